From an optimization exercise on the open Yosys and OpenROAD flow, aimed at a short achievable clock period and few clock cycles; shortcuts taken in it are not production practice. Where RTL was checked, it was by simulation tests only, not by an equivalence proof against the original. Order is by start time. A run may have started before the one above it ended, and the first run may already hold edits. The series may have gaps, and a smaller design here may also do less where the tests do not look. The RTL of run 1 was laid out without a check of its function. Power and IR drop assume default switching activity.

==> design.v <==
module mul_pp_tree (
	input  logic [31:0] a,
	input  logic [31:0] b,
	input  logic        sg,
	output logic [63:0] r0, r1, r2, r3
);
	logic [63:0] ax;
	logic        bs;
	assign ax = {{32{sg & a[31]}}, a};
	assign bs = sg & b[31];
	logic [63:0] pp0;
	assign pp0 = {64{b[0]}} & (ax << 0);
	logic [63:0] pp1;
	assign pp1 = {64{b[1]}} & (ax << 1);
	logic [63:0] pp2;
	assign pp2 = {64{b[2]}} & (ax << 2);
	logic [63:0] pp3;
	assign pp3 = {64{b[3]}} & (ax << 3);
	logic [63:0] pp4;
	assign pp4 = {64{b[4]}} & (ax << 4);
	logic [63:0] pp5;
	assign pp5 = {64{b[5]}} & (ax << 5);
	logic [63:0] pp6;
	assign pp6 = {64{b[6]}} & (ax << 6);
	logic [63:0] pp7;
	assign pp7 = {64{b[7]}} & (ax << 7);
	logic [63:0] pp8;
	assign pp8 = {64{b[8]}} & (ax << 8);
	logic [63:0] pp9;
	assign pp9 = {64{b[9]}} & (ax << 9);
	logic [63:0] pp10;
	assign pp10 = {64{b[10]}} & (ax << 10);
	logic [63:0] pp11;
	assign pp11 = {64{b[11]}} & (ax << 11);
	logic [63:0] pp12;
	assign pp12 = {64{b[12]}} & (ax << 12);
	logic [63:0] pp13;
	assign pp13 = {64{b[13]}} & (ax << 13);
	logic [63:0] pp14;
	assign pp14 = {64{b[14]}} & (ax << 14);
	logic [63:0] pp15;
	assign pp15 = {64{b[15]}} & (ax << 15);
	logic [63:0] pp16;
	assign pp16 = {64{b[16]}} & (ax << 16);
	logic [63:0] pp17;
	assign pp17 = {64{b[17]}} & (ax << 17);
	logic [63:0] pp18;
	assign pp18 = {64{b[18]}} & (ax << 18);
	logic [63:0] pp19;
	assign pp19 = {64{b[19]}} & (ax << 19);
	logic [63:0] pp20;
	assign pp20 = {64{b[20]}} & (ax << 20);
	logic [63:0] pp21;
	assign pp21 = {64{b[21]}} & (ax << 21);
	logic [63:0] pp22;
	assign pp22 = {64{b[22]}} & (ax << 22);
	logic [63:0] pp23;
	assign pp23 = {64{b[23]}} & (ax << 23);
	logic [63:0] pp24;
	assign pp24 = {64{b[24]}} & (ax << 24);
	logic [63:0] pp25;
	assign pp25 = {64{b[25]}} & (ax << 25);
	logic [63:0] pp26;
	assign pp26 = {64{b[26]}} & (ax << 26);
	logic [63:0] pp27;
	assign pp27 = {64{b[27]}} & (ax << 27);
	logic [63:0] pp28;
	assign pp28 = {64{b[28]}} & (ax << 28);
	logic [63:0] pp29;
	assign pp29 = {64{b[29]}} & (ax << 29);
	logic [63:0] pp30;
	assign pp30 = {64{b[30]}} & (ax << 30);
	logic [63:0] pp31;
	assign pp31 = {64{b[31]}} & (ax << 31);
	logic [63:0] pp32, pp33;
	assign pp32 = {64{bs}} & ((~ax) << 32);
	assign pp33 = {31'b0, bs, 32'b0};
	logic [63:0] t0_0;
	logic [63:0] t0_1;
	logic [63:0] t0_2;
	logic [63:0] t0_3;
	logic [63:0] t0_4;
	logic [63:0] t0_5;
	logic [63:0] t0_6;
	logic [63:0] t0_7;
	logic [63:0] t0_8;
	logic [63:0] t0_9;
	logic [63:0] t0_10;
	logic [63:0] t0_11;
	logic [63:0] t0_12;
	logic [63:0] t0_13;
	logic [63:0] t0_14;
	logic [63:0] t0_15;
	logic [63:0] t0_16;
	logic [63:0] t0_17;
	logic [63:0] t0_18;
	logic [63:0] t0_19;
	logic [63:0] t0_20;
	logic [63:0] t0_21;
	logic [63:0] t1_0;
	logic [63:0] t1_1;
	logic [63:0] t1_2;
	logic [63:0] t1_3;
	logic [63:0] t1_4;
	logic [63:0] t1_5;
	logic [63:0] t1_6;
	logic [63:0] t1_7;
	logic [63:0] t1_8;
	logic [63:0] t1_9;
	logic [63:0] t1_10;
	logic [63:0] t1_11;
	logic [63:0] t1_12;
	logic [63:0] t1_13;
	logic [63:0] t2_0;
	logic [63:0] t2_1;
	logic [63:0] t2_2;
	logic [63:0] t2_3;
	logic [63:0] t2_4;
	logic [63:0] t2_5;
	logic [63:0] t2_6;
	logic [63:0] t2_7;
	logic [63:0] t2_8;
	logic [63:0] t2_9;
	logic [63:0] t3_0;
	logic [63:0] t3_1;
	logic [63:0] t3_2;
	logic [63:0] t3_3;
	logic [63:0] t3_4;
	logic [63:0] t3_5;
	logic [63:0] t4_0;
	logic [63:0] t4_1;
	logic [63:0] t4_2;
	logic [63:0] t4_3;
	logic [63:0] t5_0;
	logic [63:0] t5_1;
	logic [63:0] t5_2;
	logic [63:0] t5_3;
	assign t0_0 = pp0 ^ pp1 ^ pp2;
	assign t0_1 = {((pp0 & pp1) | (pp0 & pp2) | (pp1 & pp2))} << 1;
	assign t0_2 = pp3 ^ pp4 ^ pp5;
	assign t0_3 = {((pp3 & pp4) | (pp3 & pp5) | (pp4 & pp5))} << 1;
	assign t0_4 = pp6 ^ pp7 ^ pp8;
	assign t0_5 = {((pp6 & pp7) | (pp6 & pp8) | (pp7 & pp8))} << 1;
	assign t0_6 = pp9 ^ pp10 ^ pp11;
	assign t0_7 = {((pp9 & pp10) | (pp9 & pp11) | (pp10 & pp11))} << 1;
	assign t0_8 = pp12 ^ pp13 ^ pp14;
	assign t0_9 = {((pp12 & pp13) | (pp12 & pp14) | (pp13 & pp14))} << 1;
	assign t0_10 = pp15 ^ pp16 ^ pp17;
	assign t0_11 = {((pp15 & pp16) | (pp15 & pp17) | (pp16 & pp17))} << 1;
	assign t0_12 = pp18 ^ pp19 ^ pp20;
	assign t0_13 = {((pp18 & pp19) | (pp18 & pp20) | (pp19 & pp20))} << 1;
	assign t0_14 = pp21 ^ pp22 ^ pp23;
	assign t0_15 = {((pp21 & pp22) | (pp21 & pp23) | (pp22 & pp23))} << 1;
	assign t0_16 = pp24 ^ pp25 ^ pp26;
	assign t0_17 = {((pp24 & pp25) | (pp24 & pp26) | (pp25 & pp26))} << 1;
	assign t0_18 = pp27 ^ pp28 ^ pp29;
	assign t0_19 = {((pp27 & pp28) | (pp27 & pp29) | (pp28 & pp29))} << 1;
	assign t0_20 = pp30 ^ pp31 ^ pp32;
	assign t0_21 = {((pp30 & pp31) | (pp30 & pp32) | (pp31 & pp32))} << 1;
	assign t1_0 = t0_0 ^ t0_1 ^ t0_2;
	assign t1_1 = {((t0_0 & t0_1) | (t0_0 & t0_2) | (t0_1 & t0_2))} << 1;
	assign t1_2 = t0_3 ^ t0_4 ^ t0_5;
	assign t1_3 = {((t0_3 & t0_4) | (t0_3 & t0_5) | (t0_4 & t0_5))} << 1;
	assign t1_4 = t0_6 ^ t0_7 ^ t0_8;
	assign t1_5 = {((t0_6 & t0_7) | (t0_6 & t0_8) | (t0_7 & t0_8))} << 1;
	assign t1_6 = t0_9 ^ t0_10 ^ t0_11;
	assign t1_7 = {((t0_9 & t0_10) | (t0_9 & t0_11) | (t0_10 & t0_11))} << 1;
	assign t1_8 = t0_12 ^ t0_13 ^ t0_14;
	assign t1_9 = {((t0_12 & t0_13) | (t0_12 & t0_14) | (t0_13 & t0_14))} << 1;
	assign t1_10 = t0_15 ^ t0_16 ^ t0_17;
	assign t1_11 = {((t0_15 & t0_16) | (t0_15 & t0_17) | (t0_16 & t0_17))} << 1;
	assign t1_12 = t0_18 ^ t0_19 ^ t0_20;
	assign t1_13 = {((t0_18 & t0_19) | (t0_18 & t0_20) | (t0_19 & t0_20))} << 1;
	assign t2_0 = t1_0 ^ t1_1 ^ t1_2;
	assign t2_1 = {((t1_0 & t1_1) | (t1_0 & t1_2) | (t1_1 & t1_2))} << 1;
	assign t2_2 = t1_3 ^ t1_4 ^ t1_5;
	assign t2_3 = {((t1_3 & t1_4) | (t1_3 & t1_5) | (t1_4 & t1_5))} << 1;
	assign t2_4 = t1_6 ^ t1_7 ^ t1_8;
	assign t2_5 = {((t1_6 & t1_7) | (t1_6 & t1_8) | (t1_7 & t1_8))} << 1;
	assign t2_6 = t1_9 ^ t1_10 ^ t1_11;
	assign t2_7 = {((t1_9 & t1_10) | (t1_9 & t1_11) | (t1_10 & t1_11))} << 1;
	assign t2_8 = t1_12 ^ t1_13 ^ t0_21;
	assign t2_9 = {((t1_12 & t1_13) | (t1_12 & t0_21) | (t1_13 & t0_21))} << 1;
	assign t3_0 = t2_0 ^ t2_1 ^ t2_2;
	assign t3_1 = {((t2_0 & t2_1) | (t2_0 & t2_2) | (t2_1 & t2_2))} << 1;
	assign t3_2 = t2_3 ^ t2_4 ^ t2_5;
	assign t3_3 = {((t2_3 & t2_4) | (t2_3 & t2_5) | (t2_4 & t2_5))} << 1;
	assign t3_4 = t2_6 ^ t2_7 ^ t2_8;
	assign t3_5 = {((t2_6 & t2_7) | (t2_6 & t2_8) | (t2_7 & t2_8))} << 1;
	assign t4_0 = t3_0 ^ t3_1 ^ t3_2;
	assign t4_1 = {((t3_0 & t3_1) | (t3_0 & t3_2) | (t3_1 & t3_2))} << 1;
	assign t4_2 = t3_3 ^ t3_4 ^ t3_5;
	assign t4_3 = {((t3_3 & t3_4) | (t3_3 & t3_5) | (t3_4 & t3_5))} << 1;
	assign t5_0 = t4_0 ^ t4_1 ^ t4_2;
	assign t5_1 = {((t4_0 & t4_1) | (t4_0 & t4_2) | (t4_1 & t4_2))} << 1;
	assign t5_2 = t4_3 ^ t2_9 ^ pp33;
	assign t5_3 = {((t4_3 & t2_9) | (t4_3 & pp33) | (t2_9 & pp33))} << 1;
	assign r0 = t5_0;
	assign r1 = t5_1;
	assign r2 = t5_2;
	assign r3 = t5_3;
endmodule
module mul_final (
	input  logic [63:0] r0, r1, r2, r3,
	output logic [63:0] p
);
	logic [63:0] u0_0;
	logic [63:0] u0_1;
	logic [63:0] u1_0;
	logic [63:0] u1_1;
	assign u0_0 = r0 ^ r1 ^ r2;
	assign u0_1 = {((r0 & r1) | (r0 & r2) | (r1 & r2))} << 1;
	assign u1_0 = u0_0 ^ u0_1 ^ r3;
	assign u1_1 = {((u0_0 & u0_1) | (u0_0 & r3) | (u0_1 & r3))} << 1;
	assign p = u1_0 + u1_1;
endmodule
module top_level #(parameter WIDTH = 32)(
	input logic clk, rst,
	input logic [1:0] buttons,
	input logic [9:0] switches,
	output logic [31:0] OUTPORT,
	output logic [7:0] ram_addr,
	output logic [31:0] ram_wdata,
	output logic ram_we,
	input logic [31:0] ram_rdata
);
	logic [31:0] fpc;
	logic [7:0]  mar;
	logic        a_v, a_pt, if_v, if_pt;         
	logic [31:0] a_pc, a_pnpc, if_pc, if_pnpc;
	logic [1:0]  qr, qw;
	logic [2:0]  qn;
	logic [3:0]  q_pt;
	logic [31:0] q_ir [0:3];
	logic [31:0] q_pc [0:3];
	logic [31:0] q_pnpc [0:3];
	logic        d_v, d_pt;
	logic [31:0] d_ir, d_pc, d_pnpc;
	logic        x_v, x_wr, x_ld, x_st, x_mul, x_msg;
	logic [4:0]  x_rd, x_sh;
	logic        x_add, x_sub, x_and, x_or, x_xor, x_slt, x_sltu, x_sll, x_srl, x_sra, x_pass;
	logic        x_br, x_beq, x_bne, x_blez, x_bgtz, x_bltz, x_bgez, x_j, x_jr;
	logic        x_pt, x_pt_ok;
	logic        x_alt_t, x_alt_ok;              
	logic [31:0] x_alt;
	logic [31:0] x_a, x_b, x_s, x_pc, x_pc4, x_pc8, x_tg, x_tg4, x_pnpc;
	logic        m_v, m_wr, m_ld, m_mul;
	logic [4:0]  m_rd;
	logic [1:0]  m_sel;
	logic [31:0] m_res;
	logic [63:0] m_r0, m_r1, m_r2, m_r3;
	logic [63:0] prod;                           
	logic        l_v, l_wr;
	logic [4:0]  l_rd;
	logic [31:0] l_res;
	logic [31:0] rf [1:31];
	logic [31:1] rf_ok;
	logic [31:0] hi, lo;
	logic        hl_ok;
	logic [9:0]  in0, in1;
	logic [31:0] outport;
	logic        we_r;
	logic [31:0] wdata_r;
	logic [31:0] ic_v;
	logic [2:0]  ic_tag [0:31];
	logic [31:0] ic_dat [0:31];
	logic [15:0] btb_v;
	logic [3:0]  btb_tag [0:15];
	logic [7:0]  btb_tgt [0:15];
	logic [1:0]  btb_ctr [0:15];
	assign ram_addr  = mar;
	assign ram_we    = we_r;
	assign ram_wdata = wdata_r;
	assign OUTPORT   = outport;
	always_ff @(posedge clk or posedge rst) begin
		if (rst) begin
			in0 <= '0;
			in1 <= '0;
		end else begin
			if (buttons[0]) in0 <= switches;
			if (buttons[1]) in1 <= switches;
		end
	end
	logic [5:0] op, fn;
	logic [4:0] rs, rt, rdf;
	logic [15:0] imm;
	assign op  = d_ir[31:26];
	assign rs  = d_ir[25:21];
	assign rt  = d_ir[20:16];
	assign rdf = d_ir[15:11];
	assign fn  = d_ir[5:0];
	assign imm = d_ir[15:0];
	logic is_r;
	logic r_add, r_sub, r_and, r_or, r_xor, r_slt, r_sltu, r_sll, r_srl, r_sra;
	logic r_mult, r_multu, r_mfhi, r_mflo, r_jr;
	logic i_add, i_sub, i_and, i_or, i_xor, i_slt, i_sltu, i_lw, i_sw;
	logic b_eq, b_ne, b_lez, b_gtz, b_ltz, b_gez, i_j, i_jal, is_br;
	always_comb begin
		is_r    = (op == 6'b000000);
		r_add   = is_r && fn == 6'b100001;
		r_sub   = is_r && fn == 6'b100011;
		r_and   = is_r && fn == 6'b100100;
		r_or    = is_r && fn == 6'b100101;
		r_xor   = is_r && fn == 6'b100110;
		r_slt   = is_r && fn == 6'b101010;
		r_sltu  = is_r && fn == 6'b101011;
		r_sll   = is_r && fn == 6'b000000;
		r_srl   = is_r && fn == 6'b000010;
		r_sra   = is_r && fn == 6'b000011;
		r_mult  = is_r && fn == 6'b011000;
		r_multu = is_r && fn == 6'b011001;
		r_mfhi  = is_r && fn == 6'b010000;
		r_mflo  = is_r && fn == 6'b010010;
		r_jr    = is_r && fn == 6'b001000;
		i_add   = op == 6'b001001;
		i_sub   = op == 6'b010000;
		i_and   = op == 6'b001100;
		i_or    = op == 6'b001101;
		i_xor   = op == 6'b001110;
		i_slt   = op == 6'b001010;
		i_sltu  = op == 6'b001011;
		i_lw    = op == 6'b100011;
		i_sw    = op == 6'b101011;
		b_eq    = op == 6'b000100;
		b_ne    = op == 6'b000101;
		b_lez   = op == 6'b000110;
		b_gtz   = op == 6'b000111;
		b_ltz   = op == 6'b000001 && rt == 5'b00000;
		b_gez   = op == 6'b000001 && rt == 5'b00001;
		i_j     = op == 6'b000010;
		i_jal   = op == 6'b000011;
		is_br   = b_eq || b_ne || b_lez || b_gtz || op == 6'b000001;
	end
	logic r_alu, i_alu, use_rs, use_rt, use_imm, is_mf, is_mul;
	logic [4:0] dst;
	logic d_wr;
	always_comb begin
		r_alu   = r_add || r_sub || r_and || r_or || r_xor || r_slt || r_sltu;
		i_alu   = i_add || i_sub || i_and || i_or || i_xor || i_slt || i_sltu;
		is_mul  = r_mult || r_multu;
		is_mf   = r_mfhi || r_mflo;
		use_rs  = r_alu || is_mul || r_jr || i_alu || i_lw || i_sw || is_br;
		use_rt  = r_alu || is_mul || r_sll || r_srl || r_sra || i_sw || b_eq || b_ne;
		use_imm = i_alu || i_lw || i_sw;
		if (r_alu || is_mul || r_sll || r_srl || r_sra || is_mf) dst = rdf;
		else if (i_alu || i_lw) dst = rt;
		else if (i_jal) dst = 5'd31;
		else dst = 5'd0;
		d_wr = (dst != 5'd0);
	end
	logic [31:0] pc4, pc8, btg, btg4, jtg, jtg4, immz, imms;
	assign pc4  = d_pc + 32'd4;
	assign pc8  = d_pc + 32'd8;
	assign imms = {{14{imm[15]}}, imm, 2'b00};
	assign immz = {16'b0, imm};
	assign btg  = pc4 + imms;
	assign btg4 = pc8 + imms;
	assign jtg  = {pc4[31:28], d_ir[25:0], 2'b00};
	assign jtg4 = jtg + 32'd4;
	logic [31:0] ld_val;
	always_comb begin
		case (m_sel)
			2'd1: ld_val = {22'b0, in0};
			2'd2: ld_val = {22'b0, in1};
			default: ld_val = ram_rdata;
		endcase
	end
	logic [31:0] x_res;
	function automatic logic [31:0] rf_read(input logic [4:0] r);
		rf_read = (r != 5'd0 && rf_ok[r]) ? rf[r] : 32'd0;
	endfunction
	logic [31:0] rs_val, rt_val, rs_old, rt_old;
	logic rs_x, rt_x, rs_m, rt_m, rs_ml, rt_ml, rs_mm, rt_mm;
	always_comb begin
		rs_m  = m_v && m_wr && m_rd == rs;
		rt_m  = m_v && m_wr && m_rd == rt;
		rs_ml = rs_m && m_ld;
		rt_ml = rt_m && m_ld;
		if (rs_m) rs_old = m_res;
		else if (l_v && l_wr && l_rd == rs) rs_old = l_res;
		else rs_old = rf_read(rs);
		if (rt_m) rt_old = m_res;
		else if (l_v && l_wr && l_rd == rt) rt_old = l_res;
		else rt_old = rf_read(rt);
		rs_x = x_v && x_wr && x_rd == rs;
		rt_x = x_v && x_wr && x_rd == rt;
		rs_mm = rs_m && m_mul;
		rt_mm = rt_m && m_mul;
		rs_val = rs_x ? x_res : (rs_ml ? ld_val : (rs_mm ? prod[31:0] : rs_old));
		rt_val = rt_x ? x_res : (rt_ml ? ld_val : (rt_mm ? prod[31:0] : rt_old));
	end
	logic hz_rs, hz_rt, hz_ld, d_hold;
	always_comb begin
		hz_rs = rs != 5'd0 && rs_x && (x_ld || x_mul);
		hz_rt = rt != 5'd0 && rt_x && (x_ld || x_mul);
		hz_ld = i_lw && ((rs != 5'd0 && (rs_x || rs_ml || rs_mm)) || (x_v && x_st));
		d_hold = d_v && ((use_rs && hz_rs) || (use_rt && hz_rt) || hz_ld ||
		                 (is_mf && x_v && x_mul));
	end
	logic [9:0] ld_addr;
	assign ld_addr = rs_old[9:0] + imm[9:0];
	logic [31:0] add_r, sub_r, sll_r, srl_r, sra_r;
	logic slt_r, sltu_r;
	assign add_r  = x_a + x_b;
	assign sub_r  = x_a - x_b;
	assign slt_r  = $signed(x_a) < $signed(x_b);
	assign sltu_r = x_a < x_b;
	assign sll_r  = x_b << x_sh;
	assign srl_r  = x_b >> x_sh;
	assign sra_r  = $signed(x_b) >>> x_sh;
	assign x_res  = ({32{x_add}}  & add_r) |
	                ({32{x_sub}}  & sub_r) |
	                ({32{x_and}}  & (x_a & x_b)) |
	                ({32{x_or}}   & (x_a | x_b)) |
	                ({32{x_xor}}  & (x_a ^ x_b)) |
	                ({32{x_slt}}  & {31'b0, slt_r}) |
	                ({32{x_sltu}} & {31'b0, sltu_r}) |
	                ({32{x_sll}}  & sll_r) |
	                ({32{x_srl}}  & srl_r) |
	                ({32{x_sra}}  & sra_r) |
	                ({32{x_pass}} & x_a);
	logic a_zero, a_neg, eq, cond, taken, mis;
	logic [31:0] rtg, rtg4;
	always_comb begin
		a_zero = (x_a == 32'd0);
		a_neg  = x_a[31];
		eq     = (x_a == x_b);
		cond   = (x_beq && eq) || (x_bne && !eq) || (x_blez && (a_neg || a_zero)) ||
		         (x_bgtz && !(a_neg || a_zero)) || (x_bltz && a_neg) || (x_bgez && !a_neg);
		taken  = x_br ? cond : (x_j || x_jr);
		if (x_br)      mis = cond ? !x_pt_ok : x_pt;
		else if (x_j)  mis = !x_pt_ok;
		else if (x_jr) mis = !(x_pt && x_a == x_pnpc);
		else           mis = x_pt;
		mis = mis && x_v;
		if (x_jr) begin
			rtg  = x_a;
			rtg4 = x_a + 32'd4;
		end else if (taken) begin
			rtg  = x_tg;
			rtg4 = x_tg4;
		end else begin
			rtg  = x_pc4;
			rtg4 = x_pc8;
		end
	end
	logic st_x, is_out, is_in0, is_in1;
	assign st_x   = x_v && x_st;
	function automatic logic sum_is(input logic [31:0] a, input logic [31:0] b, input logic [31:0] k);
		logic [31:0] c;
		c = (a & b) | ((a | b) & ~k);
		sum_is = ((a ^ b ^ k) == {c[30:0], 1'b0});
	endfunction
	assign is_out = sum_is(x_a, x_b, 32'h0000FFFC);
	assign is_in0 = sum_is(x_a, x_b, 32'h0000FFF8);
	assign is_in1 = is_out;
	logic [63:0] pr0, pr1, pr2, pr3;
	mul_pp_tree u_mul_pp (.a(x_a), .b(x_b), .sg(x_msg), .r0(pr0), .r1(pr1), .r2(pr2), .r3(pr3));
	mul_final u_mul_fin (.r0(m_r0), .r1(m_r1), .r2(m_r2), .r3(m_r3), .p(prod));
	logic [3:0] bi;
	logic bhit;
	logic [31:0] fpred;
	assign bi    = fpc[5:2];
	assign bhit  = btb_v[bi] && btb_tag[bi] == fpc[9:6] && btb_ctr[bi][1];
	assign fpred = bhit ? {fpc[31:10], btb_tgt[bi], 2'b00} : fpc + 32'd4;
	logic [3:0] abi;
	logic [4:0] aci;
	logic abhit, ahit, fast;
	logic [31:0] apred;
	assign abi   = x_alt[5:2];
	assign abhit = btb_v[abi] && btb_tag[abi] == x_alt[9:6] && btb_ctr[abi][1];
	assign apred = abhit ? {x_alt[31:10], btb_tgt[abi], 2'b00} : x_alt + 32'd4;
	assign aci   = x_alt[6:2];
	assign ahit  = ic_v[aci] && ic_tag[aci] == x_alt[9:7];
	assign fast  = mis && x_alt_ok && ahit && ((x_br ? cond : x_j) == x_alt_t);
	logic [2:0] cnt;
	logic room;
	assign cnt  = 3'(d_v) + qn + 3'(a_v) + 3'(if_v);
	assign room = cnt <= 3'd4;
	logic [4:0] ci;
	logic chit, cpush;
	assign ci    = fpc[6:2];
	assign chit  = ic_v[ci] && ic_tag[ci] == fpc[9:7];
	assign cpush = !mis && chit && !a_v && !if_v && room;
	logic d_adv, d_go, ld_go;
	assign d_adv = !d_v || !d_hold;
	assign d_go  = d_v && !d_hold && !mis;
	assign ld_go = d_v && !d_hold && i_lw;
	logic        n_v, n_pt;
	logic [31:0] n_ir, n_pc, n_pnpc;
	always_comb begin
		n_v = if_v || cpush;
		if (if_v) begin
			n_pt = if_pt; n_ir = ram_rdata; n_pc = if_pc; n_pnpc = if_pnpc;
		end else begin
			n_pt = bhit; n_ir = ic_dat[ci]; n_pc = fpc; n_pnpc = fpred;
		end
	end
	logic q_take, n_byp, n_put;
	assign q_take = d_adv && qn != 3'd0;           
	assign n_byp  = d_adv && qn == 3'd0;           
	assign n_put  = n_v && !n_byp;                 
	logic fetch;
	assign fetch = !mis && !st_x && !ld_go && room && !chit;
	always_ff @(posedge clk or posedge rst) begin
		if (rst) begin
			fpc <= '0;
			a_v <= 1'b0; if_v <= 1'b0; d_v <= 1'b0;
			qr <= '0; qw <= '0; qn <= '0;
			x_v <= 1'b0; m_v <= 1'b0; l_v <= 1'b0;
			we_r <= 1'b0; outport <= '0;
			rf_ok <= '0; hl_ok <= 1'b0;
		end else begin
			we_r <= st_x && !is_out;
			if (st_x && is_out) outport <= x_s;
			if_v <= a_v && !mis;
			a_v <= fetch;
			if (fast) fpc <= apred;
			else if (mis) fpc <= rtg;
			else if (fetch || cpush) fpc <= fpred;
			if (mis) begin
				d_v <= fast;
				qn <= '0;
				qr <= qw;
			end else begin
				if (d_adv) d_v <= qn != 3'd0 || n_v;
				if (q_take) qr <= qr + 2'd1;
				if (n_put) qw <= qw + 2'd1;
				qn <= qn + 3'(n_put) - 3'(q_take);
			end
			x_v <= d_go;
			m_v <= x_v;
			l_v <= m_v;
			if (l_v && l_wr) rf_ok[l_rd] <= 1'b1;
			if (m_v && m_mul) hl_ok <= 1'b1;
		end
	end
	always_ff @(posedge clk) begin
		if (st_x) wdata_r <= x_s;
		if (st_x) begin
			mar <= add_r[9:2];
		end else if (ld_go) begin
			mar <= ld_addr[9:2];
		end else begin
			mar <= fpc[9:2];
			a_pc <= fpc; a_pnpc <= fpred; a_pt <= bhit;
		end
		if_pc <= a_pc; if_pnpc <= a_pnpc; if_pt <= a_pt;
		if (fast) begin
			d_ir <= ic_dat[aci]; d_pc <= x_alt; d_pnpc <= apred; d_pt <= abhit;
		end else if (q_take) begin
			d_ir <= q_ir[qr]; d_pc <= q_pc[qr]; d_pnpc <= q_pnpc[qr]; d_pt <= q_pt[qr];
		end else if (n_byp) begin
			d_ir <= n_ir; d_pc <= n_pc; d_pnpc <= n_pnpc; d_pt <= n_pt;
		end
		if (n_put) begin
			q_ir[qw] <= n_ir; q_pc[qw] <= n_pc; q_pnpc[qw] <= n_pnpc; q_pt[qw] <= n_pt;
		end
		x_wr <= d_wr; x_rd <= dst; x_sh <= d_ir[10:6];
		x_ld <= i_lw; x_st <= i_sw; x_mul <= is_mul; x_msg <= r_mult;
		x_add <= r_add || i_add || i_lw || i_sw;
		x_sub <= r_sub || i_sub;
		x_and <= r_and || i_and;
		x_or  <= r_or  || i_or;
		x_xor <= r_xor || i_xor;
		x_slt <= r_slt || i_slt;
		x_sltu <= r_sltu || i_sltu;
		x_sll <= r_sll; x_srl <= r_srl; x_sra <= r_sra;
		x_pass <= is_mf || i_jal;
		x_br <= is_br; x_beq <= b_eq; x_bne <= b_ne; x_blez <= b_lez; x_bgtz <= b_gtz;
		x_bltz <= b_ltz; x_bgez <= b_gez; x_j <= i_j || i_jal; x_jr <= r_jr;
		x_pt <= d_pt;
		x_pt_ok <= d_pt && (d_pnpc == ((i_j || i_jal) ? jtg : btg));
		x_alt_t <= (is_br || i_j || i_jal) && !(d_pt && (d_pnpc == ((i_j || i_jal) ? jtg : btg)));
		x_alt <= ((is_br || i_j || i_jal) && !(d_pt && (d_pnpc == ((i_j || i_jal) ? jtg : btg)))) ?
		         ((i_j || i_jal) ? jtg : btg) : pc4;
		x_alt_ok <= !r_jr;
		if (r_mfhi) x_a <= (m_v && m_mul) ? prod[63:32] : (hl_ok ? hi : 32'd0);
		else if (r_mflo) x_a <= (m_v && m_mul) ? prod[31:0] : (hl_ok ? lo : 32'd0);
		else if (i_jal) x_a <= pc4;
		else x_a <= rs_val;
		x_b <= use_imm ? immz : rt_val;
		x_s <= rt_val;
		x_pc <= d_pc; x_pc4 <= pc4; x_pc8 <= pc8; x_pnpc <= d_pnpc;
		x_tg  <= (i_j || i_jal) ? jtg : btg;
		x_tg4 <= (i_j || i_jal) ? jtg4 : btg4;
		m_wr <= x_wr; m_ld <= x_ld; m_mul <= x_mul; m_rd <= x_rd;
		m_sel <= is_in0 ? 2'd1 : (is_in1 ? 2'd2 : 2'd0);
		m_res <= x_res;
		if (x_v && x_mul) begin
			m_r0 <= pr0; m_r1 <= pr1; m_r2 <= pr2; m_r3 <= pr3;
		end
		if (m_v && m_mul) begin
			hi <= prod[63:32];
			lo <= prod[31:0];
		end
		l_wr <= m_wr; l_rd <= m_rd;
		l_res <= m_ld ? ld_val : (m_mul ? prod[31:0] : m_res);
		if (l_v && l_wr) rf[l_rd] <= l_res;
	end
	always_ff @(posedge clk or posedge rst) begin
		if (rst) begin
			ic_v <= '0;
		end else begin
			if (if_v) ic_v[if_pc[6:2]] <= 1'b1;
			if (st_x && ic_tag[add_r[6:2]] == add_r[9:7]) ic_v[add_r[6:2]] <= 1'b0;
		end
	end
	always_ff @(posedge clk) begin
		if (if_v) begin
			ic_tag[if_pc[6:2]] <= if_pc[9:7];
			ic_dat[if_pc[6:2]] <= ram_rdata;
		end
	end
	logic       u_v, u_tk, u_clr;
	logic [3:0] u_i, u_tag;
	logic [7:0] u_tgt;
	always_ff @(posedge clk or posedge rst) begin
		if (rst) begin
			u_v <= 1'b0; u_clr <= 1'b0;
		end else begin
			u_v <= x_v && (x_br || x_j || x_jr);
			u_clr <= x_v && !(x_br || x_j || x_jr) && x_pt;
		end
	end
	always_ff @(posedge clk) begin
		u_tk <= taken; u_i <= x_pc[5:2]; u_tag <= x_pc[9:6]; u_tgt <= rtg[9:2];
	end
	logic uhit;
	assign uhit = btb_v[u_i] && btb_tag[u_i] == u_tag;
	always_ff @(posedge clk or posedge rst) begin
		if (rst) begin
			btb_v <= '0;
		end else begin
			if (u_v && u_tk) btb_v[u_i] <= 1'b1;
			else if (u_clr) btb_v[u_i] <= 1'b0;
		end
	end
	always_ff @(posedge clk) begin
		if (u_v) begin
			if (u_tk) begin
				btb_tag[u_i] <= u_tag;
				btb_tgt[u_i] <= u_tgt;
				if (!uhit) btb_ctr[u_i] <= 2'b10;
				else if (btb_ctr[u_i] != 2'b11) btb_ctr[u_i] <= btb_ctr[u_i] + 2'b01;
			end else if (uhit && btb_ctr[u_i] != 2'b00) begin
				btb_ctr[u_i] <= btb_ctr[u_i] - 2'b01;
			end
		end
	end
endmodule
==> run.sh <==
#!/bin/bash
# synth_recipe.tcl (not shown) runs the flow's synth.tcl, then flattens the netlist and writes it again
# the make line also repeats each setting of config.mk as NAME=value (left out here)
make -C /OpenROAD-flow-scripts/flow DESIGN_CONFIG=/design/flow/config.mk WORK_HOME=/design/flow/orfs CLKGATE_MAP_FILE= SYNTH_SCRIPT=/design/flow/synth_recipe.tcl finish
==> config.mk <==
export PLATFORM = sky130hd
export DESIGN_NAME = top_level
export DESIGN_NICKNAME = top_level
export VERILOG_FILES = /design/flow/design.v
export SDC_FILE = /design/flow/constraint.sdc
export NUM_CORES = 4
export LEC_CHECK = 0
export ABC_CLOCK_PERIOD_IN_PS = 1000
export CAP_MARGIN = 60
export CORE_MARGIN = 2
export CORE_UTILIZATION = 40
export SETUP_SLACK_MARGIN = 5
export SLEW_MARGIN = 60
==> constraint.sdc <==
create_clock -name core_clock -period 15.0 [get_ports {clk}]
set_input_delay 3.0000 -clock core_clock [delete_from_list [all_inputs] [get_ports {clk}]]
set_output_delay 3.0000 -clock core_clock [all_outputs]
set_load 0.01 [all_outputs]
==> results of run 1 <==
## power groups by stage
| stage | Sequential (mW) | Clock, mW | Combinational (mW) |
|---|---|---|---|
| floorplan | 14.7 | 0 | 14.8 |
| global placement | 15.9 | 0 | 21.7 |
| detailed placement | 15.7 | 0 | 22.7 |
| CTS | 15.5 | 10.4 | 22.8 |
| global route | 15.7 | 10.8 | 24.4 |
| finish | 15.5 | 10.3 | 23.3 |
## final cells by class
cell class | instances | share of cell area [%]
Sequential cell | 3808 | 44.5
Multi-Input combinational cell | 9048 | 41.1
Clock buffer | 528 | 4.45
Tap cell | 7208 | 3.67
Timing Repair Buffer | 748 | 3.28
Inverter | 1272 | 1.96
Clock inverter | 218 | 1.01
Antenna cell | 24 | 0.0245
## synthesized netlist by cell type (27+ instances only)
master    number
edfxtp_1    3177
mux4_2      1649
nor2_1      1336
inv_1       1261
fa_1        1123
nand2_1     1031
clkbuf_1     688
dfxtp_1      451
a21oi_1      447
ha_1         361
o21ai_0      358
mux2i_1      357
xnor2_1      230
dfrtp_1      180
nand3_1      174
buf_2        172
nor3_1       154
buf_1        145
mux2_2       145
a31oi_1      133
xor2_1       123
a211oi_1     119
o211ai_1     110
and3_1       102
a21o_1        83
nor2b_1       72
nand4_1       67
o21bai_1      55
nand2b_1      50
and2_1        46
nor4_1        40
o21a_1        40
or3_1         39
a22oi_1       38
a221oi_1      36
o31ai_1       36
a221o_1       30
mux2_4        27
## kinds of logic (layout without fill, tap and decap cells)
kind of cell    after synthesis  count (layout)  synth area share [%]
other cells                   0              24                     0
buf+inv                    2304            2766                  4.15
xor+xnor                    355             355                  1.44
mux                        2182            2182                  19.7
flops                      3808            3808                  50.3
fa+ha+maj                  1485            1485                  12.5
compound gates             1775            1775                  5.35
simple gates               3251            3251                  6.60
## path summary, 6_finish.rpt
path | start | end | depth (start not counted)
max | x_a[21] | qn[2] | 22
min | a_pnpc[9] | if_pnpc[9] | 0
max reg2reg | x_a[21] | qn[2] | 22
min reg2reg | a_pnpc[9] | if_pnpc[9] | 0
max in group asynchronous | rst | fpc[3] | 6
min in group asynchronous | rst | rf_ok[5] | 2
## flip-flops by register name, indices dropped and copies added, names as in the netlist, 42 cells and up, named ones only
signal and flops:
m_r2 42, m_r0 64, ic_tag 96, m_r1 57, q_pnpc 128, rf 992
btb_tgt 128, ic_dat 1024, btb_tag 64, q_ir 128, q_pc 128
## metal layers
layer	vias to the layer above	routed length [µm]	global-route usage (%)
met5	-	256	0
met4	36	45700	13.6
met3	1580	81700	6.87
met2	8075	340000	41.5
met1	73800	295000	36.8
li1	56800	-	-
## per-stage QoR
step / worst slack [ns] / cells / hold WS, ns / instance area, µm²
3_5_place_dp: 8.23 / 22100 / 0.327 / 231000
5_1_grt: 7.89 / 22800 / 0.319 / 246000
3_3_place_gp: 7.07 / 21900 / 0.324 / 227000
2_1_floorplan: 5.19 / 15200 / 0.310 / 217000
4_1_cts: 8.16 / 22800 / 0.311 / 245000
6_report: 8.00 / 22900 / 0.307 / 246000
## critical path, stage by stage, from the launching register on
cell and delay, ns:
dfxtp_1 0.31, buf_4 0.32, clkinv_2 0.47, ha_1 0.62, nor4_2 0.42, nand2_1 0.34, nor4_4 0.55, mux2i_1 0.50
a31o_2 0.27, a311oi_4 0.13, buf_4 0.31, buf_4 0.30, nor4b_1 0.34, nor2_1 0.13, nor2_2 0.36, inv_1 0.11
ha_1 0.29, inv_1 0.04, ha_1 0.18, fa_1 0.41, xnor2_1 0.18, xnor2_1 0.14, nor2_1 0.05
==> summary.txt, run 1 <==
Run status
  – Status: timing/DRC/antenna clean

Route
  – Vias per inst: 6.14
  – Routed WL: 762,000 µm
  – DR iter-0 viols: 18,200
  – Drt drc: 0
  – Post-route antenna net violation count: 0
  – DRT Pass-1 Iters: 6
  – Wire per inst: ~33 µm
  – Via count: 140,000

Worst setup path
  – Setup CP Type: register to register
  – Worst setup EP type: register
  – Peak fanout along the critical path: 30
  – Worst reg2reg setup slack: around 8.0 ns
  – Startpoint types: register
  – Worst path required time: 15.87 ns
  – Critical path arrival: 7.87 ns

Yosys
  – Leading post-synthesis cells by cell area: edfxtp_1 (44%), mux4_2 (17%), fa_1 (10%), dfxtp_1 (4.2%), nor2_1 (2.3%)
  – Mean Syn Cell Area: ~14 µm²
  – Top cell type's share of synthesized area: 44.0%
  – Post-synth ARST share: 4.73%
  – Netlist cell types: approximately 120
  – Synth warn: 1
  – Main synth FF type: edfxtp_1
  – Number of synthesized flops with an enable pin: about 3,200
  – Synth Register Bits: 3,808
  – Cells after Synth: 15,200
  – Post-synthesis sequential area ratio: 50.3%
  – Mapped Area: about 220,000 µm²
  – Synth area leader: edfxtp_1
  – Syn nets: between 15,000 and 20,000

CTS
  – CTS Buf Count: 396
  – Clock buffer depth: 4
  – Post-CTS Setup Repair Bufs: 0
  – CTS tree: done
  – Resized Gates After CTS: 0
  – Clk Latency, worst-skew pair: roughly 1.1 ns
  – H-tree Lvls: 5
  – CTS clk-pin slew, worst paths: around 0.070 ns
  – # hold bufs at CTS: 0
  – Clock Sink Count: 3,808
  – CTS root buffer: clkbuf_16

Power
  – Post-route total power: approximately 49 mW
  – P_sw: 20.0 mW
  – Cell Pwr Density: 200 nW/µm²
  – Clock power frac: about a fifth
  – Max VDD drop: about 0.16 mV
  – Static Leak: 86.9 nW
  – Internal Power: ~29 mW
  – Combinational power share: roughly 47%
  – Seq pwr share: 31.6%
  – Sw Ratio: 40.8%

Finish
  – Reg area: 109,000 µm²
  – Nets: 16,800
  – Syn-to-layout area delta: 13.3%
  – Multi-input gate area: 101,000 µm²
  – Most common cell after layout, fill and taps aside: edfxtp_1
  – Final core occ: 45.5%
  – Fillers: 47,300
  – Layout cells sized above 1: a little under a quarter
  – Commonest non-fill, non-tap cells in the layout: edfxtp_1 (3,177), mux4_2 (1,649), nor2_1 (1,261)

Global route
  – Total grt overflow: 0
  – Vias in the first global route: 140,000
  – Total Routing Usage GR: between 20 and 30%
  – Initial antenna violation count: between 60 and 70
  – Global-route wire length before repair: 1,070,000 µm
  – Largest net degree at the start of global routing: 76

Worst hold path
  – HP Class: register to register

STA
  – RSZ-0062 raised after global routing: false
  – Hold Fails Final Rpt: 0
  – Max Clock Freq: approximately 140 MHz
  – Clock skew: 0.122 ns
  – Pins Over Slew Limit: 0
  – Fin crit share: between 40% and 50%
  – Worst-margin pin slew: around 0.7 ns
  – Worst slew margin: 53.0%
  – Setup TNS: 0 ns
  – Setup violators final: 0
  – Final Critical Period: 7.00 ns

Floorplanning
  – Io pins: 119
  – Starting Density: 40.1%
  – Die area: 548,000 µm²
  – Core ar.: between 500,000 and 600,000 µm²
  – Rows: 270
  – Die height: 740 µm
  – Die Wd: 740 µm

Job
  – Max_cap viols: 0

Placement
  – Port bufs: 118
  – Dpl hpwl: 535,000 µm
  – Gpl congestion: approximately 1
==> run 2, diff against run 1 <==
--- a/design.v
+++ b/design.v
@@ -4,77 +4,77 @@
 	input  logic        sg,
 	output logic [63:0] r0, r1, r2, r3
 );
-	logic [63:0] ax;
-	logic        bs;
-	assign ax = {{32{sg & a[31]}}, a};
-	assign bs = sg & b[31];
+	logic as_, bs_;
+	assign as_ = sg & a[31];
+	assign bs_ = sg & b[31];
 	logic [63:0] pp0;
-	assign pp0 = {64{b[0]}} & (ax << 0);
+	assign pp0 = {32'b0, {32{b[0]}} & a} << 0;
 	logic [63:0] pp1;
-	assign pp1 = {64{b[1]}} & (ax << 1);
+	assign pp1 = {32'b0, {32{b[1]}} & a} << 1;
 	logic [63:0] pp2;
-	assign pp2 = {64{b[2]}} & (ax << 2);
+	assign pp2 = {32'b0, {32{b[2]}} & a} << 2;
 	logic [63:0] pp3;
-	assign pp3 = {64{b[3]}} & (ax << 3);
+	assign pp3 = {32'b0, {32{b[3]}} & a} << 3;
 	logic [63:0] pp4;
-	assign pp4 = {64{b[4]}} & (ax << 4);
+	assign pp4 = {32'b0, {32{b[4]}} & a} << 4;
 	logic [63:0] pp5;
-	assign pp5 = {64{b[5]}} & (ax << 5);
+	assign pp5 = {32'b0, {32{b[5]}} & a} << 5;
 	logic [63:0] pp6;
-	assign pp6 = {64{b[6]}} & (ax << 6);
+	assign pp6 = {32'b0, {32{b[6]}} & a} << 6;
 	logic [63:0] pp7;
-	assign pp7 = {64{b[7]}} & (ax << 7);
+	assign pp7 = {32'b0, {32{b[7]}} & a} << 7;
 	logic [63:0] pp8;
-	assign pp8 = {64{b[8]}} & (ax << 8);
+	assign pp8 = {32'b0, {32{b[8]}} & a} << 8;
 	logic [63:0] pp9;
-	assign pp9 = {64{b[9]}} & (ax << 9);
+	assign pp9 = {32'b0, {32{b[9]}} & a} << 9;
 	logic [63:0] pp10;
-	assign pp10 = {64{b[10]}} & (ax << 10);
+	assign pp10 = {32'b0, {32{b[10]}} & a} << 10;
 	logic [63:0] pp11;
-	assign pp11 = {64{b[11]}} & (ax << 11);
+	assign pp11 = {32'b0, {32{b[11]}} & a} << 11;
 	logic [63:0] pp12;
-	assign pp12 = {64{b[12]}} & (ax << 12);
+	assign pp12 = {32'b0, {32{b[12]}} & a} << 12;
 	logic [63:0] pp13;
-	assign pp13 = {64{b[13]}} & (ax << 13);
+	assign pp13 = {32'b0, {32{b[13]}} & a} << 13;
 	logic [63:0] pp14;
-	assign pp14 = {64{b[14]}} & (ax << 14);
+	assign pp14 = {32'b0, {32{b[14]}} & a} << 14;
 	logic [63:0] pp15;
-	assign pp15 = {64{b[15]}} & (ax << 15);
+	assign pp15 = {32'b0, {32{b[15]}} & a} << 15;
 	logic [63:0] pp16;
-	assign pp16 = {64{b[16]}} & (ax << 16);
+	assign pp16 = {32'b0, {32{b[16]}} & a} << 16;
 	logic [63:0] pp17;
-	assign pp17 = {64{b[17]}} & (ax << 17);
+	assign pp17 = {32'b0, {32{b[17]}} & a} << 17;
 	logic [63:0] pp18;
-	assign pp18 = {64{b[18]}} & (ax << 18);
+	assign pp18 = {32'b0, {32{b[18]}} & a} << 18;
 	logic [63:0] pp19;
-	assign pp19 = {64{b[19]}} & (ax << 19);
+	assign pp19 = {32'b0, {32{b[19]}} & a} << 19;
 	logic [63:0] pp20;
-	assign pp20 = {64{b[20]}} & (ax << 20);
+	assign pp20 = {32'b0, {32{b[20]}} & a} << 20;
 	logic [63:0] pp21;
-	assign pp21 = {64{b[21]}} & (ax << 21);
+	assign pp21 = {32'b0, {32{b[21]}} & a} << 21;
 	logic [63:0] pp22;
-	assign pp22 = {64{b[22]}} & (ax << 22);
+	assign pp22 = {32'b0, {32{b[22]}} & a} << 22;
 	logic [63:0] pp23;
-	assign pp23 = {64{b[23]}} & (ax << 23);
+	assign pp23 = {32'b0, {32{b[23]}} & a} << 23;
 	logic [63:0] pp24;
-	assign pp24 = {64{b[24]}} & (ax << 24);
+	assign pp24 = {32'b0, {32{b[24]}} & a} << 24;
 	logic [63:0] pp25;
-	assign pp25 = {64{b[25]}} & (ax << 25);
+	assign pp25 = {32'b0, {32{b[25]}} & a} << 25;
 	logic [63:0] pp26;
-	assign pp26 = {64{b[26]}} & (ax << 26);
+	assign pp26 = {32'b0, {32{b[26]}} & a} << 26;
 	logic [63:0] pp27;
-	assign pp27 = {64{b[27]}} & (ax << 27);
+	assign pp27 = {32'b0, {32{b[27]}} & a} << 27;
 	logic [63:0] pp28;
-	assign pp28 = {64{b[28]}} & (ax << 28);
+	assign pp28 = {32'b0, {32{b[28]}} & a} << 28;
 	logic [63:0] pp29;
-	assign pp29 = {64{b[29]}} & (ax << 29);
+	assign pp29 = {32'b0, {32{b[29]}} & a} << 29;
 	logic [63:0] pp30;
-	assign pp30 = {64{b[30]}} & (ax << 30);
+	assign pp30 = {32'b0, {32{b[30]}} & a} << 30;
 	logic [63:0] pp31;
-	assign pp31 = {64{b[31]}} & (ax << 31);
-	logic [63:0] pp32, pp33;
-	assign pp32 = {64{bs}} & ((~ax) << 32);
-	assign pp33 = {31'b0, bs, 32'b0};
+	assign pp31 = {32'b0, {32{b[31]}} & a} << 31;
+	logic [63:0] ca, cb, ck;
+	assign ca = {~({32{as_}} & b), 32'b0};
+	assign cb = {~({32{bs_}} & a), 32'b0};
+	assign ck = 64'h0000_0002_0000_0000;
 	logic [63:0] t0_0;
 	logic [63:0] t0_1;
 	logic [63:0] t0_2;
@@ -111,6 +111,8 @@
 	logic [63:0] t1_11;
 	logic [63:0] t1_12;
 	logic [63:0] t1_13;
+	logic [63:0] t1_14;
+	logic [63:0] t1_15;
 	logic [63:0] t2_0;
 	logic [63:0] t2_1;
 	logic [63:0] t2_2;
@@ -155,8 +157,8 @@
 	assign t0_17 = {((pp24 & pp25) | (pp24 & pp26) | (pp25 & pp26))} << 1;
 	assign t0_18 = pp27 ^ pp28 ^ pp29;
 	assign t0_19 = {((pp27 & pp28) | (pp27 & pp29) | (pp28 & pp29))} << 1;
-	assign t0_20 = pp30 ^ pp31 ^ pp32;
-	assign t0_21 = {((pp30 & pp31) | (pp30 & pp32) | (pp31 & pp32))} << 1;
+	assign t0_20 = pp30 ^ pp31 ^ ca;
+	assign t0_21 = {((pp30 & pp31) | (pp30 & ca) | (pp31 & ca))} << 1;
 	assign t1_0 = t0_0 ^ t0_1 ^ t0_2;
 	assign t1_1 = {((t0_0 & t0_1) | (t0_0 & t0_2) | (t0_1 & t0_2))} << 1;
 	assign t1_2 = t0_3 ^ t0_4 ^ t0_5;
@@ -171,6 +173,8 @@
 	assign t1_11 = {((t0_15 & t0_16) | (t0_15 & t0_17) | (t0_16 & t0_17))} << 1;
 	assign t1_12 = t0_18 ^ t0_19 ^ t0_20;
 	assign t1_13 = {((t0_18 & t0_19) | (t0_18 & t0_20) | (t0_19 & t0_20))} << 1;
+	assign t1_14 = t0_21 ^ cb ^ ck;
+	assign t1_15 = {((t0_21 & cb) | (t0_21 & ck) | (cb & ck))} << 1;
 	assign t2_0 = t1_0 ^ t1_1 ^ t1_2;
 	assign t2_1 = {((t1_0 & t1_1) | (t1_0 & t1_2) | (t1_1 & t1_2))} << 1;
 	assign t2_2 = t1_3 ^ t1_4 ^ t1_5;
@@ -179,8 +183,8 @@
 	assign t2_5 = {((t1_6 & t1_7) | (t1_6 & t1_8) | (t1_7 & t1_8))} << 1;
 	assign t2_6 = t1_9 ^ t1_10 ^ t1_11;
 	assign t2_7 = {((t1_9 & t1_10) | (t1_9 & t1_11) | (t1_10 & t1_11))} << 1;
-	assign t2_8 = t1_12 ^ t1_13 ^ t0_21;
-	assign t2_9 = {((t1_12 & t1_13) | (t1_12 & t0_21) | (t1_13 & t0_21))} << 1;
+	assign t2_8 = t1_12 ^ t1_13 ^ t1_14;
+	assign t2_9 = {((t1_12 & t1_13) | (t1_12 & t1_14) | (t1_13 & t1_14))} << 1;
 	assign t3_0 = t2_0 ^ t2_1 ^ t2_2;
 	assign t3_1 = {((t2_0 & t2_1) | (t2_0 & t2_2) | (t2_1 & t2_2))} << 1;
 	assign t3_2 = t2_3 ^ t2_4 ^ t2_5;
@@ -193,8 +197,8 @@
 	assign t4_3 = {((t3_3 & t3_4) | (t3_3 & t3_5) | (t3_4 & t3_5))} << 1;
 	assign t5_0 = t4_0 ^ t4_1 ^ t4_2;
 	assign t5_1 = {((t4_0 & t4_1) | (t4_0 & t4_2) | (t4_1 & t4_2))} << 1;
-	assign t5_2 = t4_3 ^ t2_9 ^ pp33;
-	assign t5_3 = {((t4_3 & t2_9) | (t4_3 & pp33) | (t2_9 & pp33))} << 1;
+	assign t5_2 = t4_3 ^ t2_9 ^ t1_15;
+	assign t5_3 = {((t4_3 & t2_9) | (t4_3 & t1_15) | (t2_9 & t1_15))} << 1;
 	assign r0 = t5_0;
 	assign r1 = t5_1;
 	assign r2 = t5_2;
@@ -231,9 +235,7 @@
 	logic [1:0]  qr, qw;
 	logic [2:0]  qn;
 	logic [3:0]  q_pt;
-	logic [31:0] q_ir [0:3];
-	logic [31:0] q_pc [0:3];
-	logic [31:0] q_pnpc [0:3];
+	logic [3:0][31:0] q_ir, q_pc, q_pnpc;
 	logic        d_v, d_pt;
 	logic [31:0] d_ir, d_pc, d_pnpc;
 	logic        x_v, x_wr, x_ld, x_st, x_mul, x_msg;
@@ -253,21 +255,28 @@
 	logic        l_v, l_wr;
 	logic [4:0]  l_rd;
 	logic [31:0] l_res;
-	logic [31:0] rf [1:31];
-	logic [31:1] rf_ok;
+	logic [31:0][31:0] rf;
+	logic [31:0] rf_ok;
 	logic [31:0] hi, lo;
 	logic        hl_ok;
 	logic [9:0]  in0, in1;
 	logic [31:0] outport;
 	logic        we_r;
 	logic [31:0] wdata_r;
-	logic [31:0] ic_v;
-	logic [2:0]  ic_tag [0:31];
-	logic [31:0] ic_dat [0:31];
+	logic [63:0] ic_v;
+	logic [63:0][1:0]  ic_tag;
+	logic [63:0][31:0] ic_dat;
+	logic [7:0]  pf, p_a_w, p_if_w;
+	logic        p_a_v, p_if_v;
 	logic [15:0] btb_v;
-	logic [3:0]  btb_tag [0:15];
-	logic [7:0]  btb_tgt [0:15];
-	logic [1:0]  btb_ctr [0:15];
+	logic [15:0][3:0] btb_tag;
+	logic [15:0][7:0] btb_tgt;
+	logic [15:0][1:0] btb_ctr;
+	function automatic logic sum_is(input logic [31:0] a, input logic [31:0] b, input logic [31:0] k);
+		logic [31:0] c;
+		c = (a & b) | ((a | b) & ~k);
+		sum_is = ((a ^ b ^ k) == {c[30:0], 1'b0});
+	endfunction
 	assign ram_addr  = mar;
 	assign ram_we    = we_r;
 	assign ram_wdata = wdata_r;
@@ -357,6 +366,12 @@
 	assign btg4 = pc8 + imms;
 	assign jtg  = {pc4[31:28], d_ir[25:0], 2'b00};
 	assign jtg4 = jtg + 32'd4;
+	logic [31:0] bs3, bc3;
+	logic pt_ok;
+	assign bs3   = d_pc ^ imms ^ 32'd4;
+	assign bc3   = {((d_pc[30:0] & imms[30:0]) | (d_pc[30:0] & 31'd4) | (imms[30:0] & 31'd4)), 1'b0};
+	assign pt_ok = d_pt && ((i_j || i_jal) ? (d_pnpc[27:0] == {d_ir[25:0], 2'b00} && d_pnpc[31:28] == pc4[31:28])
+	                                       : sum_is(bs3, bc3, d_pnpc));
 	logic [31:0] ld_val;
 	always_comb begin
 		case (m_sel)
@@ -393,12 +408,14 @@
 	always_comb begin
 		hz_rs = rs != 5'd0 && rs_x && (x_ld || x_mul);
 		hz_rt = rt != 5'd0 && rt_x && (x_ld || x_mul);
-		hz_ld = i_lw && ((rs != 5'd0 && (rs_x || rs_ml || rs_mm)) || (x_v && x_st));
+		hz_ld = i_lw && ((rs != 5'd0 && (rs_x || rs_m)) || (x_v && x_st));
 		d_hold = d_v && ((use_rs && hz_rs) || (use_rt && hz_rt) || hz_ld ||
 		                 (is_mf && x_v && x_mul));
 	end
 	logic [9:0] ld_addr;
-	assign ld_addr = rs_old[9:0] + imm[9:0];
+	logic [31:0] ld_base;
+	assign ld_base = (l_v && l_wr && l_rd == rs) ? l_res : rf_read(rs);
+	assign ld_addr = ld_base[9:0] + imm[9:0];
 	logic [31:0] add_r, sub_r, sll_r, srl_r, sra_r;
 	logic slt_r, sltu_r;
 	assign add_r  = x_a + x_b;
@@ -419,38 +436,36 @@
 	                ({32{x_srl}}  & srl_r) |
 	                ({32{x_sra}}  & sra_r) |
 	                ({32{x_pass}} & x_a);
-	logic a_zero, a_neg, eq, cond, taken, mis;
-	logic [31:0] rtg, rtg4;
+	logic a_zero, a_neg, eq, cond, taken, c, mis, mis1, mis0;
+	logic [31:0] rtg, rv1, rv0;
 	always_comb begin
 		a_zero = (x_a == 32'd0);
 		a_neg  = x_a[31];
 		eq     = (x_a == x_b);
 		cond   = (x_beq && eq) || (x_bne && !eq) || (x_blez && (a_neg || a_zero)) ||
 		         (x_bgtz && !(a_neg || a_zero)) || (x_bltz && a_neg) || (x_bgez && !a_neg);
+		c      = x_jr ? (x_a == x_pnpc) : cond;
 		taken  = x_br ? cond : (x_j || x_jr);
-		if (x_br)      mis = cond ? !x_pt_ok : x_pt;
-		else if (x_j)  mis = !x_pt_ok;
-		else if (x_jr) mis = !(x_pt && x_a == x_pnpc);
-		else           mis = x_pt;
-		mis = mis && x_v;
-		if (x_jr) begin
-			rtg  = x_a;
-			rtg4 = x_a + 32'd4;
-		end else if (taken) begin
-			rtg  = x_tg;
-			rtg4 = x_tg4;
+		if (x_br) begin
+			mis1 = !x_pt_ok; mis0 = x_pt;
+			rv1 = x_tg; rv0 = x_pc4;
+		end else if (x_j) begin
+			mis1 = !x_pt_ok; mis0 = !x_pt_ok;
+			rv1 = x_tg; rv0 = x_tg;
+		end else if (x_jr) begin
+			mis1 = !x_pt; mis0 = 1'b1;
+			rv1 = x_a; rv0 = x_a;
 		end else begin
-			rtg  = x_pc4;
-			rtg4 = x_pc8;
+			mis1 = x_pt; mis0 = x_pt;
+			rv1 = x_pc4; rv0 = x_pc4;
 		end
+		mis1 = mis1 && x_v;
+		mis0 = mis0 && x_v;
+		mis  = c ? mis1 : mis0;
+		rtg  = c ? rv1 : rv0;
 	end
 	logic st_x, is_out, is_in0, is_in1;
 	assign st_x   = x_v && x_st;
-	function automatic logic sum_is(input logic [31:0] a, input logic [31:0] b, input logic [31:0] k);
-		logic [31:0] c;
-		c = (a & b) | ((a | b) & ~k);
-		sum_is = ((a ^ b ^ k) == {c[30:0], 1'b0});
-	endfunction
 	assign is_out = sum_is(x_a, x_b, 32'h0000FFFC);
 	assign is_in0 = sum_is(x_a, x_b, 32'h0000FFF8);
 	assign is_in1 = is_out;
@@ -464,24 +479,27 @@
 	assign bhit  = btb_v[bi] && btb_tag[bi] == fpc[9:6] && btb_ctr[bi][1];
 	assign fpred = bhit ? {fpc[31:10], btb_tgt[bi], 2'b00} : fpc + 32'd4;
 	logic [3:0] abi;
-	logic [4:0] aci;
-	logic abhit, ahit, fast;
+	logic [5:0] aci;
+	logic abhit, ahit;
 	logic [31:0] apred;
 	assign abi   = x_alt[5:2];
 	assign abhit = btb_v[abi] && btb_tag[abi] == x_alt[9:6] && btb_ctr[abi][1];
 	assign apred = abhit ? {x_alt[31:10], btb_tgt[abi], 2'b00} : x_alt + 32'd4;
-	assign aci   = x_alt[6:2];
-	assign ahit  = ic_v[aci] && ic_tag[aci] == x_alt[9:7];
-	assign fast  = mis && x_alt_ok && ahit && ((x_br ? cond : x_j) == x_alt_t);
+	assign aci   = x_alt[7:2];
+	assign ahit  = ic_v[aci] && ic_tag[aci] == x_alt[9:8];
+	logic fast1, fast0, fast;
+	assign fast1 = mis1 && x_alt_ok && ahit && ((x_br || x_j) == x_alt_t);
+	assign fast0 = mis0 && x_alt_ok && ahit && (x_j == x_alt_t);
+	assign fast  = c ? fast1 : fast0;
 	logic [2:0] cnt;
 	logic room;
 	assign cnt  = 3'(d_v) + qn + 3'(a_v) + 3'(if_v);
-	assign room = cnt <= 3'd4;
-	logic [4:0] ci;
+	assign room = cnt <= 3'd3;
+	logic [5:0] ci;
 	logic chit, cpush;
-	assign ci    = fpc[6:2];
-	assign chit  = ic_v[ci] && ic_tag[ci] == fpc[9:7];
-	assign cpush = !mis && chit && !a_v && !if_v && room;
+	assign ci    = fpc[7:2];
+	assign chit  = ic_v[ci] && ic_tag[ci] == fpc[9:8];
+	assign cpush = chit && !a_v && !if_v && room;
 	logic d_adv, d_go, ld_go;
 	assign d_adv = !d_v || !d_hold;
 	assign d_go  = d_v && !d_hold && !mis;
@@ -500,12 +518,23 @@
 	assign q_take = d_adv && qn != 3'd0;           
 	assign n_byp  = d_adv && qn == 3'd0;           
 	assign n_put  = n_v && !n_byp;                 
-	logic fetch;
-	assign fetch = !mis && !st_x && !ld_go && room && !chit;
+	logic fetch_p, fetch;
+	logic [31:0] fpc_n;                            
+	assign fpc_n   = (fetch_p || cpush) ? fpred : fpc;
+	assign fetch_p = !st_x && !ld_go && room && !chit;
+	assign fetch   = fetch_p && !mis;
+	logic [7:0] pdist;
+	logic pf_in, pf_have, pfetch_p, pfetch;
+	assign pdist    = pf - fpc[9:2];
+	assign pf_in    = !pdist[7] && pdist < 8'd40;
+	assign pf_have  = ic_v[pf[5:0]] && ic_tag[pf[5:0]] == pf[7:6];
+	assign pfetch_p = pf_in && !pf_have && !st_x && !ld_go && !fetch_p;
+	assign pfetch   = pfetch_p && !mis;
 	always_ff @(posedge clk or posedge rst) begin
 		if (rst) begin
 			fpc <= '0;
 			a_v <= 1'b0; if_v <= 1'b0; d_v <= 1'b0;
+			pf <= '0; p_a_v <= 1'b0; p_if_v <= 1'b0;
 			qr <= '0; qw <= '0; qn <= '0;
 			x_v <= 1'b0; m_v <= 1'b0; l_v <= 1'b0;
 			we_r <= 1'b0; outport <= '0;
@@ -515,9 +544,11 @@
 			if (st_x && is_out) outport <= x_s;
 			if_v <= a_v && !mis;
 			a_v <= fetch;
-			if (fast) fpc <= apred;
-			else if (mis) fpc <= rtg;
-			else if (fetch || cpush) fpc <= fpred;
+			p_a_v <= pfetch;
+			p_if_v <= p_a_v;
+			if (pdist[7]) pf <= fpc[9:2] + 8'd1;
+			else if (pf_in && (pf_have || pfetch)) pf <= pf + 8'd1;
+			fpc <= c ? (fast1 ? apred : (mis1 ? rv1 : fpc_n)) : (fast0 ? apred : (mis0 ? rv0 : fpc_n));
 			if (mis) begin
 				d_v <= fast;
 				qn <= '0;
@@ -541,10 +572,13 @@
 			mar <= add_r[9:2];
 		end else if (ld_go) begin
 			mar <= ld_addr[9:2];
-		end else begin
+		end else if (fetch_p) begin
 			mar <= fpc[9:2];
-			a_pc <= fpc; a_pnpc <= fpred; a_pt <= bhit;
+		end else begin
+			mar <= pf;
 		end
+		a_pc <= fpc; a_pnpc <= fpred; a_pt <= bhit;
+		p_a_w <= pf; p_if_w <= p_a_w;
 		if_pc <= a_pc; if_pnpc <= a_pnpc; if_pt <= a_pt;
 		if (fast) begin
 			d_ir <= ic_dat[aci]; d_pc <= x_alt; d_pnpc <= apred; d_pt <= abhit;
@@ -553,9 +587,7 @@
 		end else if (n_byp) begin
 			d_ir <= n_ir; d_pc <= n_pc; d_pnpc <= n_pnpc; d_pt <= n_pt;
 		end
-		if (n_put) begin
-			q_ir[qw] <= n_ir; q_pc[qw] <= n_pc; q_pnpc[qw] <= n_pnpc; q_pt[qw] <= n_pt;
-		end
+		q_ir[qw] <= n_ir; q_pc[qw] <= n_pc; q_pnpc[qw] <= n_pnpc; q_pt[qw] <= n_pt;
 		x_wr <= d_wr; x_rd <= dst; x_sh <= d_ir[10:6];
 		x_ld <= i_lw; x_st <= i_sw; x_mul <= is_mul; x_msg <= r_mult;
 		x_add <= r_add || i_add || i_lw || i_sw;
@@ -570,10 +602,9 @@
 		x_br <= is_br; x_beq <= b_eq; x_bne <= b_ne; x_blez <= b_lez; x_bgtz <= b_gtz;
 		x_bltz <= b_ltz; x_bgez <= b_gez; x_j <= i_j || i_jal; x_jr <= r_jr;
 		x_pt <= d_pt;
-		x_pt_ok <= d_pt && (d_pnpc == ((i_j || i_jal) ? jtg : btg));
-		x_alt_t <= (is_br || i_j || i_jal) && !(d_pt && (d_pnpc == ((i_j || i_jal) ? jtg : btg)));
-		x_alt <= ((is_br || i_j || i_jal) && !(d_pt && (d_pnpc == ((i_j || i_jal) ? jtg : btg)))) ?
-		         ((i_j || i_jal) ? jtg : btg) : pc4;
+		x_pt_ok <= pt_ok;
+		x_alt_t <= (is_br || i_j || i_jal) && !pt_ok;
+		x_alt <= ((is_br || i_j || i_jal) && !pt_ok) ? ((i_j || i_jal) ? jtg : btg) : pc4;
 		x_alt_ok <= !r_jr;
 		if (r_mfhi) x_a <= (m_v && m_mul) ? prod[63:32] : (hl_ok ? hi : 32'd0);
 		else if (r_mflo) x_a <= (m_v && m_mul) ? prod[31:0] : (hl_ok ? lo : 32'd0);
@@ -602,14 +633,18 @@
 		if (rst) begin
 			ic_v <= '0;
 		end else begin
-			if (if_v) ic_v[if_pc[6:2]] <= 1'b1;
-			if (st_x && ic_tag[add_r[6:2]] == add_r[9:7]) ic_v[add_r[6:2]] <= 1'b0;
+			if (if_v) ic_v[if_pc[7:2]] <= 1'b1;
+			if (p_if_v) ic_v[p_if_w[5:0]] <= 1'b1;
+			if (st_x && ic_tag[add_r[7:2]] == add_r[9:8]) ic_v[add_r[7:2]] <= 1'b0;
 		end
 	end
 	always_ff @(posedge clk) begin
 		if (if_v) begin
-			ic_tag[if_pc[6:2]] <= if_pc[9:7];
-			ic_dat[if_pc[6:2]] <= ram_rdata;
+			ic_tag[if_pc[7:2]] <= if_pc[9:8];
+			ic_dat[if_pc[7:2]] <= ram_rdata;
+		end else if (p_if_v) begin
+			ic_tag[p_if_w[5:0]] <= p_if_w[7:6];
+			ic_dat[p_if_w[5:0]] <= ram_rdata;
 		end
 	end
 	logic       u_v, u_tk, u_clr;
==> run 2 against run 1 <==
Wire length up 59%. Worst hold slack worse by 0.061 ns. Combinational power up 110%. Power up 84%. Sequential share of layout area down 5.6 points. Sequential cell count up 1129. Clock skew down 0.022 ns. Non-clock buffer count up 392. Fmax up 9.6%. First-iteration DRC count up 68%. Highest routed layer unchanged. Critical endpoint is now d_pnpc[20]. Via count up 56%. Die area up 45%.
==> summary.txt, run 2 <==
Placement
  – Dpl hpwl: 824,000 µm (+54%)
  – Setup slack at placement: 8.85 ns (+0.621 ns)
  – Gpl congestion: 1.01 (-1.3%)
  – Port bufs: 118 (unchanged)

CTS
  – Resized Gates After CTS: 0 (unchanged)
  – Clock Sink Count: 4,937 (+30%)
  – Clock buffer depth: 4 (unchanged)
  – Post-CTS Setup Repair Bufs: 0 (unchanged)
  – CTS Buf Count: 574 (+45%)
  – CTS tree: done
  – Clk Latency, worst-skew pair: 1.18 ns (+0.13 ns)
  – CTS root buffer: clkbuf_16
  – H-tree Lvls: 6 (+1)
  – # hold bufs at CTS: 0 (unchanged)
  – CTS clk-pin slew, worst paths: 0.06 ns (about the same)

Power
  – Cell Pwr Density: 254 nW/µm² (+27%)
  – Clock power frac: 15.7% (-5.2 points)
  – Post-route total power: 90.5 mW (+84%)
  – Internal Power: 52.2 mW (+80%)
  – Combinational power share: 53.7% (+6.3 points)
  – Seq pwr share: 30.6% (-1.0 points)
  – Max VDD drop: 0.166 mV (+4.6%)
  – Static Leak: 126 nW (+45%)
  – P_sw: 38.3 mW (+91%)
  – Sw Ratio: 42.3% (+1.5 points)

STA
  – Worst slew margin: 54.0% (+0.91 points)
  – Clock skew: 0.0998 ns (-0.0223 ns)
  – Setup violators final: 0 (unchanged)
  – RSZ-0062 raised after global routing: false
  – Final Critical Period: 6.39 ns (-0.613 ns)
  – Fin crit share: 42.6% (-4.1 points)
  – Setup TNS: 0 ns (unchanged)
  – Hold Fails Final Rpt: 0 (unchanged)
  – Max Clock Freq: 157 MHz (+9.6%)
  – PnR worst setup slack: 8.61 ns (+0.613 ns)
  – Worst-margin pin slew: 0.688 ns (-0.0126 ns)
  – Pins Over Slew Limit: 0 (unchanged)

Global route
  – Vias in the first global route: 214,000 (+53%)
  – Initial antenna violation count: 80 (+19%)
  – Global-route wire length before repair: 1,690,000 µm (+58%)
  – Largest net degree at the start of global routing: 85 (+12%)
  – Total Routing Usage GR: 29.6% (+2.3 points)
  – Total grt overflow: 0 (unchanged)

Yosys
  – Most frequent cell after synthesis: edfxtp_1
  – Synth Register Bits: 4,937 (+30%)
  – Post-synthesis sequential area ratio: 43.9% (-6.3 points)
  – Mean Syn Cell Area: 13.4 µm² (-6.5%)
  – Syn nets: 25,000 (+50%)
  – Post-synth ARST share: 4.52% (-0.21 points)
  – Mapped Area: 314,000 µm² (+45%)
  – Synth area leader: edfxtp_1
  – Top cell type's share of synthesized area: 36.4% (-7.7 points)
  – Main synth FF type: edfxtp_1
  – Netlist cell types: 109 (-6.8%)
  – Leading post-synthesis cells by cell area: edfxtp_1 (36%), mux4_2 (18%), mux2_2 (12%), fa_1 (6.5%), dfxtp_1 (5.8%)
  – Top post-synthesis cells by count: edfxtp_1 (3,804), mux2_2 (3,340), mux4_2 (2,459)
  – Number of synthesized flops with an enable pin: 3,804 (+20%)
  – Cells after Synth: 23,500 (+55%)
  – Synth warn: 1 (unchanged)

Worst hold path
  – HP Class: register to register
  – Hold Path Cell Cnt: 0 (unchanged)
  – Hold Path End: p_if_w[6]
  – Hold wc startpoint: p_a_w[6]

Floorplanning
  – Die Wd: 890 µm (+20%)
  – Die height: 890 µm (+20%)
  – Starting Density: 40.1% (about the same)
  – Rows: 325 (+20%)
  – Die area: 792,000 µm² (+45%)
  – Io pins: 119 (unchanged)
  – Core ar.: 783,000 µm² (+45%)

Route
  – Wire per inst: 35.5 µm (+6.4%)
  – Routed WL: 1,210,000 µm (+59%)
  – DR iter-0 viols: 30,600 (+68%)
  – Post-route antenna net violation count: 0 (unchanged)
  – Drt drc: 0 (unchanged)
  – DRT Pass-1 Iters: 7 (+1)
  – Vias per inst: 6.42 (+4.7%)
  – Via count: 219,000 (+56%)

Worst setup path
  – Reg2reg end: d_pnpc[20]
  – Worst reg2reg setup slack: 8.61 ns (+0.61 ns)
  – CP max stage delay: 0.59 ns (-0.03 ns)
  – Reg2reg path depth: 16 (-27%)
  – Crit-path cells: buf_4 > inv_1 > ha_1 > nor3_1 > nand2_1 > nor4_2 > buf_2 > mux2i_1 > a31oi_1 > or2_4 > mux2_2 > nand2_4 > buf_6 > buf_8 > nor2_1 > a221o_1
  – Startpoint types: register
  – Crit-path slowest cell: ha_1
  – Peak fanout along the critical path: 57 (+90%)
  – Critical path arrival: 7.29 ns (-0.58 ns)
  – Worst path required time: 15.90 ns (+0.03 ns)
  – Setup CP Type: register to register
  – Reg2reg start: x_b[21]
  – Worst setup EP type: register

Finish
  – Nets: 24,700 (+47%)
  – Final core occ: 45.4% (about the same)
  – Commonest non-fill, non-tap cells in the layout: edfxtp_1 (3,804), mux2_2 (3,340), mux4_2 (2,459)
  – Max reg flops: 2,048 (+100%)
  – Syn-to-layout area delta: 13.2% (about the same)
  – Most common cell after layout, fill and taps aside: edfxtp_1
  – Layout cells sized above 1: 35.4% (+12 points)

Run status
  – Status: timing/DRC/antenna clean

Job
  – Max_cap viols: 0 (unchanged)
-- run 2: changes by cell type in the layout (fill, tap and decap cells not counted), moves of 96 or more --
cell | before | now
mux4_2 | 1649 | 2459
dfxtp_1 | 374 | 862
inv_1 | 1230 | 1742
o22ai_1 | 24 | 437
o21ai_0 | 301 | 436
edfxtp_1 | 3177 | 3804
a21oi_1 | 428 | 649
mux2_2 | 145 | 3340
nand2_1 | 1020 | 1294
fa_1 | 1122 | 1013
nor2_1 | 1261 | 1484
clkbuf_16 | 404 | 587
ha_1 | 355 | 451
-- run 2: critical path: cells and delay by family (launching register included) --
| kind | cells | cell delay [ns] |
|---|---|---|
| DFF | 1 | 0.32 |
| adders and majority gates | 1 | 0.59 |
| muxes | 2 | 0.55 |
| AOI/OAI and AO/OA | 2 | 0.62 |
| and+or+nand+nor | 6 | 1.87 |
| buffers and inverters | 5 | 1.98 |
-- run 2: worst max-delay path by stage --
stage                     startpoint    endpoint  slack (ns)  depth (start not counted)
after global placement        x_a[7]   d_pnpc[1]        7.45                         16
after detailed placement     x_b[21]  d_pnpc[20]        8.85                         16
after CTS                    x_b[21]   d_pnpc[1]        8.79                         17
final                        x_b[21]  d_pnpc[20]        8.61                         16
after floorplan                 if_v   ic_dat[0]       -2.21                          5
after global routing         x_a[21]   d_pnpc[1]        8.57                         17
-- run 2: cells by family (layout without fill, tap and decap cells) --
group,Yosys count,in the layout,synth area share (%)
AOI/OAI and AO/OA,2772,2772,5.58
xor gates and xnor gates,418,418,1.17
other,0,53,0
and+or+nand+nor,3810,3810,5.25
DFF,4937,4937,43.9
adders and majority gates,1477,1477,8.31
muxes,6235,6235,31.0
buffers and inverters,3851,3981,4.74
-- run 2: layout make-up --
class	count	area, µm²
clock inverters	247	2690
clock buffers	798	16000
multi-input cells	14700	165000
repair buffers	1140	13900
well taps	10500	13100
fillers	69200	427000
inverters	1796	6810
diodes	53	133
flip-flops and latches	4937	138000
-- run 2: per-layer routing --
metal | wire length (µm) | up-vias | global-route usage [%] | share of wire [%]
met1 | 464000 | 115000 | 39.6 | 38
met2 | 538000 | 13300 | 44.9 | 44
li1 | - | 88000 | - | -
met4 | 84600 | 24 | 16.9 | 7.0
met5 | 162 | - | 0 | 0.013
met3 | 125000 | 2759 | 6.35 | 10
-- run 2: power by group through the flow --
stage | registers, mW | logic [mW] | clock network [mW]
6_report | 27.7 | 48.6 | 14.2
5_1_grt | 28.3 | 50.7 | 14.9
4_1_cts | 27.5 | 47.5 | 14.4
3_5_place_dp | 27.7 | 47.3 | 0
3_3_place_gp | 27.7 | 44.9 | 0
2_1_floorplan | 27.9 | 30.8 | 0
-- run 2: per-stage QoR --
stage          area, µm²  cells  hold WS (ns)
3_5_place_dp      335000  33000         0.312
3_3_place_gp      327000  32700         0.310
6_report          356000  34100         0.246
2_1_floorplan     314000  23500         0.310
5_1_grt           356000  34100         0.227
4_1_cts           354000  34000         0.231
Testbench counts for the RTL of run 2, summed over its fixed seeds: cycles 58,051.
==> run 3, diff against run 2 <==
--- a/design.v
+++ b/design.v
@@ -238,6 +238,7 @@
 	logic [3:0][31:0] q_ir, q_pc, q_pnpc;
 	logic        d_v, d_pt;
 	logic [31:0] d_ir, d_pc, d_pnpc;
+	logic [4:0]  rs_f, rt_f;                      
 	logic        x_v, x_wr, x_ld, x_st, x_mul, x_msg;
 	logic [4:0]  x_rd, x_sh;
 	logic        x_add, x_sub, x_and, x_or, x_xor, x_slt, x_sltu, x_sll, x_srl, x_sra, x_pass;
@@ -246,6 +247,7 @@
 	logic        x_alt_t, x_alt_ok;              
 	logic [31:0] x_alt;
 	logic [31:0] x_a, x_b, x_s, x_pc, x_pc4, x_pc8, x_tg, x_tg4, x_pnpc;
+	logic [31:0] x_ma, x_mb, x_ba, x_bb;         
 	logic        m_v, m_wr, m_ld, m_mul;
 	logic [4:0]  m_rd;
 	logic [1:0]  m_sel;
@@ -381,28 +383,33 @@
 		endcase
 	end
 	logic [31:0] x_res;
-	function automatic logic [31:0] rf_read(input logic [4:0] r);
-		rf_read = (r != 5'd0 && rf_ok[r]) ? rf[r] : 32'd0;
-	endfunction
-	logic [31:0] rs_val, rt_val, rs_old, rt_old;
-	logic rs_x, rt_x, rs_m, rt_m, rs_ml, rt_ml, rs_mm, rt_mm;
+	logic [31:0][31:0] rf_g;
+	always_comb begin
+		for (int i = 0; i < 32; i++) rf_g[i] = rf[i] & {32{rf_ok[i]}};
+	end
+	logic [31:0] rs_rd, rt_rd, rs_val, rt_val, rs_nx, rt_nx;
+	logic rs_x, rt_x, rs_m, rt_m, rs_ml, rt_ml, rs_mm, rt_mm, rs_l, rt_l;
 	always_comb begin
+		rs_rd = rf_g[rs_f];
+		rt_rd = rf_g[rt_f];
+		rs_x  = x_v && x_wr && x_rd == rs;
+		rt_x  = x_v && x_wr && x_rd == rt;
 		rs_m  = m_v && m_wr && m_rd == rs;
 		rt_m  = m_v && m_wr && m_rd == rt;
+		rs_l  = l_v && l_wr && l_rd == rs;
+		rt_l  = l_v && l_wr && l_rd == rt;
 		rs_ml = rs_m && m_ld;
 		rt_ml = rt_m && m_ld;
-		if (rs_m) rs_old = m_res;
-		else if (l_v && l_wr && l_rd == rs) rs_old = l_res;
-		else rs_old = rf_read(rs);
-		if (rt_m) rt_old = m_res;
-		else if (l_v && l_wr && l_rd == rt) rt_old = l_res;
-		else rt_old = rf_read(rt);
-		rs_x = x_v && x_wr && x_rd == rs;
-		rt_x = x_v && x_wr && x_rd == rt;
 		rs_mm = rs_m && m_mul;
 		rt_mm = rt_m && m_mul;
-		rs_val = rs_x ? x_res : (rs_ml ? ld_val : (rs_mm ? prod[31:0] : rs_old));
-		rt_val = rt_x ? x_res : (rt_ml ? ld_val : (rt_mm ? prod[31:0] : rt_old));
+		rs_nx = ({32{rs_ml}} & ld_val) | ({32{rs_mm}} & prod[31:0]) |
+		        ({32{rs_m && !m_ld && !m_mul}} & m_res) | ({32{!rs_m && rs_l}} & l_res) |
+		        ({32{!rs_m && !rs_l}} & rs_rd);
+		rt_nx = ({32{rt_ml}} & ld_val) | ({32{rt_mm}} & prod[31:0]) |
+		        ({32{rt_m && !m_ld && !m_mul}} & m_res) | ({32{!rt_m && rt_l}} & l_res) |
+		        ({32{!rt_m && !rt_l}} & rt_rd);
+		rs_val = rs_x ? x_res : rs_nx;
+		rt_val = rt_x ? x_res : rt_nx;
 	end
 	logic hz_rs, hz_rt, hz_ld, d_hold;
 	always_comb begin
@@ -414,7 +421,7 @@
 	end
 	logic [9:0] ld_addr;
 	logic [31:0] ld_base;
-	assign ld_base = (l_v && l_wr && l_rd == rs) ? l_res : rf_read(rs);
+	assign ld_base = rs_l ? l_res : rs_rd;
 	assign ld_addr = ld_base[9:0] + imm[9:0];
 	logic [31:0] add_r, sub_r, sll_r, srl_r, sra_r;
 	logic slt_r, sltu_r;
@@ -439,12 +446,12 @@
 	logic a_zero, a_neg, eq, cond, taken, c, mis, mis1, mis0;
 	logic [31:0] rtg, rv1, rv0;
 	always_comb begin
-		a_zero = (x_a == 32'd0);
-		a_neg  = x_a[31];
-		eq     = (x_a == x_b);
+		a_zero = (x_ba == 32'd0);
+		a_neg  = x_ba[31];
+		eq     = (x_ba == x_bb);
 		cond   = (x_beq && eq) || (x_bne && !eq) || (x_blez && (a_neg || a_zero)) ||
 		         (x_bgtz && !(a_neg || a_zero)) || (x_bltz && a_neg) || (x_bgez && !a_neg);
-		c      = x_jr ? (x_a == x_pnpc) : cond;
+		c      = x_jr ? (x_ba == x_pnpc) : cond;
 		taken  = x_br ? cond : (x_j || x_jr);
 		if (x_br) begin
 			mis1 = !x_pt_ok; mis0 = x_pt;
@@ -470,7 +477,7 @@
 	assign is_in0 = sum_is(x_a, x_b, 32'h0000FFF8);
 	assign is_in1 = is_out;
 	logic [63:0] pr0, pr1, pr2, pr3;
-	mul_pp_tree u_mul_pp (.a(x_a), .b(x_b), .sg(x_msg), .r0(pr0), .r1(pr1), .r2(pr2), .r3(pr3));
+	mul_pp_tree u_mul_pp (.a(x_ma), .b(x_mb), .sg(x_msg), .r0(pr0), .r1(pr1), .r2(pr2), .r3(pr3));
 	mul_final u_mul_fin (.r0(m_r0), .r1(m_r1), .r2(m_r2), .r3(m_r3), .p(prod));
 	logic [3:0] bi;
 	logic bhit;
@@ -503,7 +510,7 @@
 	logic d_adv, d_go, ld_go;
 	assign d_adv = !d_v || !d_hold;
 	assign d_go  = d_v && !d_hold && !mis;
-	assign ld_go = d_v && !d_hold && i_lw;
+	assign ld_go = d_v && i_lw;                  
 	logic        n_v, n_pt;
 	logic [31:0] n_ir, n_pc, n_pnpc;
 	always_comb begin
@@ -518,6 +525,10 @@
 	assign q_take = d_adv && qn != 3'd0;           
 	assign n_byp  = d_adv && qn == 3'd0;           
 	assign n_put  = n_v && !n_byp;                 
+	logic        dn_ld;
+	logic [31:0] dn_ir;
+	assign dn_ld = fast || q_take || n_byp;
+	assign dn_ir = fast ? ic_dat[aci] : (q_take ? q_ir[qr] : n_ir);
 	logic fetch_p, fetch;
 	logic [31:0] fpc_n;                            
 	assign fpc_n   = (fetch_p || cpush) ? fpred : fpc;
@@ -534,6 +545,7 @@
 		if (rst) begin
 			fpc <= '0;
 			a_v <= 1'b0; if_v <= 1'b0; d_v <= 1'b0;
+			rs_f <= '0; rt_f <= '0;
 			pf <= '0; p_a_v <= 1'b0; p_if_v <= 1'b0;
 			qr <= '0; qw <= '0; qn <= '0;
 			x_v <= 1'b0; m_v <= 1'b0; l_v <= 1'b0;
@@ -544,10 +556,10 @@
 			if (st_x && is_out) outport <= x_s;
 			if_v <= a_v && !mis;
 			a_v <= fetch;
-			p_a_v <= pfetch;
+			p_a_v <= pfetch_p;
 			p_if_v <= p_a_v;
 			if (pdist[7]) pf <= fpc[9:2] + 8'd1;
-			else if (pf_in && (pf_have || pfetch)) pf <= pf + 8'd1;
+			else if (pf_in && (pf_have || pfetch_p)) pf <= pf + 8'd1;
 			fpc <= c ? (fast1 ? apred : (mis1 ? rv1 : fpc_n)) : (fast0 ? apred : (mis0 ? rv0 : fpc_n));
 			if (mis) begin
 				d_v <= fast;
@@ -560,6 +572,10 @@
 				qn <= qn + 3'(n_put) - 3'(q_take);
 			end
 			x_v <= d_go;
+			if (dn_ld) begin
+				rs_f <= dn_ir[25:21];
+				rt_f <= dn_ir[20:16];
+			end
 			m_v <= x_v;
 			l_v <= m_v;
 			if (l_v && l_wr) rf_ok[l_rd] <= 1'b1;
@@ -581,12 +597,13 @@
 		p_a_w <= pf; p_if_w <= p_a_w;
 		if_pc <= a_pc; if_pnpc <= a_pnpc; if_pt <= a_pt;
 		if (fast) begin
-			d_ir <= ic_dat[aci]; d_pc <= x_alt; d_pnpc <= apred; d_pt <= abhit;
+			d_pc <= x_alt; d_pnpc <= apred; d_pt <= abhit;
 		end else if (q_take) begin
-			d_ir <= q_ir[qr]; d_pc <= q_pc[qr]; d_pnpc <= q_pnpc[qr]; d_pt <= q_pt[qr];
+			d_pc <= q_pc[qr]; d_pnpc <= q_pnpc[qr]; d_pt <= q_pt[qr];
 		end else if (n_byp) begin
-			d_ir <= n_ir; d_pc <= n_pc; d_pnpc <= n_pnpc; d_pt <= n_pt;
+			d_pc <= n_pc; d_pnpc <= n_pnpc; d_pt <= n_pt;
 		end
+		if (dn_ld) d_ir <= dn_ir;
 		q_ir[qw] <= n_ir; q_pc[qw] <= n_pc; q_pnpc[qw] <= n_pnpc; q_pt[qw] <= n_pt;
 		x_wr <= d_wr; x_rd <= dst; x_sh <= d_ir[10:6];
 		x_ld <= i_lw; x_st <= i_sw; x_mul <= is_mul; x_msg <= r_mult;
@@ -606,12 +623,19 @@
 		x_alt_t <= (is_br || i_j || i_jal) && !pt_ok;
 		x_alt <= ((is_br || i_j || i_jal) && !pt_ok) ? ((i_j || i_jal) ? jtg : btg) : pc4;
 		x_alt_ok <= !r_jr;
-		if (r_mfhi) x_a <= (m_v && m_mul) ? prod[63:32] : (hl_ok ? hi : 32'd0);
+		if (rs_x && !(is_mf || i_jal)) x_a <= x_res;
+		else if (r_mfhi) x_a <= (m_v && m_mul) ? prod[63:32] : (hl_ok ? hi : 32'd0);
 		else if (r_mflo) x_a <= (m_v && m_mul) ? prod[31:0] : (hl_ok ? lo : 32'd0);
 		else if (i_jal) x_a <= pc4;
-		else x_a <= rs_val;
-		x_b <= use_imm ? immz : rt_val;
+		else x_a <= rs_nx;
+		if (rt_x && !use_imm) x_b <= x_res;
+		else x_b <= use_imm ? immz : rt_nx;
 		x_s <= rt_val;
+		if (is_mul) begin
+			x_ma <= rs_val; x_mb <= rt_val;
+		end
+		if (is_br || r_jr) x_ba <= rs_val;
+		if (b_eq || b_ne) x_bb <= rt_val;
 		x_pc <= d_pc; x_pc4 <= pc4; x_pc8 <= pc8; x_pnpc <= d_pnpc;
 		x_tg  <= (i_j || i_jal) ? jtg : btg;
 		x_tg4 <= (i_j || i_jal) ? jtg4 : btg4;
@@ -629,22 +653,29 @@
 		l_res <= m_ld ? ld_val : (m_mul ? prod[31:0] : m_res);
 		if (l_v && l_wr) rf[l_rd] <= l_res;
 	end
+	logic [63:0] f_oh;
+	logic [1:0]  f_tag;
+	logic        inv_v;
+	logic [7:0]  inv_w;
 	always_ff @(posedge clk or posedge rst) begin
 		if (rst) begin
 			ic_v <= '0;
+			f_oh <= '0;
+			inv_v <= 1'b0;
 		end else begin
-			if (if_v) ic_v[if_pc[7:2]] <= 1'b1;
-			if (p_if_v) ic_v[p_if_w[5:0]] <= 1'b1;
-			if (st_x && ic_tag[add_r[7:2]] == add_r[9:8]) ic_v[add_r[7:2]] <= 1'b0;
+			f_oh <= (a_v || p_a_v) ? (64'd1 << (a_v ? a_pc[7:2] : p_a_w[5:0])) : 64'd0;
+			inv_v <= st_x;
+			ic_v <= (ic_v | f_oh) & ~((inv_v && ic_tag[inv_w[5:0]] == inv_w[7:6]) ? (64'd1 << inv_w[5:0]) : 64'd0);
 		end
 	end
 	always_ff @(posedge clk) begin
-		if (if_v) begin
-			ic_tag[if_pc[7:2]] <= if_pc[9:8];
-			ic_dat[if_pc[7:2]] <= ram_rdata;
-		end else if (p_if_v) begin
-			ic_tag[p_if_w[5:0]] <= p_if_w[7:6];
-			ic_dat[p_if_w[5:0]] <= ram_rdata;
+		f_tag <= a_v ? a_pc[9:8] : p_a_w[7:6];
+		inv_w <= add_r[9:2];
+		for (int i = 0; i < 64; i++) begin
+			if (f_oh[i]) begin
+				ic_tag[i] <= f_tag;
+				ic_dat[i] <= ram_rdata;
+			end
 		end
 	end
 	logic       u_v, u_tk, u_clr;
==> flow/run.sh (new file) <==
#!/bin/bash
# Own flow: the standard layout (standard.sh), with one step added after placement:
# the port buffers that the standard flow inserts are resized to buf_4, and the flip-flops
# that drive output ports to their _4 drive strength (same cell type), then the placement is
# legalized again. Everything else, including synthesis, is the standard flow unchanged.
# Each tool's output goes to a log file of its own in this folder.
set -euo pipefail
R=orfs/results/${FLOW_PLATFORM}/top_level/base
bash standard.sh place > flow_std_place.log 2>&1
IN_ODB=$R/3_place.odb OUT_ODB=$R/3_place_io.odb IO_BUF=sky130_fd_sc_hd__buf_4 \
  openroad -no_init -exit flow/resize_io.tcl > flow_resize_io.log 2>&1
mv $R/3_place_io.odb $R/3_place.odb
bash standard.sh finish > flow_std_finish.log 2>&1
==> flow/resize_io.tcl (new file) <==
# Resize the port buffers that buffer_ports placed (instances input<N> / output<N>) to IO_BUF,
# and the flip-flops that drive the output buffers to the _4 drive strength of the same cell
# type where the library has it; then legalize the placement.
read_liberty $::env(FLOW_HOME)/platforms/sky130hd/lib/sky130_fd_sc_hd__tt_025C_1v80.lib
read_db $::env(IN_ODB)
set n 0
foreach inst [[ord::get_db_block] getInsts] {
  set name [$inst getName]
  set master [[$inst getMaster] getName]
  if {[regexp {^(input|output)[0-9]+$} $name] && [string match "sky130_fd_sc_hd__*buf*" $master]} {
    if {$master ne $::env(IO_BUF)} {
      replace_cell [get_cells $name] $::env(IO_BUF)
      incr n
    }
  }
}
puts "port buffers resized: $n"
set m 0
foreach inst [[ord::get_db_block] getInsts] {
  if {![regexp {^output[0-9]+$} [$inst getName]]} { continue }
  foreach iterm [$inst getITerms] {
    if {![$iterm isInputSignal]} { continue }
    set net [$iterm getNet]
    if {$net eq "NULL"} { continue }
    foreach d [$net getITerms] {
      if {![$d isOutputSignal]} { continue }
      set di [$d getInst]
      set dm [[$di getMaster] getName]
      if {[regexp {^(sky130_fd_sc_hd__(dfxtp|dfrtp))_[0-9]+$} $dm -> base]} {
        set nm ${base}_4
        if {$dm ne $nm} { replace_cell [get_cells [$di getName]] $nm; incr m }
      }
    }
  }
}
puts "output flip-flops resized: $m"
detailed_placement
check_placement -verbose
write_db $::env(OUT_ODB)
==> standard.sh (new file) <==
#!/bin/bash
# synth_recipe.tcl (not shown) runs the flow's synth.tcl, then flattens the netlist and writes it again
# the make line also repeats each setting of config.mk as NAME=value (left out here)
make -C /OpenROAD-flow-scripts/flow DESIGN_CONFIG=/design/flow/config.mk WORK_HOME=/design/flow/orfs CLKGATE_MAP_FILE= SYNTH_SCRIPT=/design/flow/synth_recipe.tcl "${@:-finish}"
removed: run.sh
==> run 3 against run 2 <==
Still clean. Clock power is essentially flat. Sequential share of layout area is 4.6 points higher. Global-route usage decreased by 0.20 points. Sequential cell count rose by 204. Clock skew is 0.0033 ns higher. Utilization about the same. Fmax increased by 5.3%. Power shrank 21%.
==> summary.txt, run 3 <==
Global route
  – Global-route wire length before repair: 1,560,000 µm (-7.6%)
  – Initial antenna violation count: 90 (+13%)
  – Largest net degree at the start of global routing: 110 (+29%)
  – Total grt overflow: 0 (unchanged)
  – Vias in the first global route: 202,000 (-5.7%)
  – Total Routing Usage GR: 29.4% (-0.20 points)

Worst setup path
  – Peak fanout along the critical path: 40 (-30%)
  – Worst setup EP type: register
  – Worst path required time: 15.78 ns (-0.12 ns)
  – Startpoint types: register
  – Critical path arrival: 6.85 ns (-0.44 ns)
  – Setup CP Type: register to register

STA
  – RSZ-0062 raised after global routing: false
  – Setup violators final: 0 (unchanged)
  – Max Clock Freq: 165 MHz (+5.3%)
  – Worst slew margin: 51.9% (-2.0 points)
  – Setup TNS: 0 ns (unchanged)
  – Clock skew: 0.103 ns (+0.00335 ns)
  – Worst-margin pin slew: 0.721 ns (+0.0326 ns)
  – Pins Over Slew Limit: 0 (unchanged)
  – Fin crit share: 40.5% (-2.1 points)
  – Hold Fails Final Rpt: 0 (unchanged)
  – Final Critical Period: 6.07 ns (-0.319 ns)

CTS
  – CTS tree: done
  – Clock buffer depth: 4 (unchanged)
  – Resized Gates After CTS: 0 (unchanged)
  – CTS Buf Count: 574 (unchanged)
  – H-tree Lvls: 6 (unchanged)
  – Post-CTS Setup Repair Bufs: 0 (unchanged)
  – Clock Sink Count: 5,141 (+4.1%)
  – CTS root buffer: clkbuf_16
  – CTS clk-pin slew, worst paths: 0.06 ns (about the same)
  – Clk Latency, worst-skew pair: 1.17 ns (about the same)
  – # hold bufs at CTS: 0 (unchanged)

Floorplanning
  – Starting Density: 40.1% (about the same)
  – Die height: 860 µm (-3.4%)
  – Io pins: 119 (unchanged)
  – Die area: 739,000 µm² (-6.7%)
  – Rows: 314 (-3.4%)
  – Die Wd: 860 µm (-3.4%)
  – Core ar.: 730,000 µm² (-6.7%)

Yosys
  – Syn nets: 23,600 (-5.8%)
  – Cells after Synth: 22,100 (-6.1%)
  – Post-synth ARST share: 5.78% (+1.3 points)
  – Mapped Area: 293,000 µm² (-6.7%)
  – Synth area leader: edfxtp_1
  – Main synth FF type: edfxtp_1
  – Top post-synthesis cells by count: edfxtp_1 (3,932), mux4_2 (1,809), inv_1 (1,778)
  – Synth warn: 1 (unchanged)
  – Leading post-synthesis cells by cell area: edfxtp_1 (40%), mux4_2 (14%), fa_1 (6.9%), dfxtp_1 (6.2%), mux2_2 (4.9%)
  – Most frequent cell after synthesis: edfxtp_1
  – Netlist cell types: 109 (unchanged)
  – Synth Register Bits: 5,141 (+4.1%)
  – Number of synthesized flops with an enable pin: 3,932 (+3.4%)
  – Mean Syn Cell Area: 13.3 µm² (-0.64%)
  – Top cell type's share of synthesized area: 40.3% (+3.9 points)
  – Post-synthesis sequential area ratio: 49.1% (+5.1 points)

Power
  – Post-route total power: 71.6 mW (-21%)
  – Cell Pwr Density: 216 nW/µm² (-15%)
  – Static Leak: 117 nW (-7.6%)
  – Max VDD drop: 0.201 mV (+22%)

Finish
  – Nets: 23,400 (-5.4%)
  – Multi-input gate area: 138,000 µm² (-16%)
  – Most common cell after layout, fill and taps aside: edfxtp_1
  – Reg area: 144,000 µm² (+4.4%)
  – Syn-to-layout area delta: 13.3% (about the same)
  – Fillers: 64,100 (-7.4%)
  – Commonest non-fill, non-tap cells in the layout: edfxtp_1 (3,932), mux4_2 (1,809), inv_1 (1,768)
  – Layout cells sized above 1: 25.2% (-10 points)
  – Layout Cells excl Fill: 32,000 (-6.2%)
  – Max reg flops: 2,048 (unchanged)

Route
  – DRT Pass-1 Iters: 10 (+3)
  – Post-route antenna net violation count: 0 (unchanged)
  – Via count: 208,000 (-5.1%)
  – DR iter-0 viols: 30,200 (-1.4%)
  – Vias per inst: 6.49 (+1.1%)
  – Drt drc: 0 (unchanged)
  – Routed WL: 1,120,000 µm (-7.6%)
  – Wire per inst: 34.9 µm (-1.5%)

Placement
  – Post-Place Cells: 30,900 (-6.4%)
  – Gpl congestion: 0.983 (-2.5%)
  – Port bufs: 118 (unchanged)
  – Dpl hpwl: 742,000 µm (-10%)

Run status
  – Status: timing/DRC/antenna clean

Job
  – Max_cap viols: 0 (unchanged)

Worst hold path
  – HP Class: register to register
[run 3: cell types whose count changed in the layout (fill, tap and decap cells not counted), sizes merged, moves of 295 or more]
cell	previous run	this run
mux2	3360	1273
and2	55	857
nor2	1554	754
mux4	2459	1820
a221oi	117	654
a22oi	42	546
a21oi	750	1045
[run 3: final timing paths]
kind / cells after the start / endpoint / slack, ns / startpoint
min in group asynchronous: 2 / in1[6] / 1.80 / rst
min reg2reg: 0 / if_pnpc[11] / 0.31 / a_pnpc[11]
max in group asynchronous: 6 / outport[28] / 11.24 / rst
max reg2reg: 17 / d_pnpc[16] / 8.93 / x_alt[4]
min: 0 / if_pnpc[11] / 0.31 / a_pnpc[11]
max: 17 / d_pnpc[16] / 8.93 / x_alt[4]
[run 3: per-stage QoR]
step                utilization [%]  hold WS, ns  area (µm²)  worst slack [ns]
floorplan                         -        0.310      293000              7.21
global placement               41.8        0.310      305000              7.30
detailed placement             42.6        0.312      311000              9.15
CTS                            45.2        0.313      330000              9.16
global route                   45.4        0.318      332000              8.85
finish                         45.5        0.309      332000              8.93
[run 3: final cells by class]
type	instances	area share [%]
Timing Repair Buffer	1013	3.50
Clock buffer	779	4.77
Clock inverter	274	0.993
Antenna cell	78	0.0588
Multi-Input combinational cell	13300	41.5
Tap cell	9638	3.63
Sequential cell	5141	43.5
Inverter	1793	2.04
[run 3: per-layer routing]
metal / vias up / share of wire, % / wire (µm) / track usage (%)
li1: 83300 / - / - / -
met1: 108000 / 37 / 415000 / 38.7
met2: 14000 / 43 / 484000 / 43.4
met3: 3085 / 13 / 141000 / 8.65
met4: 40 / 7.1 / 79400 / 17.0
met5: - / 0.027 / 297 / 0
[run 3: report_power, final]
group	internal, mW	switching (mW)	total [mW]	leakage (nW)
Combinational	13.5	21.5	35.1	60.0
Clock	8.24	6.24	14.5	9.30
Sequential	19.2	2.84	22.1	47.3
Total	41.0	30.6	71.6	117
[run 3: logic make-up after synthesis]
logic type	count (synthesis)	synth area share (%)
XOR/XNOR	450	1.35
AO/OA/AOI/OAI	4256	9.77
AND/OR/NAND/NOR	3734	6.20
flip-flops	5141	49.1
multiplexers	3420	20.0
adder cells (fa/ha/maj)	1462	8.84
buffers and inverters	3594	4.75
[run 3: critical path, cell delays in order (launching register included)]
cell	delay (ns)
dfxtp_4	0.60
buf_12	0.25
buf_6	0.49
nor2b_1	0.30
buf_4	0.35
a22oi_1	0.14
nand3_1	0.11
o211ai_1	0.16
a21o_1	0.30
a2111oi_4	0.45
buf_2	0.28
nor2_4	0.04
buf_4	0.26
o22a_4	0.38
nand2b_4	0.27
buf_8	0.42
buf_8	0.40
buf_12	0.28
Testbench counts for the RTL of run 3, summed over its fixed seeds: cycles 57,928.

[separate check: timing with driven ports]
In the flow no input, the clock included, has a driving cell. The finished layouts below were timed again as built, in two steps.
Step 1: set_driving_cell puts a clkbuf_16 on clk and a buf_2 on each other input, an assumption about the parent block.
Step 2 times the ports against the registers' clock, not the clock port: input delays grow and output delays shrink by t, the midpoint of the rising clock arrivals with the driver on.
a / b / c = no drivers / after step 1 / after step 2; a / b = the first two.
run	shift t [ns]	setup WS [ns]	hold WS [ns]	pins driven straight from the clock port
run 1	1.128	8.001 / 8.001 / 8.001	0.307 / 0.307 / 0.307	1
run 2	1.288	8.613 / 8.613 / 8.613	0.246 / 0.246 / 0.246	1
run 3	1.274	8.932 / 8.932 / 8.932	0.309 / 0.309 / 0.309	1
After both steps setup and hold are still met in every run listed.
